From an optimization exercise on the open Yosys and OpenROAD flow, aimed at small area; shortcuts taken in it are not production practice. Only simulation tests tie the RTL to the original design; equivalence was not proved. Order is by start time. A run may have started before the one above it ended, and the first run may already hold edits. Not every run is shown, and edits may drop behaviour that the tests do not exercise. Power and IR drop assume default switching activity.

==> design.v <==
module sync_fifo #(		
	parameter	DEPTH=8,            
	parameter	WIDTH=32,           
	parameter	AF_LEVEL = 1,       
	parameter	AE_LEVEL = 1,       
  	parameter	DEPTH_LOG=$clog2(DEPTH)  
)(
	input					clk,         
	input					rstn,        
	input					push,        
	input					pop,         
	input 		[WIDTH-1:0]	din,        
	output 		[WIDTH-1:0]	dout,       
	output					full,        
	output					empty,       
	output					a_full,      
	output					a_empty      
);
	reg [WIDTH-1:0]		mem[DEPTH-1:0]; 
	reg [DEPTH_LOG-1:0]	wr_ptr;
	reg [DEPTH_LOG-1:0]	rd_ptr;
	reg [DEPTH_LOG  :0]	diff_ptr;
	always @(posedge clk, negedge rstn)
	if	(!rstn) begin
		for (int i=0; i<DEPTH; i++) 
			mem[i] = 0;
	end else if (push) begin
		mem[wr_ptr] <= din;
	end
	always @(posedge clk, negedge rstn)
	if		(!rstn) 
		wr_ptr <= 0;
	else if (push) 
		wr_ptr <= wr_ptr + 1;
	always @(posedge clk, negedge rstn)
	if		(!rstn) 
		rd_ptr <= 0;
	else if (pop) 
		rd_ptr <= rd_ptr + 1;
	assign dout = mem[rd_ptr];
	always @(posedge clk, negedge rstn)
	if		(!rstn) 
		diff_ptr <= 0;
	else 
		diff_ptr <= diff_ptr + push - pop;	
	assign	full  = diff_ptr >= DEPTH;
	assign	a_full = diff_ptr >= DEPTH - AF_LEVEL;
	assign	empty = diff_ptr == 0;
	assign	a_empty = diff_ptr <= AE_LEVEL;	
endmodule
==> run.sh <==
#!/bin/bash
# synth_recipe.tcl (not shown) runs the flow's synth.tcl, then flattens the netlist and writes it again
# the make line also repeats each setting of config.mk as NAME=value (left out here)
make -C /OpenROAD-flow-scripts/flow DESIGN_CONFIG=/design/flow/config.mk WORK_HOME=/design/flow/orfs CLKGATE_MAP_FILE= SYNTH_SCRIPT=/design/flow/synth_recipe.tcl finish
==> config.mk <==
export PLATFORM = sky130hd
export DESIGN_NAME = sync_fifo
export DESIGN_NICKNAME = sync_fifo
export VERILOG_FILES = /design/flow/design.v
export SDC_FILE = /design/flow/constraint.sdc
export NUM_CORES = 4
export LEC_CHECK = 0
export CAP_MARGIN = 20
export CORE_MARGIN = 2
export CORE_UTILIZATION = 40
export SLEW_MARGIN = 20
==> constraint.sdc <==
create_clock -name core_clock -period 5.0 [get_ports {clk}]
set_input_delay 1.0000 -clock core_clock [delete_from_list [all_inputs] [get_ports {clk}]]
set_output_delay 1.0000 -clock core_clock [all_outputs]
set_load 0.01 [all_outputs]
==> results.cfg, run 1 <==
[timing]
period_needed_ns = 4.516
worst_slew_margin_rel_pct = 25.79
post-route-worst-setup-slack_ns = 0.4843
fin_setup_tns_ns = 0
slew_violations = 0
period_share_pct = 90.31
final-setup-viol-count = 0
final_hold_viol_count = 0
unrepaired_setup_endpoints_after_global_routing = false
post_route_clock_skew_ns = 0.008402
max_slew.worst_pin.slew_ns = 1.109
max_clock_freq_mhz = 221.5

[pwr]
pwr_density_cell_mw_per_mm2 = 753.0
vdd_drop_max_uv = 406.6
p_leak_nw = 5.988

[min_path]
hp-class = flop to flop
min-delay-start = mem[1][26]

[layout]
flow.area_growth_from_synthesis_pct = 17.31
fin_util_pct = 47.93
nNetsFinal = 989
final_cells = 1343
n_antenna_cell = 0
finalInstanceArea_mm2 = 0.01428
drive_above_1_share_pct = 41.66

[placement]
detailed_place.area_mm2 = 0.01330
detailedPlacementHpwl_um = 16310
io_buffers = 71
gp_routability_congestion = 0.7089
post-place-cells = 1291
worst_case_setup_slack_after_placement_ns = 1.043

[floorplanning]
fp.dieH_um = 178.5
core_region_area_mm2 = 0.02980
fp.dieArea_mm2 = 0.03184
core.rowCount = 63
initial_core_util_pct = 40.85
floorplan.io_pins = 72
die_w_um = 178.5

[drt]
final_antenna_net_count = 0
detailroute.via_count = 7546
detail_route.wirelength_um = 29120
m1WireLength_um = 13600
dr_wl_met2_um = 13630
wl_met3_um = 1241
top_layer_used = met4
detail_route.drc_violations = 0
detailedRoute.firstIterationViolations = 510
routedWlPerCell_um = 21.68
detail_route.vias_per_cell = 5.619
drt_pre_antenna_iters = 6

[synthesis]
syn_area_mm2 = 0.01217
syn_area_per_cell_um2 = 13.88
synth_edf_count = 0
yosysSeqAreaShare_pct = 54.68
synth_top_flop_cell = dfrtp_1
netlist_instances = 877
synth_warnings = 2
synth-seq-cells = 266
async_s_r_ff_share_synth_pct = 100.0
synth_nets = 933
synth.lib_cells_used.distinct = 28

[global_routing]
grt_antenna_before_repair = 0
wire_length_of_the_first_global_routing_pass_um = 46200
first_global_vias = 7871
gr-total-overflow = 0
grt_max_degree = 124
globalRouteTotalUtil_pct = 18.89

[setup_path]
required_ns = 4.00
criticalPathCategory = flop to output pin
critPathMaxFanout = 17
r2r-start = wr_ptr[1]
crit_path_start_kind = flop
type_of_destination_of_the_critical_path = output pin
cp.arrival_ns = 3.52
crit_path_start = rd_ptr[0]

[clocking]
path_clk_slew_ns = 0.06
ctsRootBufferMaster = clkbuf_16
tritoncts = built
clk-insertion-delay-late_ns = 0.54
htree_num_levels = 1
number_of_instances_resized_during_post_cts_repair = 0
cts-root-to-sink-buffers = 3
cts.sink_count = 266
ctsHoldBuffers = 0
tritoncts.num_buffers = 29
cts_post_setup_buffers_inserted = 0

[outcome]
run_status = no timing/DRC/antenna violations

[job]
maxCapViolations = 0
==> Yosys cell counts (all sizes together) (2+ instances only) <==
cell type,instances,area [um^2]
mux2,288,3243
dfrtp,266,6656
nand2,72,270.3
clkbuf,35,132.6
a222oi,32,320.3
a22o,32,280.3
a41oi,32,505.5
nor3,32,160.2
buf,30,145.1
ha,19,237.7
inv,14,52.55
nand3,4,20.02
a21oi,3,15.01
nor2b,3,18.77
xor2,3,26.28
and2,2,12.51
nor2,2,7.510
o21ai,2,10.01
==> metal layers <==
layer  global-route usage (%)  vias to the layer above
li1                         -                     3374
met1                    27.07                     3960
met2                    30.73                      171
met3                    2.089                       41
met4                    4.607                        0
met5                        0                        -
==> where the power goes <==
group	internal (W)	switching (W)	leakage, nW
clock	0.00127	0.000849	0.465
combinational	0.00260	0.00227	2.33
sequential	0.00324	0.000528	3.20
==> placed cells by master (no fill, tap or decap), types with 2 or more instances in the layout <==
master	n
a41oi_2	30
ha_2	3
nor2_1	2
o21ai_0	2
xor2_1	3
nor3_1	32
clkdlybuf4s50_1	70
ha_1	16
inv_1	14
a21oi_1	3
clkinv_2	4
a41oi_1	2
dfrtp_1	265
buf_12	2
clkbuf_1	7
nor2b_1	2
a222oi_1	32
nand2_1	67
buf_4	16
clkbuf_8	7
clkbuf_16	29
nand3_2	3
bufinv_16	2
mux2_2	288
a22o_1	32
nand2_2	4
and2_1	2
==> final timing paths <==
check	endpoint	slack [ns]	cells past startpoint
hold reg to reg	mem[1][26]	0.50	1
max in group asynchronous	mem[7][29]	3.29	2
setup reg to reg	mem[5][16]	2.68	5
setup / recovery	dout[27]	0.48	7
min in group asynchronous	mem[5][8]	0.57	1
hold / removal	mem[1][26]	0.50	1
==> stage by stage <==
stage / total power (W) / hold WS [ns]
finish: 0.01075 / 0.4983
global route: 0.01143 / 0.5114
CTS: 0.01085 / 0.5032
detailed placement: 0.008696 / 0.4896
global placement: 0.008591 / 0.4811
floorplan: 0.006890 / 0.4736
==> registers in the layout, summed over array words and instances (netlist names) <==
name,flops
diff_ptr,4
mem,256
rd_ptr,3
wr_ptr,3
==> area by class of cell <==
cell class | count | area [um^2]
clock inverters | 8 | 96.34
well taps | 390 | 488.0
flip-flops and latches | 266 | 6658
clock buffers | 43 | 848.3
fillers | 2611 | 15520
inverters | 14 | 52.55
multi-input cells | 532 | 5234
repair buffers | 90 | 903.4
==> critical path, cell delays in order (launching register included) <==
cell and delay, ns:
dfrtp_1 0.42, ha_1 0.24, ha_2 0.18, or4_1 0.51
or2_2 0.57, buf_12 0.28, a41oi_1 0.18, clkdlybuf4s50_1 0.56
==> cells by family (layout without fill, tap and decap cells) <==
group	after synthesis	count (layout)	share of synthesized area [%]
AOI/OAI and AO/OA	103	103	9.426
adders and majority gates	20	20	2.117
and+or+nand+nor	117	117	4.132
buffers and inverters	79	155	2.713
muxes	288	288	26.64
xor gates and xnor gates	4	4	0.2879
DFF	266	266	54.68
==> run 2, diff against run 1 <==
==> design.v (replaced) <==
module sync_fifo #(
	parameter	DEPTH=8,
	parameter	WIDTH=32,
	parameter	AF_LEVEL = 1,
	parameter	AE_LEVEL = 1,
	parameter	DEPTH_LOG=$clog2(DEPTH)
)(
	input					clk,
	input					rstn,
	input					push,
	input					pop,
	input 		[WIDTH-1:0]	din,
	output 		[WIDTH-1:0]	dout,
	output					full,
	output					empty,
	output					a_full,
	output					a_empty
);
	reg [WIDTH-1:0]		mem[DEPTH-1:0];
	integer i;
	always @(posedge clk)
	if (push) begin
		mem[0] <= din;
		for (i=1; i<DEPTH; i=i+1)
			mem[i] <= mem[i-1];
	end
	reg [4:0]	jc;
	wire		up = push & ~pop;
	wire		dn = pop & ~push;
	always @(posedge clk, negedge rstn)
	if		(!rstn)
		jc <= 5'b00000;
	else if (up)
		jc <= {jc[3:0], ~jc[4]};
	else if (dn)
		jc <= {~jc[0], jc[4:1]};
	wire [8:0] st;
	assign st[0] = ~jc[0] & ~jc[4];
	assign st[1] =  jc[0] & ~jc[1];
	assign st[2] =  jc[1] & ~jc[2];
	assign st[3] =  jc[2] & ~jc[3];
	assign st[4] =  jc[3] & ~jc[4];
	assign st[5] =  jc[4] &  jc[0];
	assign st[6] = ~jc[0] &  jc[1];
	assign st[7] = ~jc[1] &  jc[2];
	assign st[8] = ~jc[2] &  jc[3];
	genvar b;
	generate for (b=0; b<WIDTH; b=b+1) begin : rdb
		wire g0, g1;
		fifo_aoi222 u0 (.a0(st[1]), .b0(mem[0][b]), .a1(st[2]), .b1(mem[1][b]), .a2(st[3]), .b2(mem[2][b]), .y(g0));
		fifo_aoi222 u1 (.a0(st[4]), .b0(mem[3][b]), .a1(st[5]), .b1(mem[4][b]), .a2(st[6]), .b2(mem[5][b]), .y(g1));
		fifo_rdout  u2 (.g0(g0), .g1(g1), .a0(st[7]), .b0(mem[6][b]), .a1(st[8]), .b1(mem[7][b]), .y(dout[b]));
	end endgenerate
	assign	full    = st[8];
	assign	a_full  = ~jc[1] & jc[3];	 
	assign	empty   = st[0];
	assign	a_empty = ~jc[1] & ~jc[4];	 
endmodule
module fifo_aoi222 (input a0, b0, a1, b1, a2, b2, output y);
	assign y = ~((a0 & b0) | (a1 & b1) | (a2 & b2));
endmodule
module fifo_rdout (input g0, g1, a0, b0, a1, b1, output y);
	assign y = ~(g0 & g1) | (a0 & b0) | (a1 & b1);
endmodule
==> flow/run.sh (new file) <==
#!/bin/bash
# Standard ORFS layout with two changes: the port buffers use the smallest buffer
# cell, and the clock tree uses larger sink clusters of clkbuf_4 without dummy loads.
set -euo pipefail
export BUFFER_PORTS_ARGS="-buffer_cell sky130_fd_sc_hd__buf_1"
export CTS_ARGS="-sink_clustering_enable -repair_clock_nets -buf_list sky130_fd_sc_hd__clkbuf_8 -sink_clustering_size 16 -sink_clustering_max_diameter 40 -dont_use_dummy_load"
bash standard.sh > standard_make.log 2>&1
==> standard.sh (new file) <==
#!/bin/bash
# synth_recipe.tcl (not shown) runs the flow's synth.tcl, then flattens the netlist and writes it again
# the make line also repeats each setting of config.mk as NAME=value (left out here)
make -C /OpenROAD-flow-scripts/flow DESIGN_CONFIG=/design/flow/config.mk WORK_HOME=/design/flow/orfs CLKGATE_MAP_FILE= SYNTH_SCRIPT=/design/flow/synth_recipe.tcl "${@:-finish}"
--- a/config.mk
+++ b/config.mk
@@ -11 +11,3 @@
 export SLEW_MARGIN = 20
+export SYNTH_HIERARCHICAL = 1
+export SYNTH_MINIMUM_KEEP_SIZE = 0
removed: run.sh
==> results.cfg, run 2 <==
[clocking]
htree_num_levels = 2
cts.sink_count = 261
cts_post_setup_buffers_inserted = 0
clk-insertion-delay-late_ns = 0.52
tritoncts = built
ctsRootBufferMaster = clkbuf_8
path_clk_slew_ns = 0.06
cts-root-to-sink-buffers = 3
number_of_instances_resized_during_post_cts_repair = 0
ctsHoldBuffers = 0
tritoncts.num_buffers = 34

[layout]
n_antenna_cell = 0
flow.area_growth_from_synthesis_pct = 13.31
fill_cell_total_of_the_finished_layout = 1926
top_register = mem
mostFrequentLayoutCell = edfxtp_1
layout_common_cells = edfxtp_1, buf_1, a222oi_1
nNetsFinal = 570
drive_above_1_share_pct = 9.434
layout_top_registers = mem (256), jc (5)
largest_register_ff_count = 256
fin_util_pct = 45.78

[synthesis]
synth_top_flop_cell = edfxtp_1
top_cells_by_area_synth = edfxtp_1, a222oi_1, a22oi_1
syn_area_mm2 = 0.009064
yosysTopAreaCell = edfxtp_1
synth-seq-cells = 261
post-synth-top-area-fraction_pct = 84.82
synth_top_cells_by_count = edfxtp_1, a222oi_1, a22oi_1, nand3_1, nor2b_1
synth_warnings = 9
netlist_instances = 421
synth.lib_cells_used.distinct = 18
async_s_r_ff_share_synth_pct = 1.916
syn_area_per_cell_um2 = 21.53
library_cell_with_the_highest_instance_count_after_synthesis = edfxtp_1
synth_edf_count = 256
yosysSeqAreaShare_pct = 86.20
synth_nets = 459

[outcome]
run_status = no timing/DRC/antenna violations

[pwr]
pwr_density_cell_mw_per_mm2 = 486.7
vdd_drop_max_uv = 226.5
p_leak_nw = 3.316

[timing]
max_clock_freq_mhz = 277.5
unrepaired_setup_endpoints_after_global_routing = false
worst_slew_margin_rel_pct = 28.70
final-setup-viol-count = 0
final_hold_viol_count = 0
slew_violations = 0
period_share_pct = 72.09
post_route_clock_skew_ns = 0.03715
max_slew.worst_pin.slew_ns = 1.067
period_needed_ns = 3.604
fin_setup_tns_ns = 0

[global_routing]
wire_length_of_the_first_global_routing_pass_um = 28150
globalRouteTotalUtil_pct = 15.14
grt_antenna_before_repair = 0
grt_max_degree = 77
gr-total-overflow = 0
first_global_vias = 4871

[setup_path]
critical-path-top-delay-family = simple AND/OR/NAND/NOR gates
cp.arrival_ns = 2.60
critical-path-slowest-cell = nor2b_4
type_of_destination_of_the_critical_path = output pin
criticalPathCategory = flop to output pin
critPathMaxFanout = 32
timing.reg2reg.worst_path_depth = 2
path_depth = 4
cells_along_the_critical_path = nor2b_4, a222oi_1, nand3_1, buf_1
crit_path_start_kind = flop
max_stage_delay_ns = 0.92
required_ns = 4.00
timing.critical_path.buf_inv = 1

[floorplanning]
fp.dieH_um = 154.5
floorplan.io_pins = 72
initial_core_util_pct = 40.40
fp.dieArea_mm2 = 0.02388
core.rowCount = 55
core_region_area_mm2 = 0.02243
die_w_um = 154.5

[drt]
final_antenna_net_count = 0
detailedRoute.firstIterationViolations = 767
routedWlPerCell_um = 22.41
detail_route.wirelength_um = 18270
detail_route.drc_violations = 0
drt_pre_antenna_iters = 5
detail_route.vias_per_cell = 5.918
detailroute.via_count = 4823

[job]
maxCapViolations = 0

[placement]
io_buffers = 71
detailedPlacementHpwl_um = 9563
gp_routability_congestion = 0.7004

[min_path]
hp-class = input pin to async pin
==> run 2: area by class of cell <==
type / count / area (um^2) / area share, %
clock buffers: 34 / 467.9 / 4.557
inverters: 1 / 3.754 / 0.03655
multi-input cells: 158 / 1284 / 12.50
flip-flops and latches: 261 / 7812 / 76.07
well taps: 285 / 356.6 / 3.472
repair buffers: 76 / 345.3 / 3.363
==> run 2: path summary, 6_finish.rpt <==
path / to / startpoint / slack, ns
max: dout[1] / jc[2] / 1.40
min: jc[1] / rstn / 0.34
max reg2reg: jc[0] / jc[4] / 4.07
min reg2reg: mem[1][27] / mem[0][27] / 0.43
max in group asynchronous: jc[3] / rstn / 4.44
min in group core_clock: mem[1][27] / mem[0][27] / 0.43
==> run 2: layer usage <==
metal	vias up	share of wire [%]	GRT usage, %
li1	2107	-	-
met1	2426	44	23.01
met2	256	45	21.62
met3	34	9.1	3.138
met4	0	2.2	5.556
met5	-	0	0
==> run 2: cell families (layout without fill, tap and decap cells) <==
family,count (synthesis),after routing,share of synthesized area (%)
compound gates,101,101,10.10
flops,261,261,86.20
mux,3,3,0.3313
fa+ha+maj,2,2,0.2760
simple gates,52,52,2.996
buf+inv,2,111,0.09654
==> run 2: report_power, final <==
| group | total, W | internal (W) | switching, W |
|---|---|---|---|
| clock network | 0.00129 | 0.000604 | 0.000687 |
| registers | 0.00267 | 0.00257 | 0.0000978 |
| logic | 0.00104 | 0.000350 | 0.000687 |
==> run 2: metrics by stage <==
stage	worst slack, ns	std cells	hold slack, ns	total power (W)	area [um^2]
5_1_grt	1.276	815	0.3329	0.005235	10270
6_report	1.396	815	0.3370	0.004998	10270
3_3_place_gp	1.987	780	0.4309	0.003747	9782
4_1_cts	1.390	814	0.3259	0.005062	10250
2_1_floorplan	1.944	421	0.4252	0.003259	9064
3_5_place_dp	1.928	780	0.4339	0.003762	9782
==> run 2: worst register-to-register path: cells and delay by family (launching register included) <==
family,cells,cell delay (ns)
flops,1,0.48
compound gates,1,0.17
simple gates,1,0.20
==> run 2: modules after synthesis (local to each module, per instance) <==
| module | cell area [um^2] | copies in the design | flip-flops and latches | cells |
|---|---|---|---|---|
| sync_fifo | 8023 | 1 | 261 | 293 |
| fifo_rdout | 12.51 | 32 | 0 | 2 |
| fifo_aoi222 | 10.01 | 64 | 0 | 1 |
==> run 3, diff against run 2 <==
==> flow/run.sh (replaced) <==
#!/bin/bash
# Standard ORFS layout with two changes: the port buffers use the smallest buffer
# cell, and the clock tree is built with the clustering and buffers given below,
# without dummy loads.
set -euo pipefail
export BUFFER_PORTS_ARGS="-buffer_cell sky130_fd_sc_hd__buf_1"
export CTS_ARGS="-sink_clustering_enable -repair_clock_nets -buf_list sky130_fd_sc_hd__clkbuf_16 -sink_clustering_size 30 -sink_clustering_max_diameter 70 -dont_use_dummy_load"
bash standard.sh > standard_make.log 2>&1
==> results.cfg, run 3 <==
[setup_path]
cp.arrival_ns = 2.63
type_of_destination_of_the_critical_path = output pin
critPathMaxFanout = 32
required_ns = 4.00
criticalPathCategory = flop to output pin
crit_path_start_kind = flop

[global_routing]
gr-total-overflow = 0
globalRouteTotalUtil_pct = 14.59
grt_max_degree = 77
wire_length_of_the_first_global_routing_pass_um = 27520
grt_antenna_before_repair = 0
first_global_vias = 4697

[timing]
post-route-worst-setup-slack_ns = 1.369
period_share_pct = 72.63
post_route_clock_skew_ns = 0.03759
period_needed_ns = 3.631
slew_violations = 0
final-setup-viol-count = 0
fin_setup_tns_ns = 0
max_clock_freq_mhz = 275.4
worst_slew_margin_rel_pct = 28.53
final_hold_viol_count = 0
max_slew.worst_pin.slew_ns = 1.070
unrepaired_setup_endpoints_after_global_routing = false

[drt]
detail_route.vias_per_cell = 5.904
drt_pre_antenna_iters = 8
detailedRoute.firstIterationViolations = 796
routedWlPerCell_um = 22.41
detail_route.wirelength_um = 17820
detailroute.via_count = 4694
detail_route.drc_violations = 0
final_antenna_net_count = 0

[clocking]
number_of_instances_resized_during_post_cts_repair = 0
tritoncts.num_buffers = 14
ctsRootBufferMaster = clkbuf_16
htree_num_levels = 1
tritoncts = built
cts.sink_count = 261
ctsHoldBuffers = 0
path_clk_slew_ns = 0.10
cts_post_setup_buffers_inserted = 0
clk-insertion-delay-late_ns = 0.49
cts-root-to-sink-buffers = 3

[floorplanning]
core.rowCount = 55
floorplan.io_pins = 72
die_w_um = 154.5
fp.dieH_um = 154.5
fp.dieArea_mm2 = 0.02388
core_region_area_mm2 = 0.02243
initial_core_util_pct = 40.40

[layout]
mostFrequentLayoutCell = edfxtp_1
n_antenna_cell = 0
top_register = mem
layout_common_cells = edfxtp_1, buf_1, a222oi_1
drive_above_1_share_pct = 5.882
flow.area_growth_from_synthesis_pct = 12.01
layout_top_registers = mem (256), jc (5)
largest_register_ff_count = 256
nNetsFinal = 550
finalInstanceArea_mm2 = 0.01015
final_cells = 795
fill_cell_total_of_the_finished_layout = 1925

[placement]
gp_routability_congestion = 0.7004
worst_case_setup_slack_after_placement_ns = 1.928
io_buffers = 71
detailedPlacementHpwl_um = 9563
detailed_place.area_mm2 = 0.009782
post-place-cells = 780

[synthesis]
syn_area_per_cell_um2 = 21.53
top_cells_by_area_synth = edfxtp_1, a222oi_1, a22oi_1
yosysTopAreaCell = edfxtp_1
synth_top_cells_by_count = edfxtp_1, a222oi_1, a22oi_1, nand3_1, nor2b_1
syn_area_mm2 = 0.009064
yosysSeqAreaShare_pct = 86.20
synth_top_flop_cell = edfxtp_1
synth_nets = 459
synth_warnings = 9
synth-seq-cells = 261
async_s_r_ff_share_synth_pct = 1.916
post-synth-top-area-fraction_pct = 84.82
library_cell_with_the_highest_instance_count_after_synthesis = edfxtp_1
netlist_instances = 421
synth_edf_count = 256
synth.lib_cells_used.distinct = 18

[pwr]
vdd_drop_max_uv = 190.5
pwr_density_cell_mw_per_mm2 = 475.1
p_leak_nw = 3.244

[job]
maxCapViolations = 0

[outcome]
run_status = no timing/DRC/antenna violations

[min_path]
hp-class = input pin to async pin
run 3: cell counts after synthesis:
No cell type changed its count.
run 3: kinds of logic (layout without fill, tap and decap cells):
kind of cell             after synthesis  in the layout  share of synthesized area (%)
adder cells (fa/ha/maj)                2              2                         0.2760
buffers and inverters                  2             91                        0.09654
multiplexers                           3              3                         0.3313
flip-flops                           261            261                          86.20
AND/OR/NAND/NOR                       52             52                          2.996
AO/OA/AOI/OAI                        101            101                          10.10
run 3: critical path: stages (launching register included):
cell and delay (ns):
dfrtp_1 0.54, nor2b_4 0.94, a222oi_1 0.27, nand3_1 0.21, buf_1 0.17
run 3: worst paths after layout:
| check | from | endpoint | slack (ns) | cells past startpoint |
|---|---|---|---|---|
| worst min register to register | mem[0][25] | mem[1][25] | 0.41 | 0 |
| worst min-delay path | rstn | jc[0] | 0.34 | 1 |
| worst max-delay path | jc[2] | dout[1] | 1.37 | 4 |
| max in group asynchronous | rstn | jc[2] | 4.44 | 1 |
| worst max register to register | jc[4] | jc[0] | 4.06 | 2 |
| min in group core_clock | mem[0][25] | mem[1][25] | 0.41 | 0 |
run 3: per-layer routing:
layer  part of all wire, %  routed length [um]  track usage [%]  vias to the layer above
met4                   1.4                 247            2.646                        0
li1                      -                   -                -                     2070
met3                   8.4                1504            2.634                       20
met2                    46                8138            21.94                      220
met1                    44                7925            22.63                     2384
met5                     0                   0                0                        -
run 3: cell type report:
cell class / count / area (um^2) / area share, %
inverter: 1 / 3.754 / 0.03697
multi-input combinational: 158 / 1284 / 12.64
sequential: 261 / 7812 / 76.95
timing repair buffer: 76 / 345.3 / 3.402
clock buffer: 14 / 350.3 / 3.451
tap: 285 / 356.6 / 3.512
run 3: power breakdown:
part / switching, W / total [W] / leakage, nW / internal, W
Combinational: 0.000687 / 0.00104 / 0.504 / 0.000350
Clock: 0.000618 / 0.00112 / 0.173 / 0.000504
Sequential: 0.0000971 / 0.00266 / 2.57 / 0.00257
run 3: modules after synthesis (local to each module, per instance):
module | flip-flops and latches | cell area, um^2
fifo_rdout | 0 | 12.51
sync_fifo | 261 | 8023
fifo_aoi222 | 0 | 10.01
run 3: stage by stage:
step	total power (W)	hold WS, ns	util [%]
after floorplan	0.003259	0.4252	-
after global placement	0.003747	0.4309	43.60
after detailed placement	0.003762	0.4339	43.60
after CTS	0.004894	0.3318	45.16
after global routing	0.005045	0.3472	45.25
final	0.004824	0.3445	45.25
==> run 4, diff against run 3 <==
==> flow/run.sh (replaced) <==
#!/bin/bash
# Standard ORFS layout with two changes: the port buffers use the smallest buffer
# cell, and the clock tree is built with the clustering and buffers given below,
# without dummy loads.
set -euo pipefail
export BUFFER_PORTS_ARGS="-buffer_cell sky130_fd_sc_hd__buf_1"
export CTS_ARGS="-sink_clustering_enable -repair_clock_nets -buf_list sky130_fd_sc_hd__clkbuf_8 -sink_clustering_size 20 -sink_clustering_max_diameter 45 -dont_use_dummy_load"
bash standard.sh > standard_make.log 2>&1
--- a/config.mk
+++ b/config.mk
@@ -9,3 +9,3 @@
 export CORE_MARGIN = 2
-export CORE_UTILIZATION = 40
+export CORE_UTILIZATION = 65
 export SLEW_MARGIN = 20
==> results.cfg, run 4 <==
[synthesis]
synth_warnings = 9
yosysSeqAreaShare_pct = 86.20
top_cells_by_area_synth = edfxtp_1, a222oi_1, a22oi_1
post-synth-top-area-fraction_pct = 84.82
synth.lib_cells_used.distinct = 18
syn_area_per_cell_um2 = 21.53
synth_top_cells_by_count = edfxtp_1, a222oi_1, a22oi_1, nand3_1, nor2b_1
netlist_instances = 421
synth_edf_count = 256
library_cell_with_the_highest_instance_count_after_synthesis = edfxtp_1
synth_top_flop_cell = edfxtp_1
yosysTopAreaCell = edfxtp_1
syn_area_mm2 = 0.009064
synth_nets = 459
synth-seq-cells = 261
async_s_r_ff_share_synth_pct = 1.916

[drt]
detailroute.via_count = 4791
detailedRoute.firstIterationViolations = 876
detail_route.wirelength_um = 16880
drt_pre_antenna_iters = 7
detail_route.vias_per_cell = 6.854
final_antenna_net_count = 0
routedWlPerCell_um = 24.15
detail_route.drc_violations = 0

[global_routing]
grt_antenna_before_repair = 0
wire_length_of_the_first_global_routing_pass_um = 25940
first_global_vias = 4644
globalRouteTotalUtil_pct = 23.10
gr-total-overflow = 0
grt_max_degree = 103

[timing]
period_needed_ns = 3.765
max_slew.worst_pin.slew_ns = 1.041
final_hold_viol_count = 0
slew_violations = 0
post_route_clock_skew_ns = 0.05792
unrepaired_setup_endpoints_after_global_routing = false
fin_setup_tns_ns = 0
post-route-worst-setup-slack_ns = 1.235
max_clock_freq_mhz = 265.6
period_share_pct = 75.31
final-setup-viol-count = 0
worst_slew_margin_rel_pct = 30.45

[pwr]
internal_power_w = 0.003352
vdd_drop_max_uv = 301.6
p_sw_share_pct = 29.20
pwr_density_cell_mw_per_mm2 = 474.5
p_leak_nw = 3.236
share_of_total_power_in_combinational_logic_pct = 21.5
power.total_w = 0.004734
pwr-share-clk_pct = 22.2
power.switching_w = 0.001382
share_seq_of_total_power_pct = 56.3

[floorplanning]
floorplan.io_pins = 72
initial_core_util_pct = 65.81
core.rowCount = 43
fp.dieArea_mm2 = 0.01490
fp.dieH_um = 122.1
core_region_area_mm2 = 0.01377
die_w_um = 122.1

[clocking]
ctsRootBufferMaster = clkbuf_8
htree_num_levels = 1
cts-root-to-sink-buffers = 3
cts_post_setup_buffers_inserted = 0
number_of_instances_resized_during_post_cts_repair = 0
tritoncts = built
cts.sink_count = 261
clk-insertion-delay-late_ns = 0.55
ctsHoldBuffers = 0
tritoncts.num_buffers = 24
path_clk_slew_ns = 0.08

[placement]
detailed_place.area_mm2 = 0.009648
gp_routability_congestion = 0.7366
worst_case_setup_slack_after_placement_ns = 1.811
detailedPlacementHpwl_um = 9091
io_buffers = 71

[setup_path]
crit_path_start_kind = flop
critPathMaxFanout = 17
type_of_destination_of_the_critical_path = output pin
cp.arrival_ns = 2.77
required_ns = 4.00
criticalPathCategory = flop to output pin

[layout]
fill_cell_total_of_the_finished_layout = 876
top_register = mem
final-seq-area_mm2 = 0.007812
drive_above_1_share_pct = 7.129
finalInstanceArea_mm2 = 0.009978
fin_util_pct = 72.45
flow.area_growth_from_synthesis_pct = 10.09
multiInputGateArea_mm2 = 0.001281
mostFrequentLayoutCell = edfxtp_1
largest_register_ff_count = 256
layout_common_cells = edfxtp_1, buf_1, a222oi_1
nNetsFinal = 559
layout_top_registers = mem (256), jc (5)
n_antenna_cell = 0

[min_path]
hp-class = input pin to async pin

[outcome]
run_status = no timing/DRC/antenna violations

[job]
maxCapViolations = 0
[run 4: final timing paths]
check	startpoint	endpoint	slack, ns	depth (start not counted)
worst max-delay path	jc[1]	dout[9]	1.23	5
worst min-delay path	rstn	jc[3]	0.30	1
worst max register to register	jc[0]	jc[4]	4.05	2
worst min register to register	mem[1][23]	mem[2][23]	0.43	0
max in group asynchronous	rstn	jc[4]	4.48	1
min in group core_clock	mem[1][23]	mem[2][23]	0.43	0
[run 4: stage by stage]
stage / hold slack [ns] / cells
after floorplan: 0.4252 / 421
after global placement: 0.4268 / 675
after detailed placement: 0.4332 / 675
after CTS: 0.2657 / 699
after global routing: 0.2817 / 699
final: 0.2975 / 699
[run 4: routing by layer]
layer  track usage (%)  part of all wire [%]  vias up
li1                  -                     -     2084
met1             35.85                    42     2437
met2             35.09                    48      244
met3             3.792                   7.9       26
met4             6.178                   2.0        0
met5                 0                     0        -
[run 4: layout make-up]
class | count | area share (%)
flip-flops and latches | 261 | 78.29
inverters | 1 | 0.03762
multi-input cells | 158 | 12.84
repair buffers | 75 | 3.260
clock buffers | 24 | 3.310
well taps | 180 | 2.257
[run 4: power by group through the flow]
stage,Sequential (W),Clock (W),Combinational (W)
floorplan,0.00267,0,0.000588
global placement,0.00270,0,0.00100
detailed placement,0.00271,0,0.00103
CTS,0.00267,0.00108,0.00103
global route,0.00269,0.00115,0.00111
finish,0.00267,0.00105,0.00102
[run 4: critical path: stages, from the launching register on]
cell      delay, ns
dfrtp_1        0.48
and2b_1        0.82
buf_4          0.38
a222oi_1       0.17
nand3_1        0.18
buf_1          0.20
[run 4: modules after synthesis, one instance, submodules excluded]
module	cells inside	times used	flip-flops and latches	area (um^2)
sync_fifo	293	1	261	8023
fifo_rdout	2	32	0	12.51
fifo_aoi222	1	64	0	10.01
[run 4: cell families after synthesis]
logic type / count (synthesis) / share of synthesized area (%)
and+or+nand+nor: 52 / 2.996
AOI/OAI and AO/OA: 101 / 10.10
muxes: 3 / 0.3313
buffers and inverters: 2 / 0.09654
DFF: 261 / 86.20
adders and majority gates: 2 / 0.2760
==> run 5, diff against run 4 <==
==> flow/run.sh (replaced) <==
#!/bin/bash
# Standard ORFS layout with two changes: the port buffers use the smallest buffer
# cell, and the clock tree is built with the clustering and buffers given below,
# without dummy loads.
set -euo pipefail
export BUFFER_PORTS_ARGS="-buffer_cell sky130_fd_sc_hd__buf_1"
export CTS_ARGS="-sink_clustering_enable -repair_clock_nets -buf_list sky130_fd_sc_hd__clkbuf_16 -sink_clustering_size 30 -sink_clustering_max_diameter 90 -dont_use_dummy_load"
bash standard.sh > standard_make.log 2>&1
==> results.cfg, run 5 <==
[outcome]
run_status = no timing/DRC/antenna violations

[synthesis]
synth_xor_xnor_area_share_pct = 0
synth-seq-cells = 261
synth_edf_count = 256
synth_top_flop_cell = edfxtp_1
syn_area_per_cell_um2 = 21.53
synth-compound-area-share_pct = 10.10
synthAdderAreaFrac_pct = 0.2761
synth_warnings = 9
main_combinational_cell_family_by_area_after_synthesis = compound AO/OA/AOI/OAI gates
yosysSeqAreaShare_pct = 86.20
netlist_instances = 421
syn_area_mm2 = 0.009064
basic_gate_share_of_the_synthesized_area_counting_and_or_nand_and_nor_cells_pct = 2.996
top_cells_by_area_synth = edfxtp_1, a222oi_1, a22oi_1
post-synth-top-area-fraction_pct = 84.82
synth_top_cells_by_count = edfxtp_1, a222oi_1, a22oi_1, nand3_1, nor2b_1
library_cell_with_the_highest_instance_count_after_synthesis = edfxtp_1
yosysTopAreaCell = edfxtp_1
synth_nets = 459
synth.area.mux_share_pct = 0.3313
synth.lib_cells_used.distinct = 18
async_s_r_ff_share_synth_pct = 1.916

[global_routing]
globalRouteTotalUtil_pct = 22.87
grt_max_degree = 103
wire_length_of_the_first_global_routing_pass_um = 25730
first_global_vias = 4551
grt_antenna_before_repair = 0
gr-total-overflow = 0

[clocking]
ctsRootBufferMaster = clkbuf_16
path_clk_slew_ns = 0.11
cts.sink_count = 261
ctsHoldBuffers = 0
clk-insertion-delay-late_ns = 0.46
tritoncts = built
cts-root-to-sink-buffers = 3
htree_num_levels = 1
tritoncts.num_buffers = 12
number_of_instances_resized_during_post_cts_repair = 0
cts_post_setup_buffers_inserted = 0

[drt]
detail_route.vias_per_cell = 6.918
drt_pre_antenna_iters = 8
detailedRoute.firstIterationViolations = 874
routedWlPerCell_um = 24.41
detail_route.wirelength_um = 16770
detailroute.via_count = 4753
final_antenna_net_count = 0
detail_route.drc_violations = 0

[floorplanning]
core.rowCount = 43
fp.dieArea_mm2 = 0.01490
fp.dieH_um = 122.1
die_w_um = 122.1
floorplan.io_pins = 72
core_region_area_mm2 = 0.01377
initial_core_util_pct = 65.81

[pwr]
pwr_density_cell_mw_per_mm2 = 473.7
vdd_drop_max_uv = 345.6
p_leak_nw = 3.212

[setup_path]
critPathMaxFanout = 17
type_of_destination_of_the_critical_path = output pin
r2r_end = jc[0]
required_ns = 4.00
critical_path.endpoint = dout[9]
cp.arrival_ns = 2.69
crit_path_start = jc[1]
crit_path_start_kind = flop
timing.reg2reg.setup_slack_ns = 4.05
r2r-start = jc[4]
timing.reg2reg.worst_path_depth = 2
criticalPathCategory = flop to output pin

[timing]
final_hold_viol_count = 0
max_clock_freq_mhz = 271.3
worst_slew_margin_rel_pct = 31.14
final-setup-viol-count = 0
period_needed_ns = 3.686
unrepaired_setup_endpoints_after_global_routing = false
max_slew.worst_pin.slew_ns = 1.031
post-route-worst-setup-slack_ns = 1.314
fin_setup_tns_ns = 0
period_share_pct = 73.71
slew_violations = 0
post_route_clock_skew_ns = 0.02510

[placement]
io_buffers = 71
gp_routability_congestion = 0.7366
worst_case_setup_slack_after_placement_ns = 1.811
detailedPlacementHpwl_um = 9091

[layout]
layout_common_cells = edfxtp_1, buf_1, a222oi_1
n_antenna_cell = 0
mostFrequentLayoutCell = edfxtp_1
nNetsFinal = 547
top_register = mem
drive_above_1_share_pct = 4.931
layout_top_registers = mem (256), jc (5)
flow.area_growth_from_synthesis_pct = 9.760
largest_register_ff_count = 256

[job]
maxCapViolations = 0

[min_path]
hp-class = input pin to async pin
[run 5: how the worst min path moves through the flow]
stage                      end  slack (ns)  cells after the start
finish                   jc[3]        0.36                      1
global placement    mem[3][31]        0.43                      0
CTS                      jc[1]        0.36                      1
detailed placement  mem[5][30]        0.43                      0
global route             jc[3]        0.37                      1
floorplan            mem[1][0]        0.43                      0
[run 5: critical path, cell delays in order (launching register included)]
cell and delay, ns:
dfrtp_1 0.49, and2b_1 0.81, buf_4 0.39, a222oi_1 0.17, nand3_1 0.17, buf_1 0.19
[run 5: Yosys stat by module (local to each module, per instance)]
module | cell area (um^2) | times used
sync_fifo | 8023 | 1
fifo_aoi222 | 10.01 | 64
fifo_rdout | 12.51 | 32
[run 5: layout make-up]
| class | instances | area [um^2] |
|---|---|---|
| flip-flops and latches | 261 | 7812 |
| fillers | 882 | 3825 |
| clock buffers | 12 | 300.3 |
| repair buffers | 75 | 325.3 |
| well taps | 180 | 225.2 |
| multi-input cells | 158 | 1281 |
| inverters | 1 | 3.754 |
[run 5: cell families (layout without fill, tap and decap cells)]
logic type / count (synthesis) / in the layout
AO/OA/AOI/OAI: 101 / 101
adder cells (fa/ha/maj): 2 / 2
buffers and inverters: 2 / 88
flip-flops: 261 / 261
multiplexers: 3 / 3
AND/OR/NAND/NOR: 52 / 52
[run 5: through the flow]
stage / hold WS, ns / cells / instance area (um^2) / utilization (%) / total power [W]
CTS: 0.3580 / 687 / 9948 / 72.23 / 0.004748
global route: 0.3680 / 687 / 9948 / 72.23 / 0.004902
global placement: 0.4268 / 675 / 9648 / 70.05 / 0.003701
detailed placement: 0.4332 / 675 / 9648 / 70.05 / 0.003738
finish: 0.3634 / 687 / 9948 / 72.23 / 0.004713
floorplan: 0.4252 / 421 / 9064 / - / 0.003259
[run 5: where the power goes]
part	internal (W)	switching, W
clock	0.000436	0.000593
combinational	0.000353	0.000666
sequential	0.00257	0.0000961
total	0.00336	0.00136
[run 5: metal layers]
| metal | share of wire, % | wire length, um | vias to the layer above | track usage, % |
|---|---|---|---|---|
| met5 | 0 | 0 | - | 0 |
| met3 | 7.5 | 1262 | 24 | 3.090 |
| met1 | 42 | 7024 | 2415 | 35.18 |
| met4 | 2.1 | 344 | 0 | 5.532 |
| met2 | 49 | 8140 | 251 | 35.82 |
| li1 | - | - | 2063 | - |
==> run 6, diff against run 5 <==
==> flow/run.sh (replaced) <==
#!/bin/bash
# Standard ORFS layout with two changes: the port buffers use the smallest buffer
# cell, and the clock tree is built with the clustering and buffers given below,
# without dummy loads.
set -euo pipefail
export BUFFER_PORTS_ARGS="-buffer_cell sky130_fd_sc_hd__buf_1"
export CTS_ARGS="-sink_clustering_enable -repair_clock_nets -buf_list sky130_fd_sc_hd__clkbuf_8 -sink_clustering_size 20 -sink_clustering_max_diameter 70 -dont_use_dummy_load"
bash standard.sh > standard_make.log 2>&1
==> results.cfg, run 6 <==
[placement]
worst_case_setup_slack_after_placement_ns = 1.811
io_buffers = 71
post-place-cells = 675
gp_routability_congestion = 0.7366
detailedPlacementHpwl_um = 9091

[synthesis]
syn_area_per_cell_um2 = 21.53
yosysSeqAreaShare_pct = 86.20
yosysTopAreaCell = edfxtp_1
netlist_instances = 421
synth_top_flop_cell = edfxtp_1
library_cell_with_the_highest_instance_count_after_synthesis = edfxtp_1
syn_area_mm2 = 0.009064
synth-seq-cells = 261
synth.lib_cells_used.distinct = 18
synth_warnings = 9
synth_top_cells_by_count = edfxtp_1, a222oi_1, a22oi_1, nand3_1, nor2b_1
async_s_r_ff_share_synth_pct = 1.916
synth_edf_count = 256
synth_nets = 459
post-synth-top-area-fraction_pct = 84.82
top_cells_by_area_synth = edfxtp_1, a222oi_1, a22oi_1

[setup_path]
cells_along_the_critical_path = and2b_1, buf_4, a222oi_1, nand3_1, buf_1
criticalPathCategory = flop to output pin
timing.reg2reg.worst_path_depth = 2
r2r_end = jc[4]
required_ns = 4.00
timing.reg2reg.setup_slack_ns = 3.99
r2r-start = jc[3]
critical-path-slowest-cell = and2b_1
max_stage_delay_ns = 0.86
type_of_destination_of_the_critical_path = output pin
critPathMaxFanout = 17
cp.arrival_ns = 2.79
crit_path_start_kind = flop

[drt]
detailedRoute.firstIterationViolations = 812
detail_route.wirelength_um = 16870
final_antenna_net_count = 0
detail_route.vias_per_cell = 6.868
detail_route.drc_violations = 0
drt_pre_antenna_iters = 5
detailroute.via_count = 4753
routedWlPerCell_um = 24.37

[timing]
fin_setup_tns_ns = 0
max_slew.worst_pin.slew_ns = 1.051
slew_violations = 0
final_hold_viol_count = 0
worst_slew_margin_rel_pct = 29.76
final-setup-viol-count = 0
max_clock_freq_mhz = 263.6
timing.hold.ws_ns = 0.2923
period_needed_ns = 3.794
period_share_pct = 75.88
post_route_clock_skew_ns = 0.06561
post-route-worst-setup-slack_ns = 1.206
unrepaired_setup_endpoints_after_global_routing = false

[clocking]
htree_num_levels = 1
cts.sink_count = 261
path_clk_slew_ns = 0.12
ctsRootBufferMaster = clkbuf_8
number_of_instances_resized_during_post_cts_repair = 0
cts-root-to-sink-buffers = 3
ctsHoldBuffers = 0
clk-insertion-delay-late_ns = 0.53
tritoncts = built
cts_post_setup_buffers_inserted = 0
tritoncts.num_buffers = 17

[layout]
largest_register_ff_count = 256
flow.area_growth_from_synthesis_pct = 9.028
n_antenna_cell = 0
final_cells = 692
nNetsFinal = 552
top_register = mem
drive_above_1_share_pct = 5.859
fill_cell_total_of_the_finished_layout = 889
mostFrequentLayoutCell = edfxtp_1
fin_util_pct = 71.75
layout_common_cells = edfxtp_1, buf_1, a222oi_1
layout_top_registers = mem (256), jc (5)

[floorplanning]
die_w_um = 122.1
fp.dieArea_mm2 = 0.01490
fp.dieH_um = 122.1
initial_core_util_pct = 65.81
floorplan.io_pins = 72
core.rowCount = 43
core_region_area_mm2 = 0.01377

[global_routing]
globalRouteTotalUtil_pct = 22.98
grt_max_degree = 103
gr-total-overflow = 0
first_global_vias = 4633
wire_length_of_the_first_global_routing_pass_um = 25880
grt_antenna_before_repair = 0

[min_path]
hp-class = input pin to async pin

[pwr]
p_leak_nw = 3.186
vdd_drop_max_uv = 280.0
pwr_density_cell_mw_per_mm2 = 463.6

[outcome]
run_status = no timing/DRC/antenna violations

[job]
maxCapViolations = 0
==> run 6: cell counts after synthesis <==
No cell type changed its count.
==> run 6: worst max-delay path, delay by kind of cell (launching register included) <==
family | cells | cell delay [ns]
AO/OA/AOI/OAI | 1 | 0.16
buffers and inverters | 2 | 0.58
flip-flops | 1 | 0.49
AND/OR/NAND/NOR | 2 | 1.03
==> run 6: cells by family after synthesis <==
kind of cell,count (synthesis),synth area share (%)
fa+ha+maj,2,0.2760
simple gates,52,2.996
compound gates,101,10.10
flops,261,86.20
buf+inv,2,0.09654
mux,3,0.3313
==> run 6: Yosys stat by module, one instance, submodules excluded <==
module       cells inside  times used
fifo_aoi222             1          64
fifo_rdout              2          32
sync_fifo             293           1
==> run 6: worst max path at each step <==
stage / startpoint / end / slack (ns) / depth (start not counted)
after floorplan: jc[3] / dout[0] / 1.94 / 3
after global placement: jc[1] / dout[12] / 1.91 / 5
after detailed placement: jc[1] / dout[6] / 1.81 / 5
after CTS: jc[1] / dout[6] / 1.20 / 5
after global routing: jc[1] / dout[31] / 1.11 / 5
final: jc[1] / dout[9] / 1.21 / 5
==> run 6: where the power goes <==
| group | switching, W | internal [W] |
|---|---|---|
| Combinational | 0.000669 | 0.000353 |
| Clock | 0.000585 | 0.000309 |
| Sequential | 0.0000960 | 0.00257 |
==> run 6: per-layer routing <==
layer	vias to the layer above	share of wire [%]	wire, um	track usage, %
met5	-	0	0	0
met4	0	2.4	407	6.106
met3	32	9.1	1528	3.558
met2	261	47	7972	35.51
met1	2392	41	6957	35.23
li1	2068	-	-	-
==> run 6: stage by stage <==
stage	cell area (um^2)	power, W
after global routing	9882	0.004784
after detailed placement	9648	0.003738
after CTS	9882	0.004624
final	9882	0.004581
after global placement	9648	0.003701
after floorplan	9064	0.003259
==> run 6: cell type report <==
class,count,area [um^2],area share [%]
multi-input cells,158,1281,12.97
repair buffers,75,325.3,3.292
flip-flops and latches,261,7812,79.06
inverters,1,3.754,0.03798
well taps,180,225.2,2.279
clock buffers,17,234.0,2.368
==> run 7, diff against run 6 <==
--- a/design.v
+++ b/design.v
@@ -29,2 +29,10 @@
 	wire		dn = pop & ~push;
+	wire		hold = ~(up | dn);
+	wire [4:0]	jc_n;
+	wire [4:0]	jl = {jc[3:0], ~jc[4]};	 
+	wire [4:0]	jr = {~jc[0], jc[4:1]};	 
+	genvar k;
+	generate for (k=0; k<5; k=k+1) begin : jn
+		fifo_aoi222 u (.a0(up), .b0(jl[k]), .a1(dn), .b1(jr[k]), .a2(hold), .b2(jc[k]), .y(jc_n[k]));
+	end endgenerate
 	always @(posedge clk, negedge rstn)
@@ -32,6 +40,4 @@
 		jc <= 5'b00000;
-	else if (up)
-		jc <= {jc[3:0], ~jc[4]};
-	else if (dn)
-		jc <= {~jc[0], jc[4:1]};
+	else
+		jc <= ~jc_n;
 	wire [8:0] st;
==> results.cfg, run 7 <==
[placement]
io_buffers = 71
gp_routability_congestion = 0.7679
detailed_place.area_mm2 = 0.009590
detailedPlacementHpwl_um = 8608

[global_routing]
wire_length_of_the_first_global_routing_pass_um = 25450
grt_max_degree = 223
first_global_vias = 4600
grt_antenna_before_repair = 0
globalRouteTotalUtil_pct = 22.47
gr-total-overflow = 0

[timing]
max_clock_freq_mhz = 275.0
fin_setup_tns_ns = 0
final_hold_viol_count = 0
period_share_pct = 72.74
period_needed_ns = 3.637
post_route_clock_skew_ns = 0.06947
worst_slew_margin_rel_pct = 29.14
slew_violations = 0
unrepaired_setup_endpoints_after_global_routing = false
final-setup-viol-count = 0
max_slew.worst_pin.slew_ns = 1.061

[layout]
layout_common_cells = edfxtp_1, buf_1, a222oi_1
largest_register_ff_count = 256
n_antenna_cell = 0
nNetsFinal = 546
finalInstanceArea_mm2 = 0.009852
layout_top_registers = mem (256), jc (5)
drive_above_1_share_pct = 5.534
fill_cell_total_of_the_finished_layout = 825
mostFrequentLayoutCell = edfxtp_1
top_register = mem
flow.area_growth_from_synthesis_pct = 9.104

[setup_path]
r2r_end = jc[0]
critPathMaxFanout = 32
crit_path_start_kind = flop
required_ns = 4.00
type_of_destination_of_the_critical_path = output pin
cp.arrival_ns = 2.64
criticalPathCategory = flop to output pin
r2r-start = jc[4]
timing.reg2reg.setup_slack_ns = 3.87
timing.reg2reg.worst_path_depth = 3

[synthesis]
yosysTopAreaCell = edfxtp_1
top_cells_by_area_synth = edfxtp_1, a222oi_1, a22oi_1
synth-seq-cells = 261
synth_warnings = 9
synth_edf_count = 256
synth_nets = 454
netlist_instances = 416
syn_area_mm2 = 0.009030
library_cell_with_the_highest_instance_count_after_synthesis = edfxtp_1
post-synth-top-area-fraction_pct = 85.13
async_s_r_ff_share_synth_pct = 1.916
syn_area_per_cell_um2 = 21.71
yosysSeqAreaShare_pct = 86.52
synth_top_cells_by_count = edfxtp_1, a222oi_1, a22oi_1, nand3_1, inv_1
synth.lib_cells_used.distinct = 11
synth_top_flop_cell = edfxtp_1

[pwr]
share_seq_of_total_power_pct = 60.6
pwr_density_cell_mw_per_mm2 = 445.5
power.switching_w = 0.001226
internal_power_w = 0.003163
pwr-share-clk_pct = 20.6
p_sw_share_pct = 27.93
share_of_total_power_in_combinational_logic_pct = 18.9
vdd_drop_max_uv = 275.6
p_leak_nw = 3.197

[clocking]
ctsHoldBuffers = 0
ctsRootBufferMaster = clkbuf_8
cts_post_setup_buffers_inserted = 0
number_of_instances_resized_during_post_cts_repair = 0
cts-root-to-sink-buffers = 3
cts.sink_count = 261
path_clk_slew_ns = 0.11
tritoncts.num_buffers = 17
htree_num_levels = 1
tritoncts = built
clk-insertion-delay-late_ns = 0.50

[floorplanning]
initial_core_util_pct = 65.82
floorplan.io_pins = 72
fp.dieH_um = 121.9
core.rowCount = 43
core_region_area_mm2 = 0.01372
die_w_um = 121.9
fp.dieArea_mm2 = 0.01485

[drt]
drt_pre_antenna_iters = 8
detail_route.vias_per_cell = 6.837
detail_route.wirelength_um = 16920
routedWlPerCell_um = 24.67
detail_route.drc_violations = 0
detailedRoute.firstIterationViolations = 850
final_antenna_net_count = 0
detailroute.via_count = 4690

[job]
maxCapViolations = 0

[outcome]
run_status = no timing/DRC/antenna violations

[min_path]
hp-class = input pin to async pin
[run 7: cell types whose count changed after synthesis, sizes merged]
| cell | change |
|---|---|
| inv | +8 |
| and2b | -2 |
| mux2i | -3 |
| and2 | -1 |
| o21ai | -3 |
| o31ai | -2 |
| clkbuf | -1 |
| a222oi | +5 |
| nor2 | -1 |
| nand2 | -5 |
[run 7: worst max path at each step]
stage	depth (start not counted)	endpoint	startpoint
after floorplan	3	dout[0]	jc[3]
after global placement	4	dout[13]	jc[1]
after detailed placement	4	dout[15]	jc[2]
after CTS	4	dout[15]	jc[2]
after global routing	4	dout[13]	jc[1]
final	4	dout[15]	jc[2]
[run 7: cell type report]
class / instances / area [um^2] / share of cell area [%]
Clock buffer: 17 / 234.0 / 2.375
Multi-Input combinational cell: 146 / 1229 / 12.47
Inverter: 9 / 33.78 / 0.3429
Timing Repair Buffer: 73 / 317.8 / 3.226
Tap cell: 180 / 225.2 / 2.286
Sequential cell: 261 / 7812 / 79.30
[run 7: power groups by stage]
stage	combinational [W]	clock (W)	sequential (W)
finish	0.000828	0.000903	0.00266
global route	0.000897	0.000992	0.00268
CTS	0.000832	0.000930	0.00266
detailed placement	0.000824	0	0.00271
global placement	0.000819	0	0.00269
floorplan	0.000478	0	0.00267
[run 7: critical path: stages (launching register included)]
cell and delay [ns]:
dfrtp_1 0.56, nor2b_4 0.93, a222oi_1 0.28, nand3_1 0.19
buf_1 0.16
[run 7: kinds of logic after synthesis]
family | Yosys count | share of synthesized area [%]
AOI/OAI and AO/OA | 101 | 10.31
adders and majority gates | 2 | 0.2771
buffers and inverters | 9 | 0.3741
DFF | 261 | 86.52
and+or+nand+nor | 43 | 2.522
[run 7: modules after synthesis, one instance, submodules excluded]
module / flip-flops and latches / cell area [um^2] / cells inside
sync_fifo: 261 / 7939 / 283
fifo_aoi222: 0 / 10.01 / 1
fifo_rdout: 0 / 12.51 / 2
[run 7: routing by layer]
layer / global-route usage [%] / wire length [um] / part of all wire, %
met5: 0 / 0 / 0
met4: 3.951 / 147 / 0.87
met3: 3.558 / 1541 / 9.1
met2: 35.47 / 8230 / 49
met1: 34.66 / 7005 / 41
[run 7: stage by stage]
step | cells | total power (W) | hold slack (ns) | setup WS (ns) | utilization (%)
2_1_floorplan | 416 | 0.003143 | 0.4252 | 1.945 | -
3_3_place_gp | 668 | 0.003513 | 0.4300 | 1.969 | 69.90
3_5_place_dp | 668 | 0.003530 | 0.4336 | 1.943 | 69.90
4_1_cts | 685 | 0.004420 | 0.3049 | 1.367 | 71.61
5_1_grt | 686 | 0.004565 | 0.2941 | 1.224 | 71.81
6_report | 686 | 0.004389 | 0.3218 | 1.363 | 71.81
==> run 8, diff against run 7 <==
--- a/config.mk
+++ b/config.mk
@@ -7,6 +7,6 @@
 export LEC_CHECK = 0
-export CAP_MARGIN = 20
+export CAP_MARGIN = 0
 export CORE_MARGIN = 2
 export CORE_UTILIZATION = 65
-export SLEW_MARGIN = 20
+export SLEW_MARGIN = 0
 export SYNTH_HIERARCHICAL = 1
==> results.cfg, run 8 <==
[layout]
mostFrequentLayoutCell = edfxtp_1
layout_top_registers = mem (256), jc (5)
layout_common_cells = edfxtp_1, buf_1, a222oi_1
nNetsFinal = 545
fin_util_pct = 71.61
n_antenna_cell = 0
flow.area_growth_from_synthesis_pct = 8.799
top_register = mem
final-seq-area_mm2 = 0.007812
final_cells = 685
drive_above_1_share_pct = 5.347
largest_register_ff_count = 256
finalInstanceArea_mm2 = 0.009824
multiInputGateArea_mm2 = 0.001229
fill_cell_total_of_the_finished_layout = 827

[clocking]
number_of_instances_resized_during_post_cts_repair = 0
path_clk_slew_ns = 0.11
ctsHoldBuffers = 0
cts_post_setup_buffers_inserted = 0
htree_num_levels = 1
cts.sink_count = 261
tritoncts.num_buffers = 17
cts-root-to-sink-buffers = 3
tritoncts = built
ctsRootBufferMaster = clkbuf_8
clk-insertion-delay-late_ns = 0.50

[placement]
io_buffers = 71
gp_routability_congestion = 0.7679
post-place-cells = 668
detailed_place.area_mm2 = 0.009590
detailedPlacementHpwl_um = 8608

[pwr]
p_sw_share_pct = 27.85
p_leak_nw = 3.184
internal_power_w = 0.003162
share_of_total_power_in_combinational_logic_pct = 18.8
pwr_density_cell_mw_per_mm2 = 446.1
vdd_drop_max_uv = 304.4
power.switching_w = 0.001221
share_seq_of_total_power_pct = 60.7
pwr-share-clk_pct = 20.5

[synthesis]
async_s_r_ff_share_synth_pct = 1.916
post-synth-top-area-fraction_pct = 85.13
netlist_instances = 416
synth_top_flop_cell = edfxtp_1
synth-seq-cells = 261
library_cell_with_the_highest_instance_count_after_synthesis = edfxtp_1
synth.lib_cells_used.distinct = 11
syn_area_per_cell_um2 = 21.71
synth_edf_count = 256
yosysTopAreaCell = edfxtp_1
synth_top_cells_by_count = edfxtp_1, a222oi_1, a22oi_1, nand3_1, inv_1
yosysSeqAreaShare_pct = 86.52
synth_warnings = 9
synth_nets = 454
syn_area_mm2 = 0.009030
top_cells_by_area_synth = edfxtp_1, a222oi_1, a22oi_1

[timing]
post_route_clock_skew_ns = 0.06973
period_needed_ns = 3.630
unrepaired_setup_endpoints_after_global_routing = false
final_hold_viol_count = 0
max_slew.worst_pin.slew_ns = 1.209
period_share_pct = 72.61
final-setup-viol-count = 0
fin_setup_tns_ns = 0
max_clock_freq_mhz = 275.5
slew_violations = 0
worst_slew_margin_rel_pct = 19.39
timing.hold.ws_ns = 0.3199

[global_routing]
first_global_vias = 4600
wire_length_of_the_first_global_routing_pass_um = 25450
grt_antenna_before_repair = 0
grt_max_degree = 223
globalRouteTotalUtil_pct = 22.47
gr-total-overflow = 0

[floorplanning]
core_region_area_mm2 = 0.01372
fp.dieArea_mm2 = 0.01485
fp.dieH_um = 121.9
initial_core_util_pct = 65.82
floorplan.io_pins = 72
core.rowCount = 43
die_w_um = 121.9

[drt]
final_antenna_net_count = 0
routedWlPerCell_um = 24.36
detailedRoute.firstIterationViolations = 905
detail_route.wirelength_um = 16690
drt_pre_antenna_iters = 5
detailroute.via_count = 4710
detail_route.vias_per_cell = 6.876
detail_route.drc_violations = 0

[setup_path]
cp.arrival_ns = 2.63
crit_path_start_kind = flop
critPathMaxFanout = 32
type_of_destination_of_the_critical_path = output pin
r2r-start = jc[4]
timing.reg2reg.setup_slack_ns = 3.85
criticalPathCategory = flop to output pin
timing.reg2reg.worst_path_depth = 3
required_ns = 4.00
r2r_end = jc[0]

[outcome]
run_status = no timing/DRC/antenna violations

[job]
maxCapViolations = 0

[min_path]
hp-class = input pin to async pin
## run 8: layout make-up
| cell class | count | area share [%] |
|---|---|---|
| timing repair buffer | 72 | 2.955 |
| multi-input combinational | 146 | 12.51 |
| inverter | 9 | 0.3439 |
| sequential | 261 | 79.52 |
| tap | 180 | 2.292 |
| clock buffer | 17 | 2.382 |
## run 8: per-module statistics from Yosys, one instance, submodules excluded
| module | cell area, um^2 | flops+latches |
|---|---|---|
| sync_fifo | 7939 | 261 |
| fifo_rdout | 12.51 | 0 |
| fifo_aoi222 | 10.01 | 0 |
## run 8: how the worst max path moves through the flow
stage | from | slack [ns] | end | cells past startpoint
floorplan | jc[3] | 1.95 | dout[0] | 3
global placement | jc[1] | 1.97 | dout[13] | 4
detailed placement | jc[2] | 1.94 | dout[15] | 4
CTS | jc[2] | 1.37 | dout[15] | 4
global route | jc[1] | 1.22 | dout[13] | 4
finish | jc[2] | 1.37 | dout[13] | 4
## run 8: routing by layer
metal  GRT usage, %  wire length [um]
met5              0                 0
met2          35.47              8046
met3          3.558              1540
met4          3.951               163
met1          34.66              6936
## run 8: cells by family (layout without fill, tap and decap cells)
logic type / count (synthesis) / in the layout / synth area share (%)
DFF: 261 / 261 / 86.52
AOI/OAI and AO/OA: 101 / 101 / 10.31
and+or+nand+nor: 43 / 43 / 2.522
buffers and inverters: 9 / 98 / 0.3741
adders and majority gates: 2 / 2 / 0.2771
## run 8: stage by stage
step | total power (W) | setup slack, ns
after floorplan | 0.003143 | 1.945
after global placement | 0.003513 | 1.969
after detailed placement | 0.003530 | 1.943
after CTS | 0.004420 | 1.367
after global routing | 0.004565 | 1.220
final | 0.004383 | 1.370
## run 8: worst max-delay path: stages, from the launching register on
cell and delay (ns):
dfrtp_1 0.56, nor2b_4 0.95, a222oi_1 0.26, nand3_1 0.15
buf_1 0.19
## run 8: power groups by stage
stage          clock, W  sequential [W]  combinational, W
6_report       0.000898         0.00266          0.000826
5_1_grt        0.000993         0.00268          0.000895
4_1_cts        0.000930         0.00266          0.000832
3_5_place_dp          0         0.00271          0.000824
3_3_place_gp          0         0.00269          0.000819
2_1_floorplan         0         0.00267          0.000478
==> run 9, diff against run 8 <==
==> flow/run.sh (replaced) <==
#!/bin/bash
# Standard ORFS layout with three changes: the port buffers use the smallest buffer
# cell; the clock tree is built from clkbuf_8 sink clusters of up to 20 flip-flops,
# without dummy loads; and after global routing, gates on paths with slack are
# downsized (ORFS's power recovery step, which also recovers area).
set -euo pipefail
export BUFFER_PORTS_ARGS="-buffer_cell sky130_fd_sc_hd__buf_1"
export CTS_ARGS="-sink_clustering_enable -repair_clock_nets -buf_list sky130_fd_sc_hd__clkbuf_8 -sink_clustering_size 20 -sink_clustering_max_diameter 70 -dont_use_dummy_load"
export RECOVER_POWER=100
bash standard.sh > standard_make.log 2>&1
==> results.cfg, run 9 <==
[floorplanning]
core_region_area_mm2 = 0.01372
fp.dieH_um = 121.9
floorplan.io_pins = 72
initial_core_util_pct = 65.82
core.rowCount = 43
die_w_um = 121.9
fp.dieArea_mm2 = 0.01485

[timing]
period_share_pct = 81.21
final_hold_viol_count = 0
fin_setup_tns_ns = 0
period_needed_ns = 4.061
timing.hold.ws_ns = 0.3226
final-setup-viol-count = 0
slew_violations = 295
unrepaired_setup_endpoints_after_global_routing = false
post_route_clock_skew_ns = 0.07036
worst_slew_margin_rel_pct = -32.05
max_clock_freq_mhz = 246.3
max_slew.worst_pin.slew_ns = 1.981

[setup_path]
criticalPathCategory = flop to output pin
critPathMaxFanout = 33
cells_along_the_critical_path = nor2b_2, a22oi_1, nand3_1, buf_1
critical-path-slowest-cell = nor2b_2
cp.arrival_ns = 3.06
timing.critical_path.buf_inv = 1
crit_path_start_kind = flop
type_of_destination_of_the_critical_path = output pin
required_ns = 4.00
critical-path-top-delay-family = simple AND/OR/NAND/NOR gates
max_stage_delay_ns = 1.37

[synthesis]
syn_area_per_cell_um2 = 21.71
post-synth-top-area-fraction_pct = 85.13
syn_area_mm2 = 0.009030
async_s_r_ff_share_synth_pct = 1.916
yosysSeqAreaShare_pct = 86.52
library_cell_with_the_highest_instance_count_after_synthesis = edfxtp_1
yosysTopAreaCell = edfxtp_1
synth_warnings = 9
synth.lib_cells_used.distinct = 11
synth_nets = 454
netlist_instances = 416
synth_edf_count = 256
synth_top_cells_by_count = edfxtp_1, a222oi_1, a22oi_1, nand3_1, inv_1
synth_top_flop_cell = edfxtp_1
synth-seq-cells = 261
top_cells_by_area_synth = edfxtp_1, a222oi_1, a22oi_1

[pwr]
pwr_density_cell_mw_per_mm2 = 446.6
vdd_drop_max_uv = 306.8
p_leak_nw = 3.175

[layout]
nNetsFinal = 545
fin_util_pct = 71.48
layout_common_cells = edfxtp_1, a222oi_1, buf_1
finalInstanceArea_mm2 = 0.009807
mostFrequentLayoutCell = edfxtp_1
flow.area_growth_from_synthesis_pct = 8.605
drive_above_1_share_pct = 5.149
top_register = mem
layout_top_registers = mem (256), jc (5)
n_antenna_cell = 0
largest_register_ff_count = 256

[placement]
io_buffers = 71
detailed_place.area_mm2 = 0.009590
detailedPlacementHpwl_um = 8608
gp_routability_congestion = 0.7679

[clocking]
ctsRootBufferMaster = clkbuf_8
tritoncts.num_buffers = 17
ctsHoldBuffers = 0
cts_post_setup_buffers_inserted = 0
path_clk_slew_ns = 0.11
cts.sink_count = 261
number_of_instances_resized_during_post_cts_repair = 0
htree_num_levels = 1
clk-insertion-delay-late_ns = 0.50
cts-root-to-sink-buffers = 3
tritoncts = built

[drt]
detail_route.wirelength_um = 16700
detail_route.vias_per_cell = 6.826
final_antenna_net_count = 0
drt_pre_antenna_iters = 6
detailroute.via_count = 4676
detail_route.drc_violations = 0
routedWlPerCell_um = 24.37
detailedRoute.firstIterationViolations = 924

[global_routing]
gr-total-overflow = 0
grt_antenna_before_repair = 0
wire_length_of_the_first_global_routing_pass_um = 25450
globalRouteTotalUtil_pct = 22.47
first_global_vias = 4600
grt_max_degree = 223

[job]
maxCapViolations = 3

[outcome]
run_status = complete, but fails checks
check.faults = max-capacitance violations, max-slew violations

[min_path]
hp-class = input pin to async pin
## run 9: cell counts after synthesis
Identical to the previous run, type by type.
## run 9: cell type report
class | instances | area [um^2]
sequential | 261 | 7812
fill | 833 | 3913
multi-input combinational | 146 | 1224
timing repair buffer | 72 | 277.8
clock buffer | 17 | 234.0
tap | 180 | 225.2
inverter | 9 | 33.78
## run 9: cells by family (layout without fill, tap and decap cells)
group                    count (synthesis)  in the layout  synth area share (%)
flip-flops                             261            261                 86.52
AO/OA/AOI/OAI                          101            101                 10.31
AND/OR/NAND/NOR                         43             43                 2.522
adder cells (fa/ha/maj)                  2              2                0.2771
buffers and inverters                    9             98                0.3741
## run 9: path summary, 6_finish.rpt
kind                       startpoint         to  slack, ns  cells past startpoint
hold reg to reg             mem[6][6]  mem[7][6]       0.38                      0
hold / removal                   rstn      jc[2]       0.32                      1
setup reg to reg                jc[4]      jc[0]       3.87                      3
setup / recovery                jc[3]   dout[31]       0.94                      4
min in group core_clock     mem[6][6]  mem[7][6]       0.38                      0
max in group asynchronous        rstn      jc[0]       4.38                      1
## run 9: modules after synthesis (local to each module, per instance)
module	area [um^2]	flops+latches
sync_fifo	7939	261
fifo_rdout	12.51	0
fifo_aoi222	10.01	0
## run 9: power breakdown
group | switching, W | leakage (nW) | internal (W)
Clock | 0.000587 | 0.122 | 0.000309
Sequential | 0.0000905 | 2.57 | 0.00257
Combinational | 0.000539 | 0.483 | 0.000284
## run 9: worst register-to-register path, stage by stage (launching register included)
cell      delay (ns)
dfrtp_1         0.49
inv_1           0.07
a222oi_1        0.30
inv_1           0.08
## run 9: metrics by stage
step / total power [W] / setup slack, ns / std cells
floorplan: 0.003143 / 1.945 / 416
global placement: 0.003513 / 1.969 / 668
detailed placement: 0.003530 / 1.943 / 668
CTS: 0.004420 / 1.367 / 685
global route: 0.004565 / 0.7039 / 685
finish: 0.004379 / 0.9394 / 685
## run 9: metal layers
metal	wire length, um	up-vias	track usage (%)	share of wire, %
li1	-	2051	-	-
met3	1455	15	3.558	8.7
met1	6966	2365	34.66	42
met4	152	0	3.951	0.91
met5	0	-	0	0
met2	8121	245	35.47	49
==> run 10, diff against run 9 <==
==> flow/run.sh (replaced) <==
#!/bin/bash
# Standard ORFS layout with two changes: the port buffers use the smallest buffer
# cell, and the clock tree is built with the clustering and buffers given below,
# without dummy loads.
set -euo pipefail
export BUFFER_PORTS_ARGS="-buffer_cell sky130_fd_sc_hd__buf_1"
export CTS_ARGS="-sink_clustering_enable -repair_clock_nets -buf_list sky130_fd_sc_hd__clkbuf_8 -sink_clustering_size 20 -sink_clustering_max_diameter 70 -dont_use_dummy_load"
bash standard.sh > standard_make.log 2>&1
--- a/config.mk
+++ b/config.mk
@@ -9,3 +9,3 @@
 export CORE_MARGIN = 2
-export CORE_UTILIZATION = 65
+export CORE_UTILIZATION = 75
 export SLEW_MARGIN = 0
==> results.cfg, run 10 <==
[pwr]
pwr_density_cell_mw_per_mm2 = 444.8
p_leak_nw = 3.189
vdd_drop_max_uv = 394.2

[layout]
n_antenna_cell = 0
top_register = mem
fin_util_pct = 82.54
layout_common_cells = edfxtp_1, buf_1, a222oi_1
largest_register_ff_count = 256
layout_top_registers = mem (256), jc (5)
flow.area_growth_from_synthesis_pct = 8.425
drive_above_1_share_pct = 5.534
mostFrequentLayoutCell = edfxtp_1
nNetsFinal = 546

[floorplanning]
fp.dieH_um = 113.7
initial_core_util_pct = 76.13
die_w_um = 113.7
floorplan.io_pins = 72
fp.dieArea_mm2 = 0.01293
core.rowCount = 40
core_region_area_mm2 = 0.01186

[synthesis]
syn_area_mm2 = 0.009030
yosysSeqAreaShare_pct = 86.52
netlist_instances = 416
library_cell_with_the_highest_instance_count_after_synthesis = edfxtp_1
synth.lib_cells_used.distinct = 11
synth_edf_count = 256
top_cells_by_area_synth = edfxtp_1, a222oi_1, a22oi_1
syn_area_per_cell_um2 = 21.71
post-synth-top-area-fraction_pct = 85.13
async_s_r_ff_share_synth_pct = 1.916
synth-seq-cells = 261
synth_top_flop_cell = edfxtp_1
yosysTopAreaCell = edfxtp_1
synth_nets = 454
synth_top_cells_by_count = edfxtp_1, a222oi_1, a22oi_1, nand3_1, inv_1
synth_warnings = 9

[global_routing]
grt_max_degree = 164
globalRouteTotalUtil_pct = 25.02
wire_length_of_the_first_global_routing_pass_um = 24560
grt_antenna_before_repair = 0
gr-total-overflow = 0
first_global_vias = 4740

[setup_path]
timing.reg2reg.worst_path_depth = 2
crit_path_start_kind = flop
cp.arrival_ns = 2.53
required_ns = 4.00
criticalPathCategory = flop to output pin
r2r_end = jc[3]
r2r-start = jc[2]
timing.reg2reg.setup_slack_ns = 3.90
type_of_destination_of_the_critical_path = output pin
critPathMaxFanout = 32

[clocking]
ctsRootBufferMaster = clkbuf_8
clk-insertion-delay-late_ns = 0.50
tritoncts = built
cts_post_setup_buffers_inserted = 0
cts-root-to-sink-buffers = 3
path_clk_slew_ns = 0.11
ctsHoldBuffers = 0
tritoncts.num_buffers = 17
htree_num_levels = 1
cts.sink_count = 261
number_of_instances_resized_during_post_cts_repair = 0

[timing]
timing.hold.ws_ns = 0.3248
final_hold_viol_count = 0
fin_setup_tns_ns = 0
max_clock_freq_mhz = 283.1
period_share_pct = 70.65
max_slew.worst_pin.slew_ns = 0.9738
slew_violations = 0
period_needed_ns = 3.533
worst_slew_margin_rel_pct = 34.94
post_route_clock_skew_ns = 0.06311
final-setup-viol-count = 0
unrepaired_setup_endpoints_after_global_routing = false

[drt]
detailroute.via_count = 4738
detail_route.vias_per_cell = 7.256
routedWlPerCell_um = 24.74
detail_route.drc_violations = 0
final_antenna_net_count = 0
drt_pre_antenna_iters = 6
detailedRoute.firstIterationViolations = 985
detail_route.wirelength_um = 16160

[placement]
gp_routability_congestion = 0.7305
io_buffers = 71
detailedPlacementHpwl_um = 9043

[min_path]
hp-class = input pin to async pin

[job]
maxCapViolations = 0

[outcome]
run_status = no timing/DRC/antenna violations
## run 10: power by group
part | switching (W) | internal, W
combinational | 0.000530 | 0.000286
sequential | 0.0000930 | 0.00257
clock | 0.000571 | 0.000308
## run 10: kinds of logic after synthesis
kind of cell	synth area share, %
AO/OA/AOI/OAI	10.31
adder cells (fa/ha/maj)	0.2771
buffers and inverters	0.3741
flip-flops	86.52
AND/OR/NAND/NOR	2.522
## run 10: through the flow
step	instance area [um^2]	total power, W	std cells	setup WS, ns
2_1_floorplan	9030	0.003143	416	1.945
3_3_place_gp	9557	0.003492	636	2.054
3_5_place_dp	9557	0.003520	636	2.019
4_1_cts	9791	0.004381	653	1.465
5_1_grt	9791	0.004517	653	1.318
6_report	9791	0.004355	653	1.467
## run 10: layer usage
| layer | vias to the layer above | track usage, % | routed length [um] |
|---|---|---|---|
| met5 | - | 0 | 0 |
| met4 | 0 | 8.455 | 456 |
| met1 | 2355 | 34.74 | 6126 |
| met3 | 36 | 4.038 | 1465 |
| met2 | 295 | 41.92 | 8107 |
| li1 | 2052 | - | - |
## run 10: layout make-up
class	count	area (um^2)
fill	563	2071
tap	147	183.9
inverter	9	33.78
multi-input combinational	146	1229
sequential	261	7812
clock buffer	17	234.0
timing repair buffer	73	297.8
## run 10: worst max-delay path by stage
stage | slack (ns) | end | start | cells after the start
after floorplan | 1.95 | dout[0] | jc[3] | 3
after global placement | 2.05 | dout[26] | jc[1] | 4
after detailed placement | 2.02 | dout[12] | jc[1] | 4
final | 1.47 | dout[12] | jc[2] | 4
after CTS | 1.46 | dout[12] | jc[2] | 4
after global routing | 1.32 | dout[30] | jc[2] | 4
## run 10: critical path, cell delays in order, from the launching register on
cell      delay, ns
dfrtp_1        0.55
nor2b_4        0.86
a222oi_1       0.26
nand3_1        0.18
buf_1          0.16
## run 10: per-module statistics from Yosys, one instance, submodules excluded
module       times used  flops+latches  cell area [um^2]
sync_fifo             1            261              7939
fifo_aoi222          69              0             10.01
fifo_rdout           32              0             12.51
==> run 11, diff against run 10 <==
==> flow/run.sh (replaced) <==
#!/bin/bash
# Standard ORFS layout with two changes: the port buffers use the smallest buffer
# cell, and the clock tree is built with the clustering and buffers given below,
# without dummy loads.
set -euo pipefail
export BUFFER_PORTS_ARGS="-buffer_cell sky130_fd_sc_hd__buf_1"
export CTS_ARGS="-sink_clustering_enable -repair_clock_nets -buf_list sky130_fd_sc_hd__clkbuf_8 -sink_clustering_size 20 -sink_clustering_max_diameter 70 -root_buf sky130_fd_sc_hd__clkbuf_4 -tree_buf sky130_fd_sc_hd__clkbuf_4 -dont_use_dummy_load"
bash standard.sh > standard_make.log 2>&1
--- a/config.mk
+++ b/config.mk
@@ -9,3 +9,3 @@
 export CORE_MARGIN = 2
-export CORE_UTILIZATION = 75
+export CORE_UTILIZATION = 65
 export SLEW_MARGIN = 0
==> results.cfg, run 11 <==
[synthesis]
syn_area_mm2 = 0.009030
async_s_r_ff_share_synth_pct = 1.916
synth_nets = 454
top_cells_by_area_synth = edfxtp_1, a222oi_1, a22oi_1
syn_area_per_cell_um2 = 21.71
synth-seq-cells = 261
post-synth-top-area-fraction_pct = 85.13
synth_warnings = 9
yosysSeqAreaShare_pct = 86.52
yosysTopAreaCell = edfxtp_1
synth_edf_count = 256
synth.lib_cells_used.distinct = 11
library_cell_with_the_highest_instance_count_after_synthesis = edfxtp_1
synth_top_flop_cell = edfxtp_1
netlist_instances = 416
synth_top_cells_by_count = edfxtp_1, a222oi_1, a22oi_1, nand3_1, inv_1

[timing]
fin_setup_tns_ns = 0
final_hold_viol_count = 0
period_share_pct = 74.43
slew_violations = 0
unrepaired_setup_endpoints_after_global_routing = false
period_needed_ns = 3.721
final-setup-viol-count = 0
worst_slew_margin_rel_pct = 21.18
max_slew.worst_pin.slew_ns = 1.182
post_route_clock_skew_ns = 0.06890
max_clock_freq_mhz = 268.7

[clocking]
tritoncts = built
number_of_instances_resized_during_post_cts_repair = 0
clk-insertion-delay-late_ns = 0.58
cts-root-to-sink-buffers = 3
ctsHoldBuffers = 0
cts.sink_count = 261
cts_post_setup_buffers_inserted = 0
path_clk_slew_ns = 0.11
htree_num_levels = 1
tritoncts.num_buffers = 17
ctsRootBufferMaster = clkbuf_4

[global_routing]
first_global_vias = 4594
grt_antenna_before_repair = 1
wire_length_of_the_first_global_routing_pass_um = 25410
gr-total-overflow = 0
globalRouteTotalUtil_pct = 22.45
grt_max_degree = 223

[min_path]
hp-class = input pin to async pin

[setup_path]
type_of_destination_of_the_critical_path = output pin
critPathMaxFanout = 32
criticalPathCategory = flop to output pin
crit_path_start_kind = flop
cp.arrival_ns = 2.72
required_ns = 4.00

[layout]
final-seq-area_mm2 = 0.007812
fin_util_pct = 71.49
top_register = mem
largest_register_ff_count = 256
drive_above_1_share_pct = 5.347
layout_top_registers = mem (256), jc (5)
fill_cell_total_of_the_finished_layout = 830
mostFrequentLayoutCell = edfxtp_1
flow.area_growth_from_synthesis_pct = 8.619
layout_common_cells = edfxtp_1, buf_1, a222oi_1
final_cells = 686
nNetsFinal = 545
multiInputGateArea_mm2 = 0.001229

[drt]
detail_route.wirelength_um = 16720
detail_route.vias_per_cell = 6.793
routedWlPerCell_um = 24.37
final_antenna_net_count = 0
drt_pre_antenna_iters = 6
detail_route.drc_violations = 0
detailroute.via_count = 4660
detailedRoute.firstIterationViolations = 926

[pwr]
p_leak_nw = 3.176
power.switching_w = 0.001214
pwr-share-clk_pct = 19.8
vdd_drop_max_uv = 304.1
share_of_total_power_in_combinational_logic_pct = 19.0
pwr_density_cell_mw_per_mm2 = 443.1
share_seq_of_total_power_pct = 61.2
internal_power_w = 0.003132
power.total_w = 0.004346
p_sw_share_pct = 27.93

[floorplanning]
core.rowCount = 43
floorplan.io_pins = 72
fp.dieArea_mm2 = 0.01485
die_w_um = 121.9
core_region_area_mm2 = 0.01372
fp.dieH_um = 121.9
initial_core_util_pct = 65.82

[job]
maxCapViolations = 0

[placement]
post-place-cells = 668
detailedPlacementHpwl_um = 8608
io_buffers = 71
gp_routability_congestion = 0.7679

[outcome]
run_status = no timing/DRC/antenna violations
[run 11: cell counts after synthesis]
Identical to the previous run, type by type.
[run 11: metal layers]
metal	share of wire [%]	GRT usage, %	vias up
li1	-	-	2049
met4	0.96	3.951	0
met5	0	0	-
met1	42	34.64	2376
met2	48	35.44	220
met3	8.7	3.558	15
[run 11: critical path, stage by stage, from the launching register on]
cell	delay, ns
dfrtp_1	0.56
nor2b_4	0.95
a222oi_1	0.27
nand3_1	0.18
buf_1	0.16
[run 11: final timing paths]
check                           from   endpoint  slack [ns]  cells after the start
min in group core_clock    mem[6][6]  mem[7][6]        0.38                      0
min reg2reg                mem[6][6]  mem[7][6]        0.38                      0
max reg2reg                    jc[4]      jc[0]        3.86                      3
max in group asynchronous       rstn      jc[0]        4.47                      1
min                             rstn      jc[2]        0.24                      1
max                            jc[2]   dout[15]        1.28                      4
[run 11: cell type report]
class	count	share of cell area, %
flip-flops and latches	261	79.65
multi-input cells	146	12.53
repair buffers	72	2.960
well taps	180	2.296
clock buffers	17	2.194
inverters	9	0.3444
diodes	1	0.02551
[run 11: modules after synthesis, one instance, submodules excluded]
module / area, um^2 / cells inside
fifo_rdout: 12.51 / 2
sync_fifo: 7939 / 283
fifo_aoi222: 10.01 / 1
[run 11: power by group through the flow]
stage,sequential (W),clock [W],combinational [W]
final,0.00266,0.000862,0.000826
after detailed placement,0.00271,0,0.000824
after floorplan,0.00267,0,0.000478
after global placement,0.00269,0,0.000819
after CTS,0.00266,0.000897,0.000832
after global routing,0.00268,0.000959,0.000895
[run 11: cell families (layout without fill, tap and decap cells)]
| family | count (synthesis) | count (layout) | share of synthesized area [%] |
|---|---|---|---|
| DFF | 261 | 261 | 86.52 |
| AOI/OAI and AO/OA | 101 | 101 | 10.31 |
| other | 0 | 1 | 0 |
| adders and majority gates | 2 | 2 | 0.2771 |
| buffers and inverters | 9 | 98 | 0.3741 |
| and+or+nand+nor | 43 | 43 | 2.522 |
[run 11: metrics by stage]
step	worst slack [ns]	hold slack, ns	instance area, um^2
6_report	1.279	0.2388	9808
5_1_grt	1.119	0.1927	9808
3_5_place_dp	1.943	0.4336	9590
3_3_place_gp	1.969	0.4300	9590
2_1_floorplan	1.945	0.4252	9030
4_1_cts	1.265	0.2027	9806
==> run 12, diff against run 11 <==
==> flow/run.sh (replaced) <==
#!/bin/bash
# Standard ORFS layout with two changes: the port buffers use the smallest buffer
# cell, and the clock tree is built with the clustering and buffers given below,
# without dummy loads.
set -euo pipefail
export BUFFER_PORTS_ARGS="-buffer_cell sky130_fd_sc_hd__buf_1"
export CTS_ARGS="-sink_clustering_enable -repair_clock_nets -buf_list sky130_fd_sc_hd__clkbuf_8 -sink_clustering_size 21 -sink_clustering_max_diameter 70 -root_buf sky130_fd_sc_hd__clkbuf_4 -tree_buf sky130_fd_sc_hd__clkbuf_4 -dont_use_dummy_load"
bash standard.sh > standard_make.log 2>&1
--- a/config.mk
+++ b/config.mk
@@ -9,3 +9,3 @@
 export CORE_MARGIN = 2
-export CORE_UTILIZATION = 65
+export CORE_UTILIZATION = 75
 export SLEW_MARGIN = 0
==> results.cfg, run 12 <==
[clocking]
cts-root-to-sink-buffers = 3
tritoncts = built
ctsHoldBuffers = 0
cts_post_setup_buffers_inserted = 0
number_of_instances_resized_during_post_cts_repair = 0
tritoncts.num_buffers = 16
htree_num_levels = 1
path_clk_slew_ns = 0.09
cts.sink_count = 261
ctsRootBufferMaster = clkbuf_4
clk-insertion-delay-late_ns = 0.59

[floorplanning]
initial_core_util_pct = 76.13
floorplan.io_pins = 72
die_w_um = 113.7
fp.dieArea_mm2 = 0.01293
core.rowCount = 40
core_region_area_mm2 = 0.01186
fp.dieH_um = 113.7

[layout]
layout_top_registers = mem (256), jc (5)
nNetsFinal = 545
largest_register_ff_count = 256
fill_cell_total_of_the_finished_layout = 575
fin_util_pct = 82.27
flow.area_growth_from_synthesis_pct = 8.064
drive_above_1_share_pct = 5.347
layout_common_cells = edfxtp_1, buf_1, a222oi_1
top_register = mem
finalInstanceArea_mm2 = 0.009758
n_antenna_cell = 0
mostFrequentLayoutCell = edfxtp_1

[timing]
post-route-worst-setup-slack_ns = 1.416
unrepaired_setup_endpoints_after_global_routing = false
period_share_pct = 71.68
final-setup-viol-count = 0
fin_setup_tns_ns = 0
post_route_clock_skew_ns = 0.02656
worst_slew_margin_rel_pct = 32.84
max_clock_freq_mhz = 279.0
slew_violations = 0
max_slew.worst_pin.slew_ns = 1.005
final_hold_viol_count = 0
period_needed_ns = 3.584

[setup_path]
type_of_destination_of_the_critical_path = output pin
criticalPathCategory = flop to output pin
crit_path_start_kind = flop
cells_along_the_critical_path = nor2b_4, a222oi_1, nand3_1, buf_1
required_ns = 4.00
critPathMaxFanout = 32
critical-path-slowest-cell = nor2b_4
max_stage_delay_ns = 0.87
cp.arrival_ns = 2.58

[synthesis]
synth_warnings = 9
netlist_instances = 416
synth_top_cells_by_count = edfxtp_1, a222oi_1, a22oi_1, nand3_1, inv_1
syn_area_mm2 = 0.009030
syn_area_per_cell_um2 = 21.71
synth_top_flop_cell = edfxtp_1
synth-seq-cells = 261
top_cells_by_area_synth = edfxtp_1, a222oi_1, a22oi_1
synth.lib_cells_used.distinct = 11
synth_edf_count = 256
async_s_r_ff_share_synth_pct = 1.916
yosysSeqAreaShare_pct = 86.52
yosysTopAreaCell = edfxtp_1
library_cell_with_the_highest_instance_count_after_synthesis = edfxtp_1
post-synth-top-area-fraction_pct = 85.13
synth_nets = 454

[global_routing]
wire_length_of_the_first_global_routing_pass_um = 24520
grt_max_degree = 164
grt_antenna_before_repair = 0
gr-total-overflow = 0
first_global_vias = 4718
globalRouteTotalUtil_pct = 24.97

[pwr]
p_sw_share_pct = 27.64
internal_power_w = 0.003116
share_of_total_power_in_combinational_logic_pct = 19.0
power.switching_w = 0.001190
power.total_w = 0.004306
vdd_drop_max_uv = 391.6
p_leak_nw = 3.174
pwr_density_cell_mw_per_mm2 = 441.2
share_seq_of_total_power_pct = 61.8
pwr-share-clk_pct = 19.2

[drt]
final_antenna_net_count = 0
detail_route.wirelength_um = 16110
detail_route.drc_violations = 0
detailroute.via_count = 4732
drt_pre_antenna_iters = 8
routedWlPerCell_um = 24.71
detailedRoute.firstIterationViolations = 905
detail_route.vias_per_cell = 7.258

[min_path]
hp-class = input pin to async pin

[job]
maxCapViolations = 0

[placement]
worst_case_setup_slack_after_placement_ns = 2.019
gp_routability_congestion = 0.7305
detailed_place.area_mm2 = 0.009557
detailedPlacementHpwl_um = 9043
io_buffers = 71

[outcome]
run_status = no timing/DRC/antenna violations
==> run 12: cell types whose count changed in the layout (fill, tap and decap cells not counted), sizes merged <==
cell,before,now
buf,71,72
clkbuf,18,17
diode,1,0
==> run 12: kinds of logic (layout without fill, tap and decap cells) <==
logic type,count (synthesis),in the layout,synth area share (%)
flops,261,261,86.52
buf+inv,9,98,0.3741
simple gates,43,43,2.522
fa+ha+maj,2,2,0.2771
compound gates,101,101,10.31
==> run 12: modules after synthesis (local to each module, per instance) <==
module	copies in the design	cells inside
sync_fifo	1	283
fifo_aoi222	69	1
fifo_rdout	32	2
==> run 12: worst paths after layout <==
path	start	endpoint	slack, ns	depth (start not counted)
max	jc[1]	dout[30]	1.42	4
min	rstn	jc[0]	0.27	1
max in group asynchronous	rstn	jc[3]	4.52	1
min in group core_clock	mem[0][8]	mem[1][8]	0.44	0
max reg2reg	jc[2]	jc[3]	3.91	2
min reg2reg	mem[0][8]	mem[1][8]	0.44	0
==> run 12: critical path, delay by kind of cell (launching register included) <==
family	cells	cell delay (ns)
AOI/OAI and AO/OA	1	0.23
buffers and inverters	1	0.17
DFF	1	0.58
and+or+nand+nor	2	1.04
==> run 12: area by class of cell <==
type | count | area (um^2) | share of cell area [%]
tap | 147 | 183.9 | 1.885
timing repair buffer | 73 | 297.8 | 3.052
sequential | 261 | 7812 | 80.06
multi-input combinational | 146 | 1229 | 12.59
inverter | 9 | 33.78 | 0.3462
clock buffer | 16 | 201.4 | 2.064
==> run 12: power groups by stage <==
stage | Clock (W) | Combinational [W] | Sequential [W]
floorplan | 0 | 0.000478 | 0.00267
global placement | 0 | 0.000801 | 0.00269
detailed placement | 0 | 0.000813 | 0.00271
CTS | 0.000843 | 0.000816 | 0.00266
global route | 0.000901 | 0.000884 | 0.00268
finish | 0.000827 | 0.000820 | 0.00266
==> run 12: metrics by stage <==
| step | instances | hold slack (ns) |
|---|---|---|
| 2_1_floorplan | 416 | 0.4252 |
| 3_3_place_gp | 636 | 0.4271 |
| 3_5_place_dp | 636 | 0.4352 |
| 4_1_cts | 652 | 0.2641 |
| 5_1_grt | 652 | 0.2785 |
| 6_report | 652 | 0.2717 |
==> run 12: per-layer routing <==
layer  GRT usage, %  share of wire [%]
met2          41.32                 50
met4          7.561                1.7
met1          35.07                 38
met3          4.782                 10
met5              0                  0

re-timing with driven ports:
No port has a modelled driver above. Below, the same layouts with a new extraction and two added sets of constraints. Step 1, drivers: a clkbuf_16 drives clk and a buf_2 each remaining input, both assumed. Step 2, shift: input delay + t, output delay - t, t = (earliest + latest rising clock arrival at the registers) / 2. This alone moves slack from input paths to output paths. Three values: ideal, step 1, step 2; two values: the first two.
run | t (ns) | slack for setup (ns) | hold WS [ns] | clock arrival spread, ns
run 1 | 0.587 | 0.484 / 0.439 / 1.025 | 0.498 / 0.498 / 0.498 | 0.009 / 0.009
run 2 | 0.538 | 1.396 / 1.355 / 1.893 | 0.337 / 0.322 / 0.426 | 0.050 / 0.050
run 3 | 0.514 | 1.369 / 1.325 / 1.839 | 0.344 / 0.327 / 0.414 | 0.041 / 0.041
run 4 | 0.552 | 1.235 / 1.197 / 1.749 | 0.297 / 0.284 / 0.430 | 0.078 / 0.078
run 5 | 0.503 | 1.314 / 1.269 / 1.772 | 0.363 / 0.341 / 0.433 | 0.039 / 0.038
run 6 | 0.535 | 1.206 / 1.169 / 1.705 | 0.292 / 0.279 / 0.375 | 0.066 / 0.065
run 7 | 0.503 | 1.363 / 1.325 / 1.828 | 0.322 / 0.307 / 0.375 | 0.075 / 0.074
run 8 | 0.504 | 1.370 / 1.331 / 1.835 | 0.320 / 0.306 / 0.378 | 0.071 / 0.072
run 9 | 0.502 | 0.939 / 0.901 / 0.523 | 0.323 / 0.311 / 0.381 | 0.073 / 0.073
run 10 | 0.504 | 1.467 / 1.434 / 1.938 | 0.325 / 0.327 / 0.460 | 0.069 / 0.069
run 11 | 0.590 | 1.279 / 1.241 / 1.830 | 0.239 / 0.225 / 0.384 | 0.081 / 0.081
run 12 | 0.607 | 1.416 / 1.383 / 1.990 | 0.272 / 0.273 / 0.443 | 0.037 / 0.038
The setup slack of run 9, which loses most, moves by -0.038 ns with the drivers and by -0.416 ns with both steps.
